From an optimization exercise on the open Yosys and OpenROAD flow, aimed at small area; shortcuts taken in it are not production practice.
At most, simulation tests tie the RTL to the original design; equivalence was not proved.
Order is by start time. A run may have started before the one above it ended, and the first run may already hold edits.
Some runs may be left out. An edit can pass the tests and still lose a function that they never use.
No functional check of the RTL was part of runs 2 and 3.
Power is estimated from default activity; no workload was simulated.

==> design/flow/design.v <==
module fifo #(parameter WIDTH = 16,parameter DEPTH=16)
(input logic[WIDTH-1:0] fifo_data_in,input logic rst_,fifo_write,fifo_read,clk,
output logic[WIDTH-1:0] fifo_data_out,output logic fifo_full,fifo_empty);
logic [WIDTH-1:0] memory [0:DEPTH-1];
logic [$clog2(WIDTH)-1:0] wr_ptr,rd_ptr;
logic [$clog2(WIDTH):0] cntr;
always_comb begin 
	fifo_empty = cntr ==0;
	fifo_full = cntr == DEPTH;
end
always_ff@(posedge clk,negedge rst_) begin
	if(!rst_)begin
		cntr <= 0;
		wr_ptr <= 0;
		rd_ptr <= 0;
		fifo_data_out <= 0;
		for (int i = 0; i < DEPTH; i++) memory[i] <= '0;
	end
	else begin
		if(fifo_read&&!fifo_empty) begin 
			fifo_data_out <= memory[rd_ptr];
			cntr <= cntr -1;
			rd_ptr <= rd_ptr+1;
		end 
		else if(fifo_write&&!fifo_full) begin
			memory[wr_ptr] <=fifo_data_in;
			cntr <= cntr +1;
			wr_ptr <= wr_ptr+1;
		end
	end
end
endmodule
==> design/flow/run.sh <==
#!/bin/bash
# synth_recipe.tcl (not shown) runs the flow's synth.tcl, then flattens the netlist and writes it again
# the make line also repeats each setting of config.mk as NAME=value (left out here)
make -C /OpenROAD-flow-scripts/flow DESIGN_CONFIG=/design/flow/config.mk WORK_HOME=/design/flow/orfs CLKGATE_MAP_FILE= SYNTH_SCRIPT=/design/flow/synth_recipe.tcl finish
==> design/flow/config.mk <==
export PLATFORM = sky130hd
export DESIGN_NAME = fifo
export DESIGN_NICKNAME = fifo
export VERILOG_FILES = /design/flow/design.v
export SDC_FILE = /design/flow/constraint.sdc
export NUM_CORES = 4
export LEC_CHECK = 0
export CAP_MARGIN = 20
export CORE_MARGIN = 2
export CORE_UTILIZATION = 40
export SLEW_MARGIN = 20
==> design/flow/constraint.sdc <==
create_clock -name core_clock -period 5.0 [get_ports {clk}]
set_input_delay 1.0000 -clock core_clock [delete_from_list [all_inputs] [get_ports {clk}]]
set_output_delay 1.0000 -clock core_clock [all_outputs]
set_load 0.01 [all_outputs]
==> results.rst, run 1 <==
.. list-table::
   :header-rows: 1

   * - Metric
     - Value
   * - Half-perimeter wire length after detailed placement
     - 20.05 mm
   * - Crit path buffers/inverters
     - 1
   * - Insertion delay of the later-clocked pin in the worst-skew pair
     - 0.56 ns
   * - Max-slew headroom at the worst pin
     - 27.64%
   * - Clock-pin slew reported for the worst setup and hold paths after clock tree synthesis
     - 0.06 ns
   * - Clock Tree Buf Depth
     - 3
   * - Largest net degree at the start of global routing
     - ~110
   * - Net Count, Synth
     - 1036
   * - Slowest-stage cell, CP
     - sky130_fd_sc_hd__or3_1
   * - Netlist Area Pre-Place
     - 13600 µm²
   * - Layer with the highest usage after global routing
     - met2
   * - Fmax
     - 291.0 MHz
   * - Worst Setup Start Kind
     - flip-flop
   * - Filler cells
     - 3054
   * - Post-synthesis sequential element count
     - 285
   * - Synth-to-layout area growth
     - 12.49%
   * - Number of clock sinks seen by CTS
     - 285
   * - Critical Path Sink Type
     - flip-flop
   * - Height of the die
     - 188.4 µm
   * - Instance count of the mapped netlist
     - 1004
   * - Post_cts resized
     - 0
   * - Critical path arrival
     - 3.86 ns
   * - Vias in the first global route
     - 8892
   * - Cell family contributing the most delay on the critical path
     - compound AO/OA/AOI/OAI gates
   * - Buffer count from post-CTS setup fixing
     - 0
   * - Maximum ir drop on the vdd rail
     - a little over 300 µV
   * - Area used by multi-input combinational logic
     - 6017 µm²
   * - Critical path's largest stage delay
     - 0.77 ns
   * - Detailed Routing Iterations Pass 1
     - 7
   * - Transition at the pin with the smallest max-transition slack
     - 1.085 ns
   * - Cell at the root of the clock tree
     - sky130_fd_sc_hd__clkbuf_16
   * - Remaining number of nets flagged by the antenna check after routing
     - 0
   * - Distinct cell type count of the synthesized netlist
     - 60
   * - Nets
     - 1036
   * - Flip-flop and latch area
     - 7134 µm²
   * - Placed Cells incl. Taps
     - 1419
   * - CP required
     - 5.42 ns
   * - Final period util
     - roughly 69%
   * - Non-filler instance count after layout
     - approximately 1.5k
   * - Primary flip-flop cell chosen by synthesis mapping
     - sky130_fd_sc_hd__dfrtp_1
   * - Ratio of cells with drive above 1 in the final layout
     - 34.11%
   * - Cell-by-cell listing of the critical path
     - inv_1, ha_2, or3_1, o221ai_1, a311oi_1, a21oi_1
   * - Async SR Flop Fraction
     - 100.0%
   * - Core Rows
     - 67
   * - Number of H-tree levels
     - 1
   * - Total congestion overflow
     - 0
   * - Number of vias in the routed layout
     - ~8.5k
   * - Post-route DRC
     - 0
   * - Max FO, Critical Path
     - 24
   * - Worst min path class
     - reg -> reg
   * - Worst clock skew
     - 0.01082 ns
   * - Number of warnings reported in the yosys synthesis log
     - 2
   * - Antenna violations before repair
     - 0
   * - Power density cells
     - roughly 640 nW/µm²
   * - Fraction of met3 tracks used by global routing
     - 2.775%
   * - Outcome
     - complete, no violations
   * - TritonCTS Buffers
     - 31
   * - Final GP Congestion
     - roughly 0.74
   * - RSZ-0062 raised after global routing
     - false
   * - Final worst path period need
     - between 3 and 4 ns
   * - Final Max Slew Viols
     - 0
   * - Core Area
     - 33530 µm²
   * - Average vias per placed instance
     - 5.762
   * - GR met2 Demand/Resource
     - 33.22%
   * - Syn Area/Cell
     - 13.55 µm²
   * - Post-detailed-routing wire length
     - 34.92 mm
   * - Most used cells in the layout excluding fill and tap cells
     - sky130_fd_sc_hd__dfrtp_1 (283), sky130_fd_sc_hd__mux2_2 (177), sky130_fd_sc_hd__mux2_4 (80), sky130_fd_sc_hd__a22oi_1 (36), sky130_fd_sc_hd__clkdlybuf4s50_1 (36)
   * - Hold Startpoint
     - memory[0][3]
   * - Initial Utilization
     - 40.56%
   * - Number of buffers inserted by hold repair at cts
     - 0
   * - TritonCTS clock tree
     - done
   * - Source of the critical timing path
     - rd_ptr[0]
   * - Setup CP Type
     - reg -> reg
   * - Horizontal die dimension
     - 188.4 µm
   * - Max-Cap Viols
     - 0
   * - Final sum of negative setup slack
     - 0 ns
   * - Number of top-level pins
     - 38
   * - Count of routing violations after the opening detailed-route iteration
     - 612
   * - Final setup violation count
     - 0
   * - Leak Pwr
     - 6.919 nW
   * - Number of enable-type register cells in the synthesized netlist
     - 0
   * - Global-route wire length before repair
     - 55.05 mm
   * - WL/cell
     - 23.64 µm
   * - GRT Overall Usage
     - between 20% and 30%
   * - Total inserted antenna cells
     - 0
   * - Portion of the post-synthesis area used by sequential elements
     - a little over half
   * - Commonest non-fill, non-tap cell in the layout
     - sky130_fd_sc_hd__dfrtp_1
   * - Floorplan die area
     - 35490 µm²
   * - Final Hold Vio Count
     - 0
   * - Input/output buffers
     - 37
   * - FF-to-FF Start
     - rd_ptr[0]
   * - Met1 usage
     - 28.24%
synthesized netlist by cell type (6+ instances only):
cell type                   instances  share of area, %
sky130_fd_sc_hd__a311oi_1           8              0.52
sky130_fd_sc_hd__o21ai_0            7              0.26
sky130_fd_sc_hd__mux2i_1           34               2.5
sky130_fd_sc_hd__a211oi_1          14              0.77
sky130_fd_sc_hd__nand3_4            8               1.0
sky130_fd_sc_hd__a222oi_1          12              0.88
sky130_fd_sc_hd__mux2_2           177                15
sky130_fd_sc_hd__or3_1             16              0.74
sky130_fd_sc_hd__a2111oi_0          7              0.45
sky130_fd_sc_hd__a32o_1             6              0.44
sky130_fd_sc_hd__ha_1              11               1.0
sky130_fd_sc_hd__nand2_1           28              0.77
sky130_fd_sc_hd__a22oi_1           36               2.0
sky130_fd_sc_hd__a21oi_1           31               1.1
sky130_fd_sc_hd__inv_1             13              0.36
sky130_fd_sc_hd__nor2_1            14              0.39
sky130_fd_sc_hd__nor3_1             6              0.22
sky130_fd_sc_hd__dfrtp_1          285                52
sky130_fd_sc_hd__clkbuf_1          48               1.3
sky130_fd_sc_hd__mux2_4            80               8.8
sky130_fd_sc_hd__a31oi_1            8              0.37
sky130_fd_sc_hd__buf_6              9              0.75
sky130_fd_sc_hd__buf_2             11              0.40
sky130_fd_sc_hd__nand3_1           11              0.40
sky130_fd_sc_hd__nand3_2            8              0.59
sky130_fd_sc_hd__o22ai_1           12              0.55
sky130_fd_sc_hd__a221oi_1           8              0.52
sky130_fd_sc_hd__nand3b_1           9              0.50
sky130_fd_sc_hd__xnor2_1            8              0.52
sky130_fd_sc_hd__a22o_1            13              0.84
sky130_fd_sc_hd__buf_1             14              0.39
routing by layer:
layer / wire (µm) / part of all wire (%)
met1: 16160 / 46
met2: 16840 / 48
met3: 1427 / 4.1
met4: 495 / 1.4
met5: 0 / 0
where the power goes:
group | switching (mW) | internal, mW
clock network | 0.922 | 1.39
registers | 0.668 | 3.31
logic | 1.78 | 1.76
total | 3.37 | 6.46
flip-flops by register name, indices dropped and copies added (netlist names):
| name | count |
|---|---|
| memory | 256 |
| fifo_data_out | 16 |
| cntr | 5 |
| rd_ptr | 4 |
| wr_ptr | 4 |
per-stage QoR:
| stage | hold WS, ns | area, µm² | util, % | setup WS [ns] | power (mW) |
|---|---|---|---|---|---|
| 5_1_grt | 0.5137 | 15300 | 45.63 | 1.315 | 10.42 |
| 3_5_place_dp | 0.4880 | 14270 | 42.56 | 1.391 | 7.560 |
| 6_report | 0.4982 | 15300 | 45.63 | 1.564 | 9.834 |
| 3_3_place_gp | 0.4808 | 14270 | 42.56 | 1.416 | 7.484 |
| 2_1_floorplan | 0.4724 | 13600 | - | 2.112 | 6.422 |
| 4_1_cts | 0.5013 | 15300 | 45.63 | 1.549 | 9.901 |
worst paths after layout:
check	slack [ns]	to	cells past startpoint
min in group asynchronous	0.51	memory[7][12]	1
hold / removal	0.50	memory[0][3]	1
setup / recovery	1.56	fifo_data_out[15]	6
max in group asynchronous	3.53	memory[14][9]	2
hold reg to reg	0.50	memory[0][3]	1
setup reg to reg	1.56	fifo_data_out[15]	6
final cells by class:
type | instances | share of cell area [%]
sequential | 285 | 46.63
multi-input combinational | 621 | 39.33
timing repair buffer | 51 | 3.304
clock buffer | 50 | 5.929
inverter | 14 | 0.3435
clock inverter | 8 | 0.8014
tap | 448 | 3.664
cell families after synthesis:
family,Yosys count,share of synthesized area (%)
buffers and inverters,98,3.431
DFF,285,52.44
adders and majority gates,12,1.159
and+or+nand+nor,115,5.492
xor gates and xnor gates,9,0.5796
muxes,293,26.15
AOI/OAI and AO/OA,192,10.75
==> run 2, diff against run 1 <==
==> design/flow/design.v (replaced) <==
module fifo #(parameter WIDTH = 16,parameter DEPTH=16)
(input logic[WIDTH-1:0] fifo_data_in,input logic rst_,fifo_write,fifo_read,clk,
output logic[WIDTH-1:0] fifo_data_out,output logic fifo_full,fifo_empty);
logic [WIDTH-1:0] memory [0:DEPTH-1];
logic [$clog2(DEPTH):0] cntr;
logic pop, push;
logic [DEPTH-1:0] hold, sel;
logic [WIDTH-1:0] rd_data;
always_comb begin
	fifo_empty = cntr == 0;
	fifo_full = cntr == DEPTH;
	pop = fifo_read && !fifo_empty;
	push = fifo_write && !fifo_read && !fifo_full || fifo_write && fifo_empty;
	for (int i = 0; i < DEPTH; i++) begin
		hold[i] = !push && (cntr > i);
		sel[i] = cntr == i + 1;
	end
	rd_data = '0;
	for (int i = 0; i < DEPTH; i++) rd_data = rd_data | (memory[i] & {WIDTH{sel[i]}});
end
always_ff @(posedge clk) begin
	memory[0] <= (memory[0] & {WIDTH{hold[0]}}) | (fifo_data_in & {WIDTH{push}});
	for (int i = 1; i < DEPTH; i++)
		memory[i] <= (memory[i] & {WIDTH{hold[i]}}) | (memory[i-1] & {WIDTH{push}});
end
always_ff @(posedge clk, negedge rst_) begin
	if (!rst_) begin
		cntr <= 0;
		fifo_data_out <= 0;
	end
	else begin
		if (pop) begin
			fifo_data_out <= rd_data;
			cntr <= cntr - 1;
		end
		else if (push)
			cntr <= cntr + 1;
	end
end
endmodule
--- a/design/flow/config.mk
+++ b/design/flow/config.mk
@@ -10,2 +10,4 @@
 export CORE_UTILIZATION = 40
+export CTS_BUF_LIST = sky130_fd_sc_hd__clkbuf_4
+export CTS_CLUSTER_SIZE = 30
 export SLEW_MARGIN = 20
==> results.rst, run 2 <==
.. list-table::
   :header-rows: 1

   * - Metric
     - Value
   * - Outcome
     - complete, no violations
   * - Max FO, Critical Path
     - 19
   * - Worst min path class
     - reg -> reg
   * - Max-Cap Viols
     - 0
   * - RSZ-0062 raised after global routing
     - false
   * - Remaining number of nets flagged by the antenna check after routing
     - 0
   * - Antenna violations before repair
     - 1
   * - Horizontal die dimension
     - approximately 170 µm
   * - Registers with the most flip-flops
     - memory (256), fifo_data_out (16), cntr (5)
   * - Core Area
     - 26800 µm²
   * - Buffer count from post-CTS setup fixing
     - 0
   * - Average vias per placed instance
     - 6.132
   * - Number of enable-type register cells in the synthesized netlist
     - 0
   * - Final Max Slew Viols
     - 0
   * - Crit path buffers/inverters
     - 3
   * - Maximum ir drop on the vdd rail
     - 257.0 µV
   * - Primary flip-flop cell chosen by synthesis mapping
     - sky130_fd_sc_hd__dfxtp_1
   * - Switching power share of the total
     - 39.04%
   * - Clock Tree Buf Depth
     - 3
   * - WL/cell
     - 23.61 µm
   * - Critical Path Sink Type
     - output port
   * - Netlist Area Pre-Place
     - 10840 µm²
   * - Flip-flop count of the largest register after layout
     - 256
   * - Clock network fraction of total power
     - between 20 and 30%
   * - Most used cells in the layout excluding fill and tap cells
     - sky130_fd_sc_hd__dfxtp_1 (256), sky130_fd_sc_hd__a22o_1 (185), sky130_fd_sc_hd__nand2_1 (177), sky130_fd_sc_hd__clkbuf_4 (115), sky130_fd_sc_hd__nand3_1 (97)
   * - Ratio of cells with drive above 1 in the final layout
     - between 10% and 20%
   * - Top register by number of flip-flops
     - memory
   * - Final period util
     - 85.57%
   * - Cell family contributing the most delay on the critical path
     - buffers and inverters
   * - Synth cell count leaders
     - sky130_fd_sc_hd__dfxtp_1 (256), sky130_fd_sc_hd__a22o_1 (185), sky130_fd_sc_hd__nand2_1 (178)
   * - Vias in the first global route
     - ~9k
   * - Worst Setup Start Kind
     - flip-flop
   * - Cell at the root of the clock tree
     - sky130_fd_sc_hd__clkbuf_4
   * - Depth of the worst register-to-register path
     - 7
   * - Core Rows
     - 60
   * - Setup CP Type
     - reg -> out
   * - Final GP Congestion
     - 0.8621
   * - Area leader, netlist
     - sky130_fd_sc_hd__dfxtp_1
   * - Area used by multi-input combinational logic
     - a little under 5000 µm²
   * - Leak Pwr
     - 5.206 nW
   * - Post-detailed-routing wire length
     - 35.86 mm
   * - Total congestion overflow
     - 0
   * - Initial Utilization
     - 40.43%
   * - Final setup violation count
     - 0
   * - Critical path arrival
     - 3.28 ns
   * - Async SR Flop Fraction
     - roughly 7.6%
   * - Share of the synthesized area in the top cell type
     - 47.30%
   * - Net Switching
     - 2.933 mW
   * - Most used cell along the critical path
     - sky130_fd_sc_hd__inv_1
   * - Filler cells
     - 2496
   * - TritonCTS clock tree
     - done
   * - Crit path depth
     - 5
   * - Post-synthesis sequential element count
     - 277
   * - Combinational share of power
     - 30.5%
   * - Global-route wire length before repair
     - 54.25 mm
   * - GRT Overall Usage
     - 25.21%
   * - Final Hold Vio Count
     - 0
   * - Detailed Routing Iterations Pass 1
     - 8
   * - Worst hold path depth
     - 2
   * - Final sum of negative setup slack
     - 0 ns
   * - Distinct cell type count of the synthesized netlist
     - 57
   * - Number of top-level pins
     - 38
   * - Commonest non-fill, non-tap cell in the layout
     - sky130_fd_sc_hd__dfxtp_1
   * - Net Count, Synth
     - 1110
   * - Worst hold slack
     - 0.4525 ns
   * - Fmax
     - 233.7 MHz
   * - Final worst path period need
     - 4.279 ns
   * - Number of buffers inserted by hold repair at cts
     - 0
   * - Cell-by-cell listing of the critical path
     - inv_1, ha_1, or4b_1, inv_1, clkdlybuf4s50_1
   * - Internal power summed over all cells
     - 4.580 mW
   * - Height of the die
     - 168.6 µm
   * - Leading cell type by number of instances after synthesis
     - sky130_fd_sc_hd__dfxtp_1
   * - Clock-pin slew reported for the worst setup and hold paths after clock tree synthesis
     - 0.07 ns
   * - Insertion delay of the later-clocked pin in the worst-skew pair
     - roughly 0.67 ns
   * - Floorplan die area
     - 28420 µm²
   * - Number of vias in the routed layout
     - 9314
   * - Max-slew headroom at the worst pin
     - 16.79%
   * - Half-perimeter wire length after detailed placement
     - 21.74 mm
   * - CP required
     - 4.00 ns
   * - Slowest-stage cell, CP
     - sky130_fd_sc_hd__or4b_1
   * - Top cells by area in the synthesized netlist
     - sky130_fd_sc_hd__dfxtp_1 (47%), sky130_fd_sc_hd__a22o_1 (15%), sky130_fd_sc_hd__nand2_1 (6.2%)
   * - Largest net degree at the start of global routing
     - 144
   * - Synth-to-layout area growth
     - 15.24%
   * - Input/output buffers
     - 37
   * - Instance count of the mapped netlist
     - 1084
   * - Post-route DRC
     - 0
   * - Fraction of power consumed by sequential logic
     - 41.4%
   * - TritonCTS Buffers
     - 73
   * - Post_cts resized
     - 0
   * - Transition at the pin with the smallest max-transition slack
     - between 1 and 1.5 ns
   * - Count of routing violations after the opening detailed-route iteration
     - about 1.3k
   * - Flip-flop and latch area
     - 5652 µm²
   * - Number of H-tree levels
     - 3
   * - Worst clock skew
     - 0.03043 ns
   * - Nets
     - 1151
   * - Critical path's largest stage delay
     - 0.83 ns
   * - Power density cells
     - 601.6 nW/µm²
   * - Portion of the post-synthesis area used by sequential elements
     - 52.15%
   * - Number of warnings reported in the yosys synthesis log
     - 2
   * - Number of clock sinks seen by CTS
     - 277
   * - Syn Area/Cell
     - 9.996 µm²
## run 2: layer usage
metal | global-route usage [%] | share of wire, % | wire (µm)
met5 | 0 | 0 | 0
met4 | 9.108 | 2.6 | 915
met3 | 5.167 | 9.1 | 3252
met2 | 39.61 | 45 | 16290
met1 | 34.48 | 43 | 15390
## run 2: kinds of logic (layout without fill, tap and decap cells)
| family | Yosys count | in the layout | share of synthesized area [%] |
|---|---|---|---|
| xor+xnor | 3 | 3 | 0.2425 |
| mux | 28 | 28 | 3.014 |
| fa+ha+maj | 6 | 6 | 0.6928 |
| simple gates | 341 | 341 | 14.50 |
| flops | 277 | 277 | 52.15 |
| compound gates | 325 | 325 | 25.01 |
| buf+inv | 104 | 197 | 4.388 |
| other cells | 0 | 1 | 0 |
## run 2: final timing paths
kind | start | slack, ns | end
max | cntr[1] | 0.72 | fifo_empty
min | memory[7][12] | 0.45 | memory[8][12]
max reg2reg | cntr[1] | 1.46 | memory[1][7]
min reg2reg | memory[7][12] | 0.45 | memory[8][12]
max in group asynchronous | rst_ | 3.98 | fifo_data_out[9]
min in group asynchronous | rst_ | 0.71 | fifo_data_out[15]
## run 2: power by group through the flow
stage | clock, mW | sequential, mW | combinational [mW]
2_1_floorplan | 0 | 2.93 | 1.39
3_3_place_gp | 0 | 3.14 | 2.20
3_5_place_dp | 0 | 3.14 | 2.26
4_1_cts | 2.16 | 3.09 | 2.26
5_1_grt | 2.29 | 3.17 | 2.40
6_report | 2.11 | 3.11 | 2.29
## run 2: layout make-up
type                            instances  share of cell area, %
Antenna cell                            1                0.02004
Clock buffer                          115                  6.914
Clock inverter                         12                 0.9920
Inverter                                7                 0.2104
Multi-Input combinational cell        703                  38.47
Sequential cell                       277                  45.26
Tap cell                              341                  3.417
Timing Repair Buffer                   63                  4.719
## run 2: metrics by stage
stage                     setup slack [ns]  utilization (%)  area, µm²  total power [mW]  cells
after floorplan                      2.297                -      10840             4.321   1084
after global placement               1.079            42.74      11450             5.341   1390
after detailed placement             1.466            42.88      11490             5.394   1391
after CTS                           0.7365            46.56      12480             7.506   1518
after global routing                0.5613            46.59      12490             7.854   1519
final                               0.7213            46.59      12490             7.513   1519
## run 2: tightest hold or removal path: stages (launching register included)
cell	delay (ns)
sky130_fd_sc_hd__dfxtp_1	0.33
sky130_fd_sc_hd__nand2_1	0.06
sky130_fd_sc_hd__nand2_1	0.04
==> run 3, diff against run 2 <==
--- a/design/flow/config.mk
+++ b/design/flow/config.mk
@@ -10,4 +10,2 @@
 export CORE_UTILIZATION = 40
-export CTS_BUF_LIST = sky130_fd_sc_hd__clkbuf_4
-export CTS_CLUSTER_SIZE = 30
 export SLEW_MARGIN = 20
==> results.rst, run 3 <==
.. list-table::
   :header-rows: 1

   * - Metric
     - Value
   * - Outcome
     - complete, no violations
   * - Horizontal die dimension
     - 168.6 µm
   * - Reg-to-reg endpoint
     - fifo_data_out[12]
   * - Number of enable-type register cells in the synthesized netlist
     - 0
   * - Final standard cell area without fillers
     - 12490 µm²
   * - Final worst path period need
     - 4.141 ns
   * - Post_cts resized
     - 0
   * - Setup CP Type
     - reg -> out
   * - Final GP Congestion
     - 0.8621
   * - Distinct cell type count of the synthesized netlist
     - 57
   * - Detailed Routing Iterations Pass 1
     - 5
   * - Filler cells
     - between 2k and 2.5k
   * - Nets
     - 1107
   * - Portion of the post-synthesis area used by sequential elements
     - 52.15%
   * - Utilization after layout
     - 46.60%
   * - Core Area
     - around 27000 µm²
   * - Cell at the root of the clock tree
     - sky130_fd_sc_hd__clkbuf_16
   * - Half-perimeter wire length after detailed placement
     - 21.74 mm
   * - Top register by number of flip-flops
     - memory
   * - Leading cell type by number of instances after synthesis
     - sky130_fd_sc_hd__dfxtp_1
   * - Final period util
     - 82.82%
   * - Most used cell along the critical path
     - sky130_fd_sc_hd__inv_1
   * - Termination of the worst setup path
     - fifo_empty
   * - Area used by multi-input combinational logic
     - 4803 µm²
   * - Commonest non-fill, non-tap cell in the layout
     - sky130_fd_sc_hd__dfxtp_1
   * - Final Max Slew Viols
     - 0
   * - TritonCTS clock tree
     - done
   * - Final setup violation count
     - 0
   * - CP required
     - 4.00 ns
   * - Slowest-stage cell, CP
     - sky130_fd_sc_hd__or4b_1
   * - Critical path arrival
     - 3.14 ns
   * - Critical path's largest stage delay
     - roughly 0.83 ns
   * - Async SR Flop Fraction
     - 7.581%
   * - Most used cells in the layout excluding fill and tap cells
     - sky130_fd_sc_hd__dfxtp_1 (256), sky130_fd_sc_hd__a22o_1 (185), sky130_fd_sc_hd__nand2_1 (177), sky130_fd_sc_hd__nand3_1 (97), sky130_fd_sc_hd__a22oi_1 (51)
   * - Core Rows
     - 60
   * - Netlist Area Pre-Place
     - about 11000 µm²
   * - Number of buffers inserted by hold repair at cts
     - 0
   * - Crit path buffers/inverters
     - 3
   * - Post-detailed-routing wire length
     - about 35 mm
   * - Number of warnings reported in the yosys synthesis log
     - 2
   * - FF-to-FF Start
     - cntr[1]
   * - Placed Area
     - 11490 µm²
   * - Antenna violations before repair
     - 0
   * - Cell family contributing the most delay on the critical path
     - buffers and inverters
   * - Fmax
     - 241.5 MHz
   * - Power density cells
     - 611.2 nW/µm²
   * - Average vias per placed instance
     - 6.204
   * - Floorplan die area
     - approximately 28000 µm²
   * - Synth-to-layout area growth
     - 15.25%
   * - Primary flip-flop cell chosen by synthesis mapping
     - sky130_fd_sc_hd__dfxtp_1
   * - Non-filler instance count after layout
     - 1444
   * - Count of routing violations after the opening detailed-route iteration
     - approximately 1.1k
   * - Buffer count from post-CTS setup fixing
     - 0
   * - Transition at the pin with the smallest max-transition slack
     - about 1.2 ns
   * - Number of top-level pins
     - 38
   * - Max-slew headroom at the worst pin
     - 18.31%
   * - Placed Cells incl. Taps
     - ~1.4k
   * - Number of clock sinks seen by CTS
     - between 200 and 300
   * - Total inserted antenna cells
     - 0
   * - Global-route wire length before repair
     - between 50 and 60 mm
   * - Worst clock skew
     - 0.01097 ns
   * - RSZ-0062 raised after global routing
     - false
   * - Flip-flop and latch area
     - 5652 µm²
   * - Syn Area/Cell
     - approximately 10 µm²
   * - Worst min path class
     - reg -> reg
   * - Number of H-tree levels
     - 1
   * - Cell-by-cell listing of the critical path
     - inv_1, ha_1, or4b_1, inv_1, clkdlybuf4s50_1
   * - Height of the die
     - 168.6 µm
   * - Share of the synthesized area in the top cell type
     - 47.30%
   * - Remaining number of nets flagged by the antenna check after routing
     - 0
   * - Number of vias in the routed layout
     - 8959
   * - Depth of the worst register-to-register path
     - 7
   * - Ratio of cells with drive above 1 in the final layout
     - 10.70%
   * - Initial Utilization
     - 40.43%
   * - Synth cell count leaders
     - sky130_fd_sc_hd__dfxtp_1 (256), sky130_fd_sc_hd__a22o_1 (185), sky130_fd_sc_hd__nand2_1 (178)
   * - Source of the critical timing path
     - cntr[1]
   * - GRT Overall Usage
     - around a quarter
   * - Clock-pin slew reported for the worst setup and hold paths after clock tree synthesis
     - 0.06 ns
   * - Registers with the most flip-flops
     - memory (256), fifo_data_out (16), cntr (5)
   * - Net Count, Synth
     - 1110
   * - Crit path depth
     - 5
   * - Largest net degree at the start of global routing
     - 144
   * - Area leader, netlist
     - sky130_fd_sc_hd__dfxtp_1
   * - Input/output buffers
     - 37
   * - Clock Tree Buf Depth
     - 3
   * - Maximum ir drop on the vdd rail
     - 374.1 µV
   * - TritonCTS Buffers
     - 29
   * - Final sum of negative setup slack
     - 0 ns
   * - Max FO, Critical Path
     - 19
   * - Critical Path Sink Type
     - output port
   * - Pre-CTS worst setup slack
     - 1.466 ns
   * - Vias in the first global route
     - between 8k and 9k
   * - Worst Setup Start Kind
     - flip-flop
   * - Insertion delay of the later-clocked pin in the worst-skew pair
     - 0.54 ns
   * - Leak Pwr
     - between 5 and 6 nW
   * - Slack of the critical path
     - 0.8589 ns
   * - Total congestion overflow
     - 0
   * - Flip-flop count of the largest register after layout
     - roughly 260
   * - Post-synthesis sequential element count
     - 277
   * - Post-route DRC
     - 0
   * - Max-Cap Viols
     - 0
   * - Final Hold Vio Count
     - 0
   * - Register-to-register path setup slack
     - 1.56 ns
   * - WL/cell
     - 24.46 µm
   * - Top cells by area in the synthesized netlist
     - sky130_fd_sc_hd__dfxtp_1 (47%), sky130_fd_sc_hd__a22o_1 (15%), sky130_fd_sc_hd__nand2_1 (6.2%)
   * - Instance count of the mapped netlist
     - roughly 1.1k
## run 3: cell counts after synthesis
No cell type changed its count.
## run 3: power by group
| group | switching (mW) | internal [mW] |
|---|---|---|
| clock | 0.891 | 1.34 |
| sequential | 0.484 | 2.63 |
| combinational | 1.54 | 0.756 |
| total | 2.91 | 4.72 |
## run 3: worst register-to-register path, stage by stage, from the launching register on
cell	delay, ns
sky130_fd_sc_hd__dfrtp_1	0.62
sky130_fd_sc_hd__inv_1	0.26
sky130_fd_sc_hd__ha_1	0.27
sky130_fd_sc_hd__or4b_1	0.69
sky130_fd_sc_hd__nand2_1	0.40
sky130_fd_sc_hd__a221o_1	0.36
sky130_fd_sc_hd__a2111oi_0	0.55
sky130_fd_sc_hd__a21oi_1	0.14
## run 3: how the worst min path moves through the flow
stage | startpoint | end | slack, ns | depth (start not counted)
finish | memory[9][14] | memory[10][14] | 0.45 | 2
global route | memory[9][8] | memory[10][8] | 0.47 | 2
CTS | memory[3][2] | memory[4][2] | 0.46 | 2
detailed placement | memory[7][11] | memory[8][11] | 0.45 | 2
global placement | memory[2][1] | memory[3][1] | 0.44 | 2
floorplan | memory[2][0] | memory[3][0] | 0.43 | 2
## run 3: cells by family after synthesis
| kind of cell | share of synthesized area (%) |
|---|---|
| muxes | 3.014 |
| and+or+nand+nor | 14.50 |
| buffers and inverters | 4.388 |
| AOI/OAI and AO/OA | 25.01 |
| DFF | 52.15 |
| xor gates and xnor gates | 0.2425 |
| adders and majority gates | 0.6928 |
## run 3: cell type report
cell class                      count  area share [%]
Multi-Input combinational cell    703           38.46
Tap cell                          341           3.416
Timing Repair Buffer               63           4.719
Clock buffer                       42           6.843
Inverter                            7          0.2104
Clock inverter                     11           1.092
Sequential cell                   277           45.26
## run 3: per-layer routing
layer,vias up,routed length [µm],global-route usage [%]
met5,-,0,0
met4,0,852,8.021
met3,76,2799,3.063
met2,431,16130,39.04
met1,4376,15530,34.65
li1,4076,-,-
## run 3: per-stage QoR
stage	hold slack [ns]	power [mW]
finish	0.4522	7.633
global route	0.4743	7.907
CTS	0.4569	7.596
detailed placement	0.4485	5.394
global placement	0.4439	5.341
floorplan	0.4283	4.321
==> run 4, diff against run 3 <==
==> design/flow/design.v (replaced) <==
module fifo_ao22 (input logic a, b, c, d, output logic y);
	assign y = a & b | c & d;
endmodule
module fifo_aoi222 (input logic a1, a2, b1, b2, c1, c2, output logic y);
	assign y = !(a1 & a2 | b1 & b2 | c1 & c2);
endmodule
module fifo_nand2 (input logic a, b, output logic y);
	assign y = !(a & b);
endmodule
module fifo_nand3 (input logic a, b, c, output logic y);
	assign y = !(a & b & c);
endmodule
module fifo_ao211 (input logic a1, a2, b, c, output logic y);
	assign y = a1 & a2 | b | c;
endmodule
module fifo_rdbit (input logic [15:0] q, sel, input logic keep, cur, output logic y);
	logic [5:0] g;
	logic n0, n1;
	fifo_aoi222 u_g0 (q[0],  sel[0],  q[1],  sel[1],  q[2],  sel[2],  g[0]);
	fifo_aoi222 u_g1 (q[3],  sel[3],  q[4],  sel[4],  q[5],  sel[5],  g[1]);
	fifo_aoi222 u_g2 (q[6],  sel[6],  q[7],  sel[7],  q[8],  sel[8],  g[2]);
	fifo_aoi222 u_g3 (q[9],  sel[9],  q[10], sel[10], q[11], sel[11], g[3]);
	fifo_aoi222 u_g4 (q[12], sel[12], q[13], sel[13], q[14], sel[14], g[4]);
	fifo_nand2  u_g5 (q[15], sel[15], g[5]);
	fifo_nand3  u_n0 (g[0], g[1], g[2], n0);
	fifo_nand3  u_n1 (g[3], g[4], g[5], n1);
	fifo_ao211  u_o  (cur, keep, n0, n1, y);
endmodule
module fifo #(parameter WIDTH = 16,parameter DEPTH=16)
(input logic[WIDTH-1:0] fifo_data_in,input logic rst_,fifo_write,fifo_read,clk,
output logic[WIDTH-1:0] fifo_data_out,output logic fifo_full,fifo_empty);
logic [WIDTH-1:0] memory [0:DEPTH-1];
logic [WIDTH-1:0] mem_d [0:DEPTH-1];
logic [$clog2(DEPTH):0] top;
logic pop, push, npush, keep;
logic [DEPTH-1:0] sel;
logic [WIDTH-1:0] rd_data;
always_comb begin
	fifo_empty = top[$clog2(DEPTH)];
	fifo_full = top == DEPTH - 1;
	pop = fifo_read && !fifo_empty;
	push = fifo_write && !pop && !fifo_full;
	npush = !push;
	keep = !pop;
	for (int i = 0; i < DEPTH; i++) sel[i] = pop && top[$clog2(DEPTH)-1:0] == i;
end
for (genvar i = 0; i < DEPTH; i++) begin : row
	for (genvar b = 0; b < WIDTH; b++) begin : bit_
		fifo_ao22 u_nx (.a(memory[i][b]), .b(npush),
			.c(i == 0 ? fifo_data_in[b] : memory[i == 0 ? 0 : i-1][b]), .d(push),
			.y(mem_d[i][b]));
	end
end
for (genvar b = 0; b < WIDTH; b++) begin : col
	logic [DEPTH-1:0] q;
	for (genvar i = 0; i < DEPTH; i++) assign q[i] = memory[i][b];
	fifo_rdbit u_rd (.q(q), .sel(sel), .keep(keep), .cur(fifo_data_out[b]), .y(rd_data[b]));
end
always_ff @(posedge clk) begin
	for (int i = 0; i < DEPTH; i++) memory[i] <= mem_d[i];
end
always_ff @(posedge clk, negedge rst_) begin
	if (!rst_) begin
		top <= '1;
		fifo_data_out <= 0;
	end
	else begin
		fifo_data_out <= rd_data;
		if (pop)
			top <= top - 1;
		else if (push)
			top <= top + 1;
	end
end
endmodule
--- a/design/flow/config.mk
+++ b/design/flow/config.mk
@@ -11 +11,3 @@
 export SLEW_MARGIN = 20
+export SYNTH_HIERARCHICAL = 1
+export SYNTH_MINIMUM_KEEP_SIZE = 0
==> results.rst, run 4 <==
.. list-table::
   :header-rows: 1

   * - Metric
     - Value
   * - Outcome
     - complete, no violations
   * - Horizontal die dimension
     - 157.6 µm
   * - Netlist Area Pre-Place
     - 9438 µm²
   * - Number of vias in the routed layout
     - 7267
   * - TritonCTS clock tree
     - done
   * - Height of the die
     - 157.6 µm
   * - Fraction of met3 tracks used by global routing
     - ~2.5%
   * - Portion of the post-synthesis area used by sequential elements
     - 59.94%
   * - Clock Tree Buf Depth
     - 3
   * - FF-to-FF Start
     - top[4]
   * - Setup CP Type
     - reg -> out
   * - Filler cells
     - about 2.0k
   * - Net Count, Synth
     - roughly 760
   * - Share of the synthesized area in the top cell type
     - 54.30%
   * - Synth-to-layout area growth
     - 20.07%
   * - Total inserted antenna cells
     - 0
   * - Most used cells in the layout excluding fill and tap cells
     - sky130_fd_sc_hd__a22o_1 (256), sky130_fd_sc_hd__dfxtp_1 (256), sky130_fd_sc_hd__a222oi_1 (80), sky130_fd_sc_hd__clkdlybuf4s50_1 (37), sky130_fd_sc_hd__nand3_1 (36)
   * - Final Max Slew Viols
     - 0
   * - Fmax
     - 307.9 MHz
   * - WL/cell
     - 21.04 µm
   * - Final setup violation count
     - 0
   * - Registers with the most flip-flops
     - memory (256), fifo_data_out (16), top (5)
   * - RSZ-0062 raised after global routing
     - false
   * - Syn Area/Cell
     - approximately 13 µm²
   * - CP required
     - 4.00 ns
   * - GR met2 Demand/Resource
     - between 20% and 30%
   * - Total congestion overflow
     - 0
   * - Vias in the first global route
     - 6805
   * - Max FO, Critical Path
     - 15
   * - Largest net degree at the start of global routing
     - 257
   * - Source of the critical timing path
     - top[2]
   * - Input/output buffers
     - 37
   * - Flip-flop count of the largest register after layout
     - 256
   * - Critical Path Sink Type
     - output port
   * - Number of buffers inserted by hold repair at cts
     - 0
   * - Worst Setup Start Kind
     - flip-flop
   * - Number of top-level pins
     - 38
   * - Number of clock sinks seen by CTS
     - about 280
   * - Depth of the worst register-to-register path
     - 7
   * - Power density cells
     - 686.9 nW/µm²
   * - Ratio of cells with drive above 1 in the final layout
     - a little under a tenth
   * - Clock-pin slew reported for the worst setup and hold paths after clock tree synthesis
     - about 0.060 ns
   * - Global-route wire length before repair
     - around 38 mm
   * - Number of warnings reported in the yosys synthesis log
     - 10
   * - Initial Utilization
     - 40.45%
   * - Top register by number of flip-flops
     - memory
   * - Number of H-tree levels
     - 1
   * - Post-synthesis sequential element count
     - 277
   * - Final GP Congestion
     - 0.8265
   * - Area leader, netlist
     - sky130_fd_sc_hd__dfxtp_1
   * - Layer with the highest usage after global routing
     - met2
   * - Number of enable-type register cells in the synthesized netlist
     - 0
   * - TritonCTS Buffers
     - 28
   * - Floorplan die area
     - around 25000 µm²
   * - Instance count of the mapped netlist
     - between 700 and 800
   * - Distinct cell type count of the synthesized netlist
     - 36
   * - Detailed Routing Iterations Pass 1
     - 6
   * - Crit path buffers/inverters
     - 1
   * - Register-to-register path setup slack
     - 2.42 ns
   * - Post-detailed-routing wire length
     - 24.41 mm
   * - Insertion delay of the later-clocked pin in the worst-skew pair
     - 0.54 ns
   * - Cell family contributing the most delay on the critical path
     - flip-flops
   * - Average vias per placed instance
     - ~6.3
   * - Slowest-stage cell, CP
     - sky130_fd_sc_hd__dfstp_2
   * - Worst hold slack
     - 0.4886 ns
   * - Crit path depth
     - 3
   * - Final Total Pwr
     - 7.784 mW
   * - Cell-by-cell listing of the critical path
     - nand4_1, nor2_1, clkdlybuf4s50_1
   * - Leak Pwr
     - 4.580 nW
   * - Termination of the worst setup path
     - fifo_full
   * - Primary flip-flop cell chosen by synthesis mapping
     - sky130_fd_sc_hd__dfxtp_1
   * - Max-Cap Viols
     - 0
   * - Worst clock skew
     - 0.01277 ns
   * - Transition at the pin with the smallest max-transition slack
     - ~1.3 ns
   * - Synth cell count leaders
     - sky130_fd_sc_hd__a22o_1 (256), sky130_fd_sc_hd__dfxtp_1 (256), sky130_fd_sc_hd__a222oi_1 (80)
   * - Half-perimeter wire length after detailed placement
     - 14.27 mm
   * - Met1 usage
     - 27.79%
   * - Worst min path class
     - reg -> reg
   * - Post-route DRC
     - 0
   * - Count of routing violations after the opening detailed-route iteration
     - 819
   * - Critical path arrival
     - 2.25 ns
   * - Maximum ir drop on the vdd rail
     - between 200 and 300 µV
   * - Post_cts resized
     - 0
   * - Top cells by area in the synthesized netlist
     - sky130_fd_sc_hd__dfxtp_1 (54%), sky130_fd_sc_hd__a22o_1 (24%), sky130_fd_sc_hd__a222oi_1 (8.5%)
   * - GRT Overall Usage
     - between 10% and 20%
   * - Reg-to-reg endpoint
     - top[2]
   * - Final Hold Vio Count
     - 0
   * - Async SR Flop Fraction
     - 7.581%
   * - Antenna violations before repair
     - 0
   * - Buffer count from post-CTS setup fixing
     - 0
   * - Remaining number of nets flagged by the antenna check after routing
     - 0
   * - Cell at the root of the clock tree
     - sky130_fd_sc_hd__clkbuf_16
   * - Core Rows
     - 56
   * - Critical path's largest stage delay
     - 0.74 ns
   * - Final period util
     - 64.95%
   * - Final worst path period need
     - 3.247 ns
   * - Max-slew headroom at the worst pin
     - 15.23%
   * - Nets
     - 841
   * - Core Area
     - around 23000 µm²
==> run 4: routing by layer <==
layer | wire (µm) | vias up
li1 | - | 3372
met4 | 503 | 0
met5 | 0 | -
met2 | 11180 | 251
met3 | 1589 | 37
met1 | 11130 | 3607
==> run 4: worst min path at each step <==
stage,from,end,slack (ns),cells past startpoint
floorplan,memory[15][0],memory[15][0],0.46,1
global placement,memory[15][15],memory[15][15],0.47,1
detailed placement,memory[15][3],memory[15][3],0.47,1
CTS,memory[15][7],memory[15][7],0.49,1
global route,memory[15][9],memory[15][9],0.51,1
finish,memory[15][0],memory[15][0],0.49,1
==> run 4: power by group <==
group	switching [mW]	internal (mW)
Sequential	0.888	3.24
Combinational	0.620	0.925
Clock	0.848	1.26
Total	2.36	5.43
==> run 4: Yosys stat by module (local to each module, per instance), a selection <==
module / flip-flops and latches / area, µm² / times used / cells
fifo_aoi222: 0 / 10.01 / 80 / 1
fifo: 277 / 6035 / 1 / 342
fifo_ao22: 0 / 8.758 / 256 / 1
fifo_ao211: 0 / 8.758 / 16 / 1
fifo_nand2: 0 / 3.754 / 16 / 1
fifo_nand3: 0 / 5.005 / 32 / 1
==> run 4: kinds of logic (layout without fill, tap and decap cells) <==
family	count (synthesis)	in the layout	share of synthesized area [%]
AO/OA/AOI/OAI	363	363	34.64
flip-flops	277	277	59.94
AND/OR/NAND/NOR	86	86	4.401
buffers and inverters	12	111	0.5833
XOR/XNOR	2	2	0.1856
adder cells (fa/ha/maj)	1	1	0.1326
multiplexers	1	1	0.1193
==> run 4: area by class of cell <==
class / count / area, µm² / share of cell area (%)
clock inverters: 10 / 136.4 / 1.203
flip-flops and latches: 277 / 5657 / 49.92
well taps: 319 / 399.1 / 3.522
clock buffers: 41 / 799.5 / 7.055
inverters: 5 / 23.77 / 0.2098
repair buffers: 55 / 530.5 / 4.681
multi-input cells: 453 / 3786 / 33.41
==> run 4: through the flow <==
step / utilization (%) / setup WS [ns] / cell area, µm² / TNS (ns) / cells
floorplan: - / -4.675 / 9478 / -1196.75 / 742
global placement: 44.56 / 1.489 / 10400 / 0 / 1109
detailed placement: 44.56 / 1.308 / 10400 / 0 / 1109
CTS: 48.57 / 1.757 / 11330 / 0 / 1160
global route: 48.57 / 1.651 / 11330 / 0 / 1160
finish: 48.57 / 1.753 / 11330 / 0 / 1160
==> run 4: worst reg2reg max path: cells and delay by family (launching register included) <==
kind                       cells  cell delay, ns
DFF                            1            0.67
buffers and inverters          1            0.60
AOI/OAI and AO/OA              1            0.33
xor gates and xnor gates       2            0.33
and+or+nand+nor                2            0.31
adders and majority gates      1            0.26
==> run 5, diff against run 4 <==
==> design/flow/flow/run.sh (new file) <==
#!/bin/bash
# The standard layout with two changes: the port buffers are the smallest
# buffer, and the clock tree is built from larger clusters of clkbuf_8
# leaves without dummy loads.
set -euo pipefail
P=sky130_fd_sc_hd__
bash standard.sh \
  "BUFFER_PORTS_ARGS=-buffer_cell ${P}buf_1" \
  "CTS_ARGS=-sink_clustering_enable -sink_clustering_size 16 -sink_clustering_max_diameter 100 -buf_list ${P}clkbuf_8 -root_buf ${P}clkbuf_16 -dont_use_dummy_load -repair_clock_nets" \
  finish > standard_finish.log 2>&1
==> design/flow/standard.sh (new file) <==
#!/bin/bash
# synth_recipe.tcl (not shown) runs the flow's synth.tcl, then flattens the netlist and writes it again
# the make line also repeats each setting of config.mk as NAME=value (left out here)
make -C /OpenROAD-flow-scripts/flow DESIGN_CONFIG=/design/flow/config.mk WORK_HOME=/design/flow/orfs CLKGATE_MAP_FILE= SYNTH_SCRIPT=/design/flow/synth_recipe.tcl "${@:-finish}"
removed: design/flow/run.sh
==> results.rst, run 5 <==
.. list-table::
   :header-rows: 1

   * - Metric
     - Value
   * - Outcome
     - complete, no violations
   * - Net Switching
     - 2.136 mW
   * - Final Hold Vio Count
     - 0
   * - Syn Area/Cell
     - about 13 µm²
   * - Registers with the most flip-flops
     - memory (256), fifo_data_out (16), top (5)
   * - Vias in the first global route
     - between 6k and 7k
   * - Final standard cell area without fillers
     - around 10000 µm²
   * - Primary flip-flop cell chosen by synthesis mapping
     - sky130_fd_sc_hd__dfxtp_1
   * - Core Area
     - 23330 µm²
   * - Horizontal die dimension
     - 157.6 µm
   * - Transition at the pin with the smallest max-transition slack
     - about 1.2 ns
   * - Netlist Area Pre-Place
     - 9438 µm²
   * - Worst clock skew
     - 0.04618 ns
   * - Utilization after layout
     - approximately 45%
   * - Fraction of power consumed by sequential logic
     - around three fifths
   * - Max FO, Critical Path
     - 16
   * - Critical path arrival
     - 3.42 ns
   * - Fmax
     - 332.7 MHz
   * - Fraction of met3 tracks used by global routing
     - 2.080%
   * - Max-Cap Viols
     - 0
   * - Top cells by area in the synthesized netlist
     - sky130_fd_sc_hd__dfxtp_1 (54%), sky130_fd_sc_hd__a22o_1 (24%), sky130_fd_sc_hd__a222oi_1 (8.5%)
   * - Combinational share of power
     - 21.7%
   * - Most used cells in the layout excluding fill and tap cells
     - sky130_fd_sc_hd__a22o_1 (256), sky130_fd_sc_hd__dfxtp_1 (256), sky130_fd_sc_hd__a222oi_1 (80), sky130_fd_sc_hd__buf_1 (37), sky130_fd_sc_hd__nand3_1 (36)
   * - Maximum ir drop on the vdd rail
     - 239.3 µV
   * - Input/output buffers
     - 37
   * - Number of top-level pins
     - 38
   * - Remaining number of nets flagged by the antenna check after routing
     - 0
   * - Core Rows
     - 56
   * - GRT Overall Usage
     - 18.42%
   * - Final setup violation count
     - 0
   * - Final worst path period need
     - 3.006 ns
   * - Max-slew headroom at the worst pin
     - about 19%
   * - Synth cell count leaders
     - sky130_fd_sc_hd__a22o_1 (256), sky130_fd_sc_hd__dfxtp_1 (256), sky130_fd_sc_hd__a222oi_1 (80)
   * - Register-to-register path setup slack
     - 2.35 ns
   * - Count of routing violations after the opening detailed-route iteration
     - 839
   * - Average vias per placed instance
     - 6.305
   * - Leak Pwr
     - approximately 4.2 nW
   * - Total inserted antenna cells
     - 0
   * - Worst Setup Start Kind
     - input port
   * - Floorplan die area
     - ~25000 µm²
   * - Distinct cell type count of the synthesized netlist
     - 36
   * - Placed Area
     - 10130 µm²
   * - Antenna violations before repair
     - 0
   * - Pre-CTS worst setup slack
     - around 1.6 ns
   * - Insertion delay of the later-clocked pin in the worst-skew pair
     - 0.50 ns
   * - Number of enable-type register cells in the synthesized netlist
     - 0
   * - Worst hold path depth
     - 1
   * - Final period util
     - 60.12%
   * - Critical Path Sink Type
     - flip-flop
   * - Switching power share of the total
     - 32.14%
   * - Post_cts resized
     - 0
   * - GR met2 Demand/Resource
     - about 29%
   * - Cell at the root of the clock tree
     - sky130_fd_sc_hd__clkbuf_16
   * - TritonCTS clock tree
     - done
   * - TritonCTS Buffers
     - 21
   * - Synth-to-layout area growth
     - 10.71%
   * - Clock network fraction of total power
     - approximately 17%
   * - Initial Utilization
     - 40.45%
   * - Clock Tree Buf Depth
     - 3
   * - Half-perimeter wire length after detailed placement
     - 13.05 mm
   * - Global-route wire length before repair
     - 36.69 mm
   * - Area leader, netlist
     - sky130_fd_sc_hd__dfxtp_1
   * - Net Count, Synth
     - 763
   * - Number of warnings reported in the yosys synthesis log
     - 10
   * - Final Max Slew Viols
     - 0
   * - Largest net degree at the start of global routing
     - roughly 260
   * - Top register by number of flip-flops
     - memory
   * - Portion of the post-synthesis area used by sequential elements
     - 59.94%
   * - Power density cells
     - 635.9 nW/µm²
   * - Depth of the worst register-to-register path
     - 5
   * - Post-detailed-routing wire length
     - 23.30 mm
   * - Height of the die
     - 157.6 µm
   * - Number of clock sinks seen by CTS
     - 277
   * - Instance count of the mapped netlist
     - 742
   * - Number of buffers inserted by hold repair at cts
     - 0
   * - Share of the synthesized area in the top cell type
     - 54.30%
   * - Clock-pin slew reported for the worst setup and hold paths after clock tree synthesis
     - around 0.10 ns
   * - WL/cell
     - a little over 20 µm
   * - Setup CP Type
     - in -> reg
   * - RSZ-0062 raised after global routing
     - false
   * - Layer with the highest usage after global routing
     - met2
   * - Detailed Routing Iterations Pass 1
     - 9
   * - Async SR Flop Fraction
     - 7.581%
   * - Nets
     - 828
   * - CP required
     - 5.41 ns
   * - Post-route DRC
     - 0
   * - Number of H-tree levels
     - 1
   * - Buffer count from post-CTS setup fixing
     - 0
   * - Internal power summed over all cells
     - 4.509 mW
   * - Post-synthesis sequential element count
     - 277
   * - Final GP Congestion
     - roughly 0.83
   * - Flip-flop count of the largest register after layout
     - about 260
   * - Ratio of cells with drive above 1 in the final layout
     - a little under 7%
   * - Worst min path class
     - reg -> reg
   * - Number of vias in the routed layout
     - 7087
   * - Met1 usage
     - 26.53%
   * - Total congestion overflow
     - 0
   * - Slack of the critical path
     - 1.994 ns
## run 5: cell counts after synthesis
No cell type changed its count.
## run 5: power by group through the flow
stage                     registers [mW]  logic, mW  clock network, mW
after floorplan                     3.86       1.22                  0
after global placement              4.06       1.37                  0
after detailed placement            4.12       1.45                  0
after CTS                           4.08       1.45               1.14
after global routing                4.24       1.58               1.22
final                               4.10       1.44               1.10
## run 5: metrics by stage
stage	cells	power (mW)	hold slack, ns	setup TNS, ns
after floorplan	742	5.074	0.4560	-1196.75
after global placement	1103	5.428	0.4684	0
after detailed placement	1103	5.572	0.4709	0
after CTS	1124	6.673	0.4438	0
after global routing	1124	7.045	0.4620	0
final	1124	6.644	0.4486	0
## run 5: cells by family after synthesis
group                      synth area share [%]
AOI/OAI and AO/OA                         34.64
DFF                                       59.94
muxes                                    0.1193
adders and majority gates                0.1326
buffers and inverters                    0.5833
xor gates and xnor gates                 0.1856
and+or+nand+nor                           4.401
## run 5: final timing paths
path	from	end
worst max-delay path	fifo_read	fifo_data_out[2]
worst min-delay path	memory[3][15]	memory[4][15]
worst min register to register	memory[3][15]	memory[4][15]
worst max register to register	top[1]	fifo_data_out[2]
min in group asynchronous	rst_	fifo_data_out[6]
max in group asynchronous	rst_	top[3]
## run 5: routing by layer
| layer | up-vias | part of all wire (%) |
|---|---|---|
| li1 | 3311 | - |
| met1 | 3525 | 47 |
| met2 | 215 | 46 |
| met3 | 36 | 4.6 |
| met4 | 0 | 2.0 |
| met5 | - | 0 |
## run 5: cell type report
type                       instances  area, µm²
fill                            2124      12880
sequential                       277       5657
multi-input combinational        453       3805
tap                              319      399.1
clock buffer                      21      322.8
timing repair buffer              49      241.5
inverter                           5      23.77
## run 5: modules after synthesis (local to each module, per instance), a selection
module / cells / area, µm² / flops+latches
fifo: 342 / 6035 / 277
fifo_ao22: 1 / 8.758 / 0
fifo_nand2: 1 / 3.754 / 0
fifo_ao211: 1 / 8.758 / 0
fifo_aoi222: 1 / 10.01 / 0
fifo_nand3: 1 / 5.005 / 0
## run 5: critical path: stages
cell and delay [ns]:
sky130_fd_sc_hd__buf_1 0.33, sky130_fd_sc_hd__or4b_1 0.65, sky130_fd_sc_hd__nor2_2 0.84, sky130_fd_sc_hd__a222oi_1 0.21, sky130_fd_sc_hd__nand3_1 0.25, sky130_fd_sc_hd__a211o_1 0.12
==> run 6, diff against run 5 <==
==> design/flow/design.v (replaced) <==
module fifo_ao22 (input logic a1, a2, b1, b2, output logic y);    
	assign y = a1 & a2 | b1 & b2;
endmodule
module fifo_aoi222 (input logic a1, a2, b1, b2, c1, c2, output logic y);   
	assign y = !(a1 & a2 | b1 & b2 | c1 & c2);
endmodule
module fifo_ao211 (input logic a1, a2, b, c, output logic y);    
	assign y = a1 & a2 | b | c;
endmodule
module fifo_ao32 (input logic a1, a2, a3, b1, b2, output logic y);   
	assign y = a1 & a2 & a3 | b1 & b2;
endmodule
module fifo_inv (input logic a, output logic y);
	assign y = !a;
endmodule
module fifo_nand2 (input logic a, b, output logic y);
	assign y = !(a & b);
endmodule
module fifo_nand3 (input logic a, b, c, output logic y);
	assign y = !(a & b & c);
endmodule
module fifo_nand4 (input logic a, b, c, d, output logic y);
	assign y = !(a & b & c & d);
endmodule
module fifo_nor2 (input logic a, b, output logic y);
	assign y = !(a | b);
endmodule
module fifo_nor3 (input logic a, b, c, output logic y);
	assign y = !(a | b | c);
endmodule
module fifo_nor4 (input logic a, b, c, d, output logic y);
	assign y = !(a | b | c | d);
endmodule
module fifo_and3 (input logic a, b, c, output logic y);
	assign y = a & b & c;
endmodule
module fifo_or2 (input logic a, b, output logic y);
	assign y = a | b;
endmodule
module fifo_andn (input logic a, b, output logic y);
	assign y = !a & b;
endmodule
module fifo_orn (input logic a, b, output logic y);
	assign y = a | !b;
endmodule
module fifo_nor2and (input logic a, b, c, output logic y);
	assign y = !a & !b & c;
endmodule
module fifo_nand3n (input logic a, b, c, output logic y);
	assign y = !(!a & b & c);
endmodule
module fifo_or3n (input logic a, b, c, output logic y);
	assign y = a | b | !c;
endmodule
module fifo_xor2 (input logic a, b, output logic y);
	assign y = a ^ b;
endmodule
module fifo_mux2 (input logic a, b, s, output logic y);
	assign y = s ? b : a;
endmodule
module fifo_rdbit (input logic [15:0] q, sel, input logic keep, cur, output logic y);
	logic [5:0] g;
	logic n0, n1;
	fifo_aoi222 u_g0 (q[0],  sel[0],  q[1],  sel[1],  q[2],  sel[2],  g[0]);
	fifo_aoi222 u_g1 (q[3],  sel[3],  q[4],  sel[4],  q[5],  sel[5],  g[1]);
	fifo_aoi222 u_g2 (q[6],  sel[6],  q[7],  sel[7],  q[8],  sel[8],  g[2]);
	fifo_aoi222 u_g3 (q[9],  sel[9],  q[10], sel[10], q[11], sel[11], g[3]);
	fifo_aoi222 u_g4 (q[12], sel[12], q[13], sel[13], q[14], sel[14], g[4]);
	fifo_nand2  u_g5 (q[15], sel[15], g[5]);
	fifo_nand3  u_n0 (g[0], g[1], g[2], n0);
	fifo_nand3  u_n1 (g[3], g[4], g[5], n1);
	fifo_ao211  u_o  (cur, keep, n0, n1, y);
endmodule
module fifo_ctrl (input logic [4:0] top, input logic fifo_read, fifo_write,
	output logic fifo_full, pop, keep, push, npush, output logic [15:0] sel,
	output logic [4:0] top_d);
	logic na4, a4, any, d2, t2, u3, d3, t3, d4, t4;
	logic [3:0] nlo, nhi;
	logic [4:0] tg;
	fifo_nand4   u_na4 (top[0], top[1], top[2], top[3], na4);
	fifo_nor2    u_full (top[4], na4, fifo_full);
	fifo_andn    u_pop (top[4], fifo_read, pop);
	fifo_inv     u_keep (pop, keep);
	fifo_nor2and u_push (pop, fifo_full, fifo_write, push);
	fifo_inv     u_npush (push, npush);
	fifo_or2     u_lo0 (top[1], top[0], nlo[0]);
	fifo_orn     u_lo1 (top[1], top[0], nlo[1]);
	fifo_orn     u_lo2 (top[0], top[1], nlo[2]);
	fifo_nand2   u_lo3 (top[1], top[0], nlo[3]);
	fifo_or3n    u_hi0 (top[3], top[2], pop, nhi[0]);
	fifo_nand3n  u_hi1 (top[3], top[2], pop, nhi[1]);
	fifo_nand3n  u_hi2 (top[2], top[3], pop, nhi[2]);
	fifo_nand3   u_hi3 (top[3], top[2], pop, nhi[3]);
	for (genvar i = 0; i < 16; i++) begin : dec
		fifo_nor2 u_sel (nhi[i/4], nlo[i%4], sel[i]);
	end
	fifo_nand2   u_any (npush, keep, tg[0]);
	fifo_mux2    u_t1 (pop, push, top[0], tg[1]);
	fifo_nor2    u_d2 (top[0], top[1], d2);
	fifo_ao32    u_t2 (push, top[0], top[1], pop, d2, tg[2]);
	fifo_and3    u_u3 (top[0], top[1], top[2], u3);
	fifo_nor3    u_d3 (top[0], top[1], top[2], d3);
	fifo_ao22    u_t3 (push, u3, pop, d3, tg[3]);
	fifo_inv     u_a4 (na4, a4);
	fifo_nor4    u_d4 (top[0], top[1], top[2], top[3], d4);
	fifo_ao22    u_t4 (push, a4, pop, d4, tg[4]);
	for (genvar i = 0; i < 5; i++) begin : cnt
		fifo_xor2 u_x (top[i], tg[i], top_d[i]);
	end
endmodule
module fifo #(parameter WIDTH = 16,parameter DEPTH=16)
(input logic[WIDTH-1:0] fifo_data_in,input logic rst_,fifo_write,fifo_read,clk,
output logic[WIDTH-1:0] fifo_data_out,output logic fifo_full,fifo_empty);
logic [DEPTH-1:0][WIDTH-1:0] memory, mem_d;
logic [4:0] top, top_d;
logic pop, push, npush, keep;
logic [DEPTH-1:0] sel;
logic [WIDTH-1:0] rd_data;
assign fifo_empty = top[4];
fifo_ctrl u_ctrl (.top(top), .fifo_read(fifo_read), .fifo_write(fifo_write),
	.fifo_full(fifo_full), .pop(pop), .keep(keep), .push(push), .npush(npush),
	.sel(sel), .top_d(top_d));
for (genvar i = 0; i < DEPTH; i++) begin : row
	for (genvar b = 0; b < WIDTH; b++) begin : bit_
		if (i == 0) begin : first
			fifo_ao22 u_nx (memory[i][b], npush, fifo_data_in[b], push, mem_d[i][b]);
		end else begin : next
			fifo_ao22 u_nx (memory[i][b], npush, memory[i-1][b], push, mem_d[i][b]);
		end
	end
end
for (genvar b = 0; b < WIDTH; b++) begin : col
	logic [DEPTH-1:0] q;
	for (genvar i = 0; i < DEPTH; i++) begin : r
		assign q[i] = memory[i][b];
	end
	fifo_rdbit u_rd (.q(q), .sel(sel), .keep(keep), .cur(fifo_data_out[b]), .y(rd_data[b]));
end
always_ff @(posedge clk) memory <= mem_d;
always_ff @(posedge clk, negedge rst_) begin
	if (!rst_) begin
		top <= '1;
		fifo_data_out <= 0;
	end
	else begin
		top <= top_d;
		fifo_data_out <= rd_data;
	end
end
endmodule
==> results.rst, run 6 <==
.. list-table::
   :header-rows: 1

   * - Metric
     - Value
   * - Outcome
     - complete, no violations
   * - Leading cell type by number of instances after synthesis
     - sky130_fd_sc_hd__a22o_1
   * - Worst min path class
     - reg -> reg
   * - RSZ-0062 raised after global routing
     - false
   * - Cell at the root of the clock tree
     - sky130_fd_sc_hd__clkbuf_16
   * - Number of vias in the routed layout
     - 6960
   * - Post_cts resized
     - 0
   * - Hold Startpoint
     - memory[28]
   * - Pre-CTS worst setup slack
     - 2.035 ns
   * - Transition at the pin with the smallest max-transition slack
     - 1.154 ns
   * - Buffer count from post-CTS setup fixing
     - 0
   * - Instance count of the mapped netlist
     - approximately 720
   * - Vias in the first global route
     - 6834
   * - Number of H-tree levels
     - 1
   * - Horizontal die dimension
     - ~160 µm
   * - Placed Area
     - about 10000 µm²
   * - Worst hold slack
     - 0.4520 ns
   * - Portion of the post-synthesis area used by sequential elements
     - 60.55%
   * - Remaining number of nets flagged by the antenna check after routing
     - 0
   * - Registers with the most flip-flops
     - memory (256), fifo_data_out (16), top (5)
   * - Area leader, netlist
     - sky130_fd_sc_hd__dfxtp_1
   * - Area used by multi-input combinational logic
     - 3687 µm²
   * - Register-to-register path setup slack
     - 2.35 ns
   * - Height of the die
     - 156.8 µm
   * - Core Area
     - 22780 µm²
   * - Largest net degree at the start of global routing
     - 261
   * - Final Hold Vio Count
     - 0
   * - CP required
     - roughly 4 ns
   * - Distinct cell type count of the synthesized netlist
     - 23
   * - Final sum of negative setup slack
     - 0 ns
   * - TritonCTS clock tree
     - done
   * - Number of top-level pins
     - 38
   * - Fmax
     - 361.2 MHz
   * - Insertion delay of the later-clocked pin in the worst-skew pair
     - 0.50 ns
   * - Core Rows
     - 55
   * - Post-detailed-routing wire length
     - 23.10 mm
   * - Antenna violations before repair
     - 0
   * - Clock-pin slew reported for the worst setup and hold paths after clock tree synthesis
     - 0.11 ns
   * - Power density cells
     - 637.4 nW/µm²
   * - Async SR Flop Fraction
     - 7.581%
   * - Slack of the critical path
     - between 2 and 2.5 ns
   * - Final worst path period need
     - 2.769 ns
   * - Utilization after layout
     - 45.51%
   * - Non-filler instance count after layout
     - 1110
   * - Setup CP Type
     - reg -> out
   * - Most used cells in the layout excluding fill and tap cells
     - sky130_fd_sc_hd__a22o_1 (258), sky130_fd_sc_hd__dfxtp_1 (256), sky130_fd_sc_hd__a222oi_1 (80), sky130_fd_sc_hd__buf_1 (37), sky130_fd_sc_hd__nand3_1 (33)
   * - Source of the critical timing path
     - top[0]
   * - Total inserted antenna cells
     - 0
   * - Number of enable-type register cells in the synthesized netlist
     - 0
   * - Final Max Slew Viols
     - 0
   * - Post-synthesis sequential element count
     - 277
   * - Critical path arrival
     - between 1.5 and 2 ns
   * - TritonCTS Buffers
     - 21
   * - Top cells by area in the synthesized netlist
     - sky130_fd_sc_hd__dfxtp_1 (55%), sky130_fd_sc_hd__a22o_1 (24%), sky130_fd_sc_hd__a222oi_1 (8.6%)
   * - Netlist Area Pre-Place
     - 9341 µm²
   * - Share of the synthesized area in the top cell type
     - 54.86%
   * - Max-slew headroom at the worst pin
     - 23.06%
   * - Number of clock sinks seen by CTS
     - 277
   * - GRT Overall Usage
     - 18.41%
   * - Filler cells
     - 2105
   * - Leak Pwr
     - 4.137 nW
   * - Placed Cells incl. Taps
     - 1089
   * - Final standard cell area without fillers
     - 10370 µm²
   * - Post-route DRC
     - 0
   * - Worst Setup Start Kind
     - flip-flop
   * - Max-Cap Viols
     - 0
   * - Half-perimeter wire length after detailed placement
     - 13.22 mm
   * - Syn Area/Cell
     - 12.94 µm²
   * - Ratio of cells with drive above 1 in the final layout
     - 6.524%
   * - Commonest non-fill, non-tap cell in the layout
     - sky130_fd_sc_hd__a22o_1
   * - Clock Tree Buf Depth
     - 3
   * - Nets
     - 819
   * - Max FO, Critical Path
     - 12
   * - Synth-to-layout area growth
     - 10.97%
   * - Final setup violation count
     - 0
   * - Final Total Pwr
     - 6.607 mW
   * - Number of warnings reported in the yosys synthesis log
     - 7
   * - Input/output buffers
     - 37
   * - Final GP Congestion
     - 0.7450
   * - Floorplan die area
     - 24590 µm²
   * - Worst clock skew
     - 0.05151 ns
   * - Initial Utilization
     - 41.01%
   * - Number of buffers inserted by hold repair at cts
     - 0
   * - Critical Path Sink Type
     - output port
   * - Flip-flop count of the largest register after layout
     - 256
   * - WL/cell
     - between 20 and 25 µm
   * - Global-route wire length before repair
     - between 30 and 40 mm
   * - Maximum ir drop on the vdd rail
     - about 320 µV
   * - Top register by number of flip-flops
     - memory
   * - Synth cell count leaders
     - sky130_fd_sc_hd__a22o_1 (258), sky130_fd_sc_hd__dfxtp_1 (256), sky130_fd_sc_hd__a222oi_1 (80)
   * - Primary flip-flop cell chosen by synthesis mapping
     - sky130_fd_sc_hd__dfxtp_1
   * - Average vias per placed instance
     - roughly 6.3
   * - Flip-flop and latch area
     - around 5700 µm²
   * - Net Count, Synth
     - 742
   * - Count of routing violations after the opening detailed-route iteration
     - 1050
   * - Final period util
     - between 50% and 60%
   * - FF-to-FF Start
     - top[0]
   * - Total congestion overflow
     - 0
   * - Detailed Routing Iterations Pass 1
     - 7
[run 6: report_power, final]
group	internal (mW)	leakage, nW	switching (mW)
Combinational	0.864	1.59	0.721
Sequential	3.15	2.38	0.766
Clock	0.434	0.166	0.676
[run 6: final cells by class]
type                    instances  area share, %
flip-flops and latches        277          54.57
inverters                       3         0.1569
repair buffers                 54          2.812
multi-input cells             442          35.57
well taps                     313          3.778
clock buffers                  21          3.114
[run 6: cells by family after synthesis]
| kind of cell | after synthesis | share of synthesized area [%] |
|---|---|---|
| DFF | 277 | 60.55 |
| buffers and inverters | 3 | 0.1205 |
| AOI/OAI and AO/OA | 355 | 34.37 |
| muxes | 1 | 0.1607 |
| and+or+nand+nor | 81 | 4.326 |
| xor gates and xnor gates | 5 | 0.4688 |
[run 6: routing by layer]
layer,wire (µm),up-vias,track usage (%)
met4,375,0,5.417
met1,10970,3438,26.20
li1,-,3254,-
met2,10450,235,29.14
met3,1312,33,2.548
met5,0,-,0
[run 6: final timing paths]
path / cells past startpoint / to
worst max-delay path: 3 / fifo_full
worst min-delay path: 1 / memory[44]
worst max register to register: 6 / memory[100]
worst min register to register: 1 / memory[44]
max in group asynchronous: 2 / top[0]
min in group asynchronous: 2 / fifo_data_out[11]
[run 6: modules after synthesis, one instance, submodules excluded, a selection]
module,area (µm²),times used,cells
fifo_nand4,6.256,1,1
fifo_nand3,5.005,33,1
fifo_nor3,10.01,1,1
fifo_nor2,3.754,18,1
fifo_inv,3.754,3,1
fifo_ao22,8.758,258,1
fifo,5657,1,277
fifo_ao32,10.01,1,1
fifo_or2,6.256,1,1
fifo_xor2,8.758,5,1
[run 6: worst max-delay path, cell delays in order (launching register included)]
cell                      delay (ns)
sky130_fd_sc_hd__dfstp_2        0.68
sky130_fd_sc_hd__nand4_1        0.16
sky130_fd_sc_hd__nor2_1         0.24
sky130_fd_sc_hd__buf_1          0.19
==> run 7, diff against run 6 <==
--- a/design/flow/design.v
+++ b/design/flow/design.v
@@ -8,2 +8,5 @@
 	assign y = a1 & a2 | b | c;
+endmodule
+module fifo_ao21 (input logic a1, a2, b, output logic y);    
+	assign y = a1 & a2 | b;
 endmodule
@@ -26,8 +29,2 @@
 	assign y = !(a | b);
-endmodule
-module fifo_nor3 (input logic a, b, c, output logic y);
-	assign y = !(a | b | c);
-endmodule
-module fifo_nor4 (input logic a, b, c, d, output logic y);
-	assign y = !(a | b | c | d);
 endmodule
@@ -57,5 +54,2 @@
 endmodule
-module fifo_mux2 (input logic a, b, s, output logic y);
-	assign y = s ? b : a;
-endmodule
 module fifo_rdbit (input logic [15:0] q, sel, input logic keep, cur, output logic y);
@@ -76,3 +70,3 @@
 	output logic [4:0] top_d);
-	logic na4, a4, any, d2, t2, u3, d3, t3, d4, t4;
+	logic na4, a4, n0, d2, u3, d3;
 	logic [3:0] nlo, nhi;
@@ -97,3 +91,4 @@
 	fifo_nand2   u_any (npush, keep, tg[0]);
-	fifo_mux2    u_t1 (pop, push, top[0], tg[1]);
+	fifo_inv     u_n0 (top[0], n0);
+	fifo_ao22    u_t1 (push, top[0], pop, n0, tg[1]);
 	fifo_nor2    u_d2 (top[0], top[1], d2);
@@ -101,7 +96,6 @@
 	fifo_and3    u_u3 (top[0], top[1], top[2], u3);
-	fifo_nor3    u_d3 (top[0], top[1], top[2], d3);
+	fifo_nor2    u_d3 (nlo[0], top[2], d3);
 	fifo_ao22    u_t3 (push, u3, pop, d3, tg[3]);
 	fifo_inv     u_a4 (na4, a4);
-	fifo_nor4    u_d4 (top[0], top[1], top[2], top[3], d4);
-	fifo_ao22    u_t4 (push, a4, pop, d4, tg[4]);
+	fifo_ao21    u_t4 (push, a4, sel[0], tg[4]);
 	for (genvar i = 0; i < 5; i++) begin : cnt
==> design/flow/flow/run.sh (replaced) <==
#!/bin/bash
# The standard layout with two changes: the port buffers are the smallest
# buffer, and the clock tree is built from small clusters of clkbuf_4
# leaves under a clkbuf_8 root, without dummy loads.
set -euo pipefail
P=sky130_fd_sc_hd__
bash standard.sh \
  "BUFFER_PORTS_ARGS=-buffer_cell ${P}buf_1" \
  "CTS_ARGS=-sink_clustering_enable -sink_clustering_size 10 -sink_clustering_max_diameter 100 -buf_list ${P}clkbuf_4 -root_buf ${P}clkbuf_8 -dont_use_dummy_load -repair_clock_nets" \
  finish > standard_finish.log 2>&1
==> results.rst, run 7 <==
.. list-table::
   :header-rows: 1

   * - Metric
     - Value
   * - Ratio of cells with drive above 1 in the final layout
     - 7.512%
   * - Nets
     - 834
   * - Area leader, netlist
     - sky130_fd_sc_hd__dfxtp_1
   * - Synth cell count leaders
     - sky130_fd_sc_hd__a22o_1 (258), sky130_fd_sc_hd__dfxtp_1 (256), sky130_fd_sc_hd__a222oi_1 (80)
   * - Remaining number of nets flagged by the antenna check after routing
     - 0
   * - Instance count of the mapped netlist
     - 722
   * - Async SR Flop Fraction
     - 7.581%
   * - Slowest-stage cell, CP
     - sky130_fd_sc_hd__inv_6
   * - Crit path buffers/inverters
     - 2
   * - Clock-pin slew reported for the worst setup and hold paths after clock tree synthesis
     - 0.11 ns
   * - Number of enable-type register cells in the synthesized netlist
     - 0
   * - Height of the die
     - 156.6 µm
   * - Commonest non-fill, non-tap cell in the layout
     - sky130_fd_sc_hd__a22o_1
   * - Horizontal die dimension
     - 156.6 µm
   * - Average vias per placed instance
     - 6.188
   * - TritonCTS Buffers
     - 31
   * - Flip-flop count of the largest register after layout
     - 256
   * - Placed Cells incl. Taps
     - ~1.1k
   * - Max-Cap Viols
     - 0
   * - Post-detailed-routing wire length
     - 22.56 mm
   * - Synth-to-layout area growth
     - 10.63%
   * - Final period util
     - 55.97%
   * - Insertion delay of the later-clocked pin in the worst-skew pair
     - between 0.5 and 0.6 ns
   * - TritonCTS clock tree
     - done
   * - Power density cells
     - 645.4 nW/µm²
   * - Leak Pwr
     - 4.166 nW
   * - Worst Setup Start Kind
     - flip-flop
   * - Top cells by area in the synthesized netlist
     - sky130_fd_sc_hd__dfxtp_1 (55%), sky130_fd_sc_hd__a22o_1 (24%), sky130_fd_sc_hd__a222oi_1 (8.6%)
   * - Core Area
     - 22780 µm²
   * - Final GP Congestion
     - 0.7932
   * - Net Count, Synth
     - between 700 and 800
   * - Final setup violation count
     - 0
   * - Syn Area/Cell
     - approximately 13 µm²
   * - Critical path arrival
     - approximately 3.3 ns
   * - Outcome
     - complete, no violations
   * - Cell-by-cell listing of the critical path
     - nand4_1, nor2_1, nor3b_4, inv_6, buf_4, a22o_1
   * - Clock Tree Buf Depth
     - 3
   * - Portion of the post-synthesis area used by sequential elements
     - 60.70%
   * - Post-route DRC
     - 0
   * - Global-route wire length before repair
     - around 36 mm
   * - Primary flip-flop cell chosen by synthesis mapping
     - sky130_fd_sc_hd__dfxtp_1
   * - Vias in the first global route
     - 6575
   * - Share of the synthesized area in the top cell type
     - 54.99%
   * - Post-synthesis sequential element count
     - 277
   * - Final Total Pwr
     - 6.654 mW
   * - Number of clock sinks seen by CTS
     - between 200 and 300
   * - Number of buffers inserted by hold repair at cts
     - 0
   * - Filler cells
     - 2127
   * - Worst min path class
     - in -> async
   * - Maximum ir drop on the vdd rail
     - 191.8 µV
   * - Max FO, Critical Path
     - 154
   * - Half-perimeter wire length after detailed placement
     - 12.66 mm
   * - Post_cts resized
     - 0
   * - Non-filler instance count after layout
     - 1125
   * - Cell at the root of the clock tree
     - sky130_fd_sc_hd__clkbuf_8
   * - RSZ-0062 raised after global routing
     - false
   * - Max-slew headroom at the worst pin
     - roughly 25%
   * - Critical path's largest stage delay
     - 0.73 ns
   * - Final Hold Vio Count
     - 0
   * - Antenna violations before repair
     - 0
   * - Buffer count from post-CTS setup fixing
     - 0
   * - Floorplan die area
     - 24530 µm²
   * - Total congestion overflow
     - 0
   * - Most used cells in the layout excluding fill and tap cells
     - sky130_fd_sc_hd__a22o_1 (258), sky130_fd_sc_hd__dfxtp_1 (256), sky130_fd_sc_hd__a222oi_1 (80), sky130_fd_sc_hd__buf_1 (37), sky130_fd_sc_hd__nand3_1 (33)
   * - Top register by number of flip-flops
     - memory
   * - Detailed Routing Iterations Pass 1
     - 6
   * - Critical Path Sink Type
     - flip-flop
   * - Worst clock skew
     - 0.04234 ns
   * - WL/cell
     - ~20 µm
   * - Input/output buffers
     - 37
   * - Register-to-register path setup slack
     - 2.20 ns
   * - Cell family contributing the most delay on the critical path
     - buffers and inverters
   * - Total inserted antenna cells
     - 0
   * - Final worst path period need
     - 2.798 ns
   * - Netlist Area Pre-Place
     - 9319 µm²
   * - Utilization after layout
     - 45.26%
   * - Number of warnings reported in the yosys synthesis log
     - 7
   * - Number of H-tree levels
     - 1
   * - Core Rows
     - 55
   * - FF-to-FF Start
     - top[0]
   * - GRT Overall Usage
     - 18.09%
   * - Initial Utilization
     - between 40% and 50%
   * - Distinct cell type count of the synthesized netlist
     - 21
   * - Final Max Slew Viols
     - 0
   * - Transition at the pin with the smallest max-transition slack
     - 1.131 ns
   * - CP required
     - 5.49 ns
   * - Reg-to-reg endpoint
     - memory[17]
   * - Setup CP Type
     - reg -> reg
   * - Count of routing violations after the opening detailed-route iteration
     - 923
   * - Fmax
     - 357.4 MHz
   * - Largest net degree at the start of global routing
     - 261
   * - Registers with the most flip-flops
     - memory (256), fifo_data_out (16), top (5)
   * - Number of top-level pins
     - 38
   * - Leading cell type by number of instances after synthesis
     - sky130_fd_sc_hd__a22o_1
   * - Number of vias in the routed layout
     - between 6k and 7k
   * - Depth of the worst register-to-register path
     - 6
run 7: stage by stage:
step / setup slack (ns) / instance area (µm²) / hold WS, ns / TNS, ns
after floorplan: -8.406 / 9325 / 0.4560 / -2167.00
after global routing: 2.109 / 10310 / 0.3800 / 0
after CTS: 2.191 / 10280 / 0.3756 / 0
after global placement: 2.098 / 10030 / 0.4708 / 0
final: 2.202 / 10310 / 0.4072 / 0
after detailed placement: 2.005 / 10030 / 0.4705 / 0
run 7: cells by family (layout without fill, tap and decap cells):
family / Yosys count / count (layout) / share of synthesized area (%)
AO/OA/AOI/OAI: 356 / 356 / 34.53
XOR/XNOR: 5 / 5 / 0.4699
buffers and inverters: 4 / 94 / 0.1611
flip-flops: 277 / 277 / 60.70
AND/OR/NAND/NOR: 80 / 80 / 4.135
run 7: worst max-delay path by stage:
stage,start,endpoint,slack [ns],depth (start not counted)
after floorplan,fifo_read,memory[0],-8.41,4
after detailed placement,fifo_read,memory[81],2.00,6
final,top[0],memory[17],2.20,6
after global placement,fifo_read,memory[20],2.10,6
after global routing,top[0],memory[41],2.11,6
after CTS,top[0],fifo_full,2.19,3
run 7: layout make-up:
type                            count  area [µm²]  area share [%]
Clock buffer                       31       251.5           2.439
Inverter                            4       20.02          0.1942
Multi-Input combinational cell    441        3654           35.44
Sequential cell                   277        5657           54.87
Tap cell                          313       391.6           3.799
Timing Repair Buffer               59       336.6           3.265
run 7: modules after synthesis (local to each module, per instance), excerpt:
module / flops+latches / area [µm²] / cells inside / times used
fifo_ao32: 0 / 10.01 / 1 / 1
fifo_ao21: 0 / 7.507 / 1 / 1
fifo_nor2: 0 / 3.754 / 1 / 19
fifo_aoi222: 0 / 10.01 / 1 / 80
fifo_nand4: 0 / 6.256 / 1 / 1
fifo_or3n: 0 / 8.758 / 1 / 1
fifo_nand3n: 0 / 7.507 / 1 / 2
fifo_nand2: 0 / 3.754 / 1 / 18
fifo_xor2: 0 / 8.758 / 1 / 5
fifo_andn: 0 / 13.76 / 1 / 1
run 7: metal layers:
layer	share of wire (%)	global-route usage [%]	vias to the layer above
met5	0	0	-
met4	2.1	5.854	0
met3	5.7	3.102	36
met2	45	28.07	203
met1	47	25.69	3428
li1	-	-	3295
run 7: power by group:
group	switching [mW]	internal [mW]
clock network	0.668	0.314
logic	0.716	0.915
registers	0.808	3.23
total	2.19	4.46
==> run 8, diff against run 7 <==
--- a/design/flow/config.mk
+++ b/design/flow/config.mk
@@ -9,3 +9,3 @@
 export CORE_MARGIN = 2
-export CORE_UTILIZATION = 40
+export CORE_UTILIZATION = 60
 export SLEW_MARGIN = 20
==> results.rst, run 8 <==
.. list-table::
   :header-rows: 1

   * - Metric
     - Value
   * - Outcome
     - complete, no violations
   * - Syn Area/Cell
     - 12.91 µm²
   * - Final Max Slew Viols
     - 0
   * - CP required
     - ~5.5 ns
   * - Cell family contributing the most delay on the critical path
     - buffers and inverters
   * - Multiplexer share of the synthesized area
     - 0%
   * - Area leader, netlist
     - sky130_fd_sc_hd__dfxtp_1
   * - Placed Cells incl. Taps
     - 969
   * - Transition at the pin with the smallest max-transition slack
     - 1.037 ns
   * - Critical Path Sink Type
     - flip-flop
   * - Crit path depth
     - 6
   * - Number of H-tree levels
     - 1
   * - Worst clock skew
     - 0.02530 ns
   * - Cell-by-cell listing of the critical path
     - nand4_1, nor2_1, nor3b_4, inv_6, buf_4, a22o_1
   * - Crit path buffers/inverters
     - 2
   * - Adder-cell share of the synthesized area
     - 0%
   * - Insertion delay of the later-clocked pin in the worst-skew pair
     - 0.54 ns
   * - Total congestion overflow
     - 0
   * - Number of enable-type register cells in the synthesized netlist
     - 0
   * - Remaining number of nets flagged by the antenna check after routing
     - 0
   * - Max-Cap Viols
     - 0
   * - TritonCTS Buffers
     - 31
   * - Post_cts resized
     - 0
   * - Depth of the worst register-to-register path
     - 6
   * - Register-to-register path setup slack
     - 2.09 ns
   * - Post-detailed-routing wire length
     - 21.67 mm
   * - Met2 Routed Length
     - slightly below 10 mm
   * - Worst Setup Start Kind
     - flip-flop
   * - Cell at the root of the clock tree
     - sky130_fd_sc_hd__clkbuf_8
   * - Registers with the most flip-flops
     - memory (256), fifo_data_out (16), top (5)
   * - Most used cells in the layout excluding fill and tap cells
     - sky130_fd_sc_hd__a22o_1 (258), sky130_fd_sc_hd__dfxtp_1 (256), sky130_fd_sc_hd__a222oi_1 (80), sky130_fd_sc_hd__buf_1 (37), sky130_fd_sc_hd__nand3_1 (33)
   * - Antenna violations before repair
     - 0
   * - Dominant combinational cell family by area after synthesis
     - compound AO/OA/AOI/OAI gates
   * - Total inserted antenna cells
     - 0
   * - Core Rows
     - 45
   * - Share of the synthesized area in the top cell type
     - 54.99%
   * - Area share of xor/xnor cells in the synthesized design
     - less than 1%
   * - Core Area
     - around 15000 µm²
   * - Flip-flop count of the largest register after layout
     - 256
   * - Vias in the first global route
     - 6573
   * - Source of the critical timing path
     - top[0]
   * - Input/output buffers
     - 37
   * - Area fraction in compound gates after synthesis
     - about 35%
   * - Nets
     - 834
   * - Final Hold Vio Count
     - 0
   * - Half-perimeter wire length after detailed placement
     - 12.46 mm
   * - Worst min path class
     - in -> async
   * - Ratio of cells with drive above 1 in the final layout
     - 7.512%
   * - GRT Overall Usage
     - approximately a quarter
   * - Max-slew headroom at the worst pin
     - 30.84%
   * - Async SR Flop Fraction
     - 7.581%
   * - Count of routing violations after the opening detailed-route iteration
     - 895
   * - Synth-to-layout area growth
     - 8.607%
   * - Top register by number of flip-flops
     - memory
   * - Floorplan die area
     - 16540 µm²
   * - Height of the die
     - 128.6 µm
   * - RSZ-0062 raised after global routing
     - false
   * - Net Count, Synth
     - 742
   * - Slowest-stage cell, CP
     - sky130_fd_sc_hd__buf_4
   * - Buffer count from post-CTS setup fixing
     - 0
   * - Termination of the worst setup path
     - memory[110]
   * - Met3 routed wirelength
     - 1.502 mm
   * - Portion of the post-synthesis area used by sequential elements
     - 60.70%
   * - Initial Utilization
     - between 60% and 70%
   * - Average vias per placed instance
     - roughly 7.0
   * - Netlist Area Pre-Place
     - 9319 µm²
   * - Primary flip-flop cell chosen by synthesis mapping
     - sky130_fd_sc_hd__dfxtp_1
   * - Highest metal layer used by the detailed router
     - met4
   * - Final GP Congestion
     - 0.7725
   * - Number of clock sinks seen by CTS
     - 277
   * - Met1 wire length
     - 10.00 mm
   * - Number of warnings reported in the yosys synthesis log
     - 7
   * - Slack of the critical path
     - 2.090 ns
   * - Critical path arrival
     - 3.39 ns
   * - Largest net degree at the start of global routing
     - 126
   * - Instance count of the mapped netlist
     - 722
   * - Distinct cell type count of the synthesized netlist
     - 21
   * - Pre-CTS worst setup slack
     - roughly 1.7 ns
   * - Final setup violation count
     - 0
   * - Placed Area
     - 9869 µm²
   * - FF-to-FF Start
     - top[0]
   * - Leak Pwr
     - between 4 and 5 nW
   * - Number of top-level pins
     - 38
   * - WL/cell
     - between 20 and 25 µm
   * - Leading cell type by number of instances after synthesis
     - sky130_fd_sc_hd__a22o_1
   * - Global-route wire length before repair
     - 34.62 mm
   * - Power density cells
     - 655.5 nW/µm²
   * - Post-synthesis sequential element count
     - roughly 280
   * - TritonCTS clock tree
     - done
   * - Top cells by area in the synthesized netlist
     - sky130_fd_sc_hd__dfxtp_1 (55%), sky130_fd_sc_hd__a22o_1 (24%), sky130_fd_sc_hd__a222oi_1 (8.6%)
   * - Detailed Routing Iterations Pass 1
     - 7
   * - Number of vias in the routed layout
     - ~7.0k
   * - Max FO, Critical Path
     - 125
   * - Clock Tree Buf Depth
     - 3
   * - Fmax
     - 343.6 MHz
   * - Horizontal die dimension
     - 128.6 µm
   * - Final standard cell area without fillers
     - 10120 µm²
   * - Clock-pin slew reported for the worst setup and hold paths after clock tree synthesis
     - 0.11 ns
   * - Final worst path period need
     - 2.910 ns
   * - Post-route DRC
     - 0
   * - Non-filler instance count after layout
     - roughly 1.0k
   * - Number of buffers inserted by hold repair at cts
     - 0
   * - Critical path's largest stage delay
     - 0.70 ns
   * - Filler cells
     - 1192
   * - Synth cell count leaders
     - sky130_fd_sc_hd__a22o_1 (258), sky130_fd_sc_hd__dfxtp_1 (256), sky130_fd_sc_hd__a222oi_1 (80)
   * - Final period util
     - 58.20%
   * - Setup CP Type
     - reg -> reg
   * - Reg-to-reg endpoint
     - memory[110]
   * - Maximum ir drop on the vdd rail
     - 331.7 µV
   * - Fraction of the mapped netlist area in simple logic gates
     - 4.135%
   * - Commonest non-fill, non-tap cell in the layout
     - sky130_fd_sc_hd__a22o_1
run 8: cells by family after synthesis:
| group | count (synthesis) |
|---|---|
| AO/OA/AOI/OAI | 356 |
| XOR/XNOR | 5 |
| buffers and inverters | 4 |
| flip-flops | 277 |
| AND/OR/NAND/NOR | 80 |
run 8: modules after synthesis, one instance, submodules excluded, excerpt:
module       cells  cell area [µm²]
fifo_nand3n      1            7.507
fifo_xor2        1            8.758
fifo_orn         1            6.256
fifo_aoi222      1            10.01
fifo_nand4       1            6.256
fifo_or2         1            6.256
fifo_nor2        1            3.754
fifo_ao21        1            7.507
run 8: power by group:
group	leakage, nW	internal, mW	switching, mW
Clock	0.150	0.315	0.653
Sequential	2.38	3.23	0.815
Combinational	1.63	0.904	0.715
run 8: routing by layer:
metal,GRT usage (%),vias up
met1,37.46,3456
met2,39.02,272
met4,8.376,0
met3,5.780,37
met5,0,-
li1,-,3283
run 8: final cells by class:
class | count | area [µm²] | share of cell area (%)
inverter | 4 | 20.02 | 0.1978
sequential | 277 | 5657 | 55.89
clock buffer | 31 | 251.5 | 2.485
tap | 188 | 235.2 | 2.324
multi-input combinational | 441 | 3654 | 36.10
timing repair buffer | 59 | 304.0 | 3.004
run 8: worst min path at each step:
stage,to,slack (ns),depth (start not counted)
after CTS,fifo_data_out[5],0.39,2
final,fifo_data_out[5],0.41,2
after floorplan,memory[240],0.46,1
after detailed placement,memory[241],0.47,1
after global placement,memory[241],0.47,1
after global routing,fifo_data_out[7],0.43,2
run 8: per-stage QoR:
stage | setup TNS [ns] | total power, mW | utilization [%] | hold WS, ns
after floorplan | -2167.00 | 5.167 | - | 0.4560
after global placement | 0 | 5.532 | 64.92 | 0.4685
after detailed placement | 0 | 5.678 | 64.92 | 0.4704
after CTS | 0 | 6.634 | 66.58 | 0.3941
after global routing | 0 | 7.027 | 66.58 | 0.4332
final | 0 | 6.634 | 66.58 | 0.4126
==> run 9, diff against run 8 <==
--- a/design/flow/design.v
+++ b/design/flow/design.v
@@ -33,5 +33,2 @@
 endmodule
-module fifo_or2 (input logic a, b, output logic y);
-	assign y = a | b;
-endmodule
 module fifo_andn (input logic a, b, output logic y);
@@ -39,13 +36,4 @@
 endmodule
-module fifo_orn (input logic a, b, output logic y);
-	assign y = a | !b;
-endmodule
 module fifo_nor2and (input logic a, b, c, output logic y);
 	assign y = !a & !b & c;
-endmodule
-module fifo_nand3n (input logic a, b, c, output logic y);
-	assign y = !(!a & b & c);
-endmodule
-module fifo_or3n (input logic a, b, c, output logic y);
-	assign y = a | b | !c;
 endmodule
@@ -70,4 +58,4 @@
 	output logic [4:0] top_d);
-	logic na4, a4, n0, d2, u3, d3;
-	logic [3:0] nlo, nhi;
+	logic na4, a4, u3;
+	logic [3:0] nt, lo, hi;
 	logic [4:0] tg;
@@ -79,21 +67,21 @@
 	fifo_inv     u_npush (push, npush);
-	fifo_or2     u_lo0 (top[1], top[0], nlo[0]);
-	fifo_orn     u_lo1 (top[1], top[0], nlo[1]);
-	fifo_orn     u_lo2 (top[0], top[1], nlo[2]);
-	fifo_nand2   u_lo3 (top[1], top[0], nlo[3]);
-	fifo_or3n    u_hi0 (top[3], top[2], pop, nhi[0]);
-	fifo_nand3n  u_hi1 (top[3], top[2], pop, nhi[1]);
-	fifo_nand3n  u_hi2 (top[2], top[3], pop, nhi[2]);
-	fifo_nand3   u_hi3 (top[3], top[2], pop, nhi[3]);
+	for (genvar i = 0; i < 4; i++) begin : inv
+		fifo_inv u_nt (top[i], nt[i]);
+	end
+	fifo_nor2    u_lo0 (top[1], top[0], lo[0]);
+	fifo_nor2    u_lo1 (top[1], nt[0], lo[1]);
+	fifo_nor2    u_lo2 (nt[1], top[0], lo[2]);
+	fifo_nor2    u_lo3 (nt[1], nt[0], lo[3]);
+	fifo_nor2    u_hi0 (top[3], top[2], hi[0]);
+	fifo_nor2    u_hi1 (top[3], nt[2], hi[1]);
+	fifo_nor2    u_hi2 (nt[3], top[2], hi[2]);
+	fifo_nor2    u_hi3 (nt[3], nt[2], hi[3]);
 	for (genvar i = 0; i < 16; i++) begin : dec
-		fifo_nor2 u_sel (nhi[i/4], nlo[i%4], sel[i]);
+		fifo_and3 u_sel (pop, hi[i/4], lo[i%4], sel[i]);
 	end
 	fifo_nand2   u_any (npush, keep, tg[0]);
-	fifo_inv     u_n0 (top[0], n0);
-	fifo_ao22    u_t1 (push, top[0], pop, n0, tg[1]);
-	fifo_nor2    u_d2 (top[0], top[1], d2);
-	fifo_ao32    u_t2 (push, top[0], top[1], pop, d2, tg[2]);
+	fifo_ao22    u_t1 (push, top[0], pop, nt[0], tg[1]);
+	fifo_ao32    u_t2 (push, top[0], top[1], pop, lo[0], tg[2]);
 	fifo_and3    u_u3 (top[0], top[1], top[2], u3);
-	fifo_nor2    u_d3 (nlo[0], top[2], d3);
-	fifo_ao22    u_t3 (push, u3, pop, d3, tg[3]);
+	fifo_ao32    u_t3 (pop, lo[0], nt[2], push, u3, tg[3]);
 	fifo_inv     u_a4 (na4, a4);
==> results.rst, run 9 <==
.. list-table::
   :header-rows: 1

   * - Metric
     - Value
   * - Outcome
     - complete, no violations
   * - Net Count, Synth
     - 743
   * - Input/output buffers
     - 37
   * - Leading cell type by number of instances after synthesis
     - sky130_fd_sc_hd__a22o_1
   * - Height of the die
     - 128.8 µm
   * - Vias in the first global route
     - 6399
   * - Internal power summed over all cells
     - 4.413 mW
   * - Post_cts resized
     - 0
   * - Nets
     - 818
   * - Max-Cap Viols
     - 0
   * - GRT Overall Usage
     - 26.33%
   * - Final period util
     - 57.19%
   * - Share of the synthesized area in the top cell type
     - a little over half
   * - Critical path's largest stage delay
     - 0.64 ns
   * - Worst min path class
     - in -> async
   * - Syn Area/Cell
     - 12.92 µm²
   * - Net Switching
     - 2.241 mW
   * - Total inserted antenna cells
     - 0
   * - Utilization after layout
     - 66.06%
   * - Final setup violation count
     - 0
   * - Worst hold slack
     - 0.4011 ns
   * - Worst Setup Start Kind
     - flip-flop
   * - Number of top-level pins
     - 38
   * - CP required
     - roughly 4 ns
   * - WL/cell
     - 22.80 µm
   * - Max-slew headroom at the worst pin
     - 22.85%
   * - Global-route wire length before repair
     - 34.98 mm
   * - Synth cell count leaders
     - sky130_fd_sc_hd__a22o_1 (257), sky130_fd_sc_hd__dfxtp_1 (256), sky130_fd_sc_hd__a222oi_1 (80)
   * - Core Area
     - 15200 µm²
   * - Top cells by area in the synthesized netlist
     - sky130_fd_sc_hd__dfxtp_1 (55%), sky130_fd_sc_hd__a22o_1 (24%), sky130_fd_sc_hd__a222oi_1 (8.6%)
   * - Power density cells
     - 662.6 nW/µm²
   * - RSZ-0062 raised after global routing
     - false
   * - Instance count of the mapped netlist
     - 723
   * - Antenna violations before repair
     - 0
   * - Setup CP Type
     - reg -> out
   * - Max FO, Critical Path
     - 8
   * - TritonCTS clock tree
     - done
   * - Floorplan die area
     - 16590 µm²
   * - Area leader, netlist
     - sky130_fd_sc_hd__dfxtp_1
   * - Critical path arrival
     - around 1.9 ns
   * - Final standard cell area without fillers
     - 10040 µm²
   * - Remaining number of nets flagged by the antenna check after routing
     - 0
   * - Combinational share of power
     - about 25%
   * - Core Rows
     - between 40 and 50
   * - Post-synthesis sequential element count
     - 277
   * - Worst clock skew
     - 0.03572 ns
   * - Detailed Routing Iterations Pass 1
     - 9
   * - TritonCTS Buffers
     - 31
   * - Leak Pwr
     - 4.151 nW
   * - Initial Utilization
     - 61.46%
   * - Portion of the post-synthesis area used by sequential elements
     - 60.55%
   * - Number of buffers inserted by hold repair at cts
     - 0
   * - Number of warnings reported in the yosys synthesis log
     - 7
   * - Area used by multi-input combinational logic
     - 3666 µm²
   * - Primary flip-flop cell chosen by synthesis mapping
     - sky130_fd_sc_hd__dfxtp_1
   * - Clock-pin slew reported for the worst setup and hold paths after clock tree synthesis
     - 0.12 ns
   * - Final Max Slew Viols
     - 0
   * - Clock network fraction of total power
     - 14.6%
   * - Cell at the root of the clock tree
     - sky130_fd_sc_hd__clkbuf_8
   * - Final Hold Vio Count
     - 0
   * - Async SR Flop Fraction
     - 7.581%
   * - Maximum ir drop on the vdd rail
     - about 320 µV
   * - Fraction of power consumed by sequential logic
     - 60.5%
   * - Average vias per placed instance
     - 7.247
   * - Filler cells
     - 1183
   * - Netlist Area Pre-Place
     - 9343 µm²
   * - Horizontal die dimension
     - between 100 and 150 µm
   * - Distinct cell type count of the synthesized netlist
     - 17
   * - Top register by number of flip-flops
     - memory
   * - Final worst path period need
     - approximately 2.9 ns
   * - Slowest-stage cell, CP
     - sky130_fd_sc_hd__dfstp_2
   * - Flip-flop and latch area
     - 5657 µm²
   * - Final GP Congestion
     - just under 0.8
   * - Post-detailed-routing wire length
     - 22.44 mm
   * - Half-perimeter wire length after detailed placement
     - 12.71 mm
   * - Ratio of cells with drive above 1 in the final layout
     - 5.528%
   * - Cell-by-cell listing of the critical path
     - nand4_1, nor2_1, buf_1
   * - Placed Area
     - 9791 µm²
   * - Number of H-tree levels
     - 1
   * - Flip-flop count of the largest register after layout
     - 256
   * - Commonest non-fill, non-tap cell in the layout
     - sky130_fd_sc_hd__a22o_1
   * - Buffer count from post-CTS setup fixing
     - 0
   * - Registers with the most flip-flops
     - memory (256), fifo_data_out (16), top (5)
   * - Final sum of negative setup slack
     - 0 ns
   * - Insertion delay of the later-clocked pin in the worst-skew pair
     - 0.56 ns
   * - Clock Tree Buf Depth
     - 3
   * - Pre-CTS worst setup slack
     - approximately 2.0 ns
   * - Transition at the pin with the smallest max-transition slack
     - 1.157 ns
   * - Synth-to-layout area growth
     - 7.486%
   * - Number of clock sinks seen by CTS
     - between 200 and 300
   * - Switching power share of the total
     - 33.68%
   * - Number of enable-type register cells in the synthesized netlist
     - 0
   * - Non-filler instance count after layout
     - 984
   * - Post-route DRC
     - 0
   * - Final Total Pwr
     - 6.653 mW
   * - Most used cells in the layout excluding fill and tap cells
     - sky130_fd_sc_hd__a22o_1 (257), sky130_fd_sc_hd__dfxtp_1 (256), sky130_fd_sc_hd__a222oi_1 (80), sky130_fd_sc_hd__buf_1 (37), sky130_fd_sc_hd__nand3_1 (32)
   * - Largest net degree at the start of global routing
     - 261
   * - Count of routing violations after the opening detailed-route iteration
     - 1066
   * - Total congestion overflow
     - 0
   * - Critical Path Sink Type
     - output port
   * - Number of vias in the routed layout
     - just over 7k
   * - Slack of the critical path
     - 2.141 ns
   * - Placed Cells incl. Taps
     - 953
   * - Fmax
     - 349.7 MHz
## run 9: changes by cell type after synthesis
cell and change:
sky130_fd_sc_hd__or3b_1 -1, sky130_fd_sc_hd__nand3_1 -1, sky130_fd_sc_hd__nand2b_1 -2, sky130_fd_sc_hd__nand2_1 -1, sky130_fd_sc_hd__nand3b_1 -2, sky130_fd_sc_hd__a32o_1 +1, sky130_fd_sc_hd__nor2_1 -10, sky130_fd_sc_hd__or2_1 -1
sky130_fd_sc_hd__inv_1 +3, sky130_fd_sc_hd__and3_1 +16, sky130_fd_sc_hd__a22o_1 -1
## run 9: power groups by stage
stage	sequential (mW)	clock [mW]	combinational [mW]
6_report	4.03	0.973	1.66
5_1_grt	4.14	1.10	1.80
4_1_cts	3.99	1.00	1.64
3_5_place_dp	4.03	0	1.64
3_3_place_gp	3.98	0	1.56
2_1_floorplan	3.83	0	1.30
## run 9: cells by family after synthesis
family                 after synthesis  synth area share, %
XOR/XNOR                             5               0.4687
AO/OA/AOI/OAI                      356                34.46
AND/OR/NAND/NOR                     78                4.245
buffers and inverters                7               0.2813
flip-flops                         277                60.55
## run 9: Yosys stat by module (local to each module, per instance), a selection
module | copies in the design | flip-flops and latches | cells
fifo | 1 | 277 | 277
fifo_nand4 | 1 | 0 | 1
fifo_nand3 | 32 | 0 | 1
fifo_inv | 7 | 0 | 1
fifo_ao21 | 1 | 0 | 1
fifo_ao32 | 2 | 0 | 1
fifo_nor2and | 1 | 0 | 1
fifo_and3 | 17 | 0 | 1
fifo_ao22 | 257 | 0 | 1
## run 9: path summary, 6_finish.rpt
| kind | from | end | slack [ns] | cells past startpoint |
|---|---|---|---|---|
| max | top[0] | fifo_full | 2.14 | 3 |
| min | rst_ | fifo_data_out[15] | 0.40 | 2 |
| max reg2reg | top[0] | memory[69] | 2.25 | 6 |
| min reg2reg | memory[88] | memory[104] | 0.48 | 1 |
| max in group asynchronous | rst_ | top[0] | 4.28 | 2 |
| min in group core_clock | memory[88] | memory[104] | 0.48 | 1 |
## run 9: critical path: cells and delay by family (launching register included)
kind	cells	cell delay (ns)
buffers and inverters	1	0.19
DFF	1	0.64
and+or+nand+nor	2	0.48
## run 9: final cells by class
class | instances | area share (%)
Timing Repair Buffer | 42 | 2.006
Tap cell | 188 | 2.342
Inverter | 7 | 0.3115
Multi-Input combinational cell | 439 | 36.51
Sequential cell | 277 | 56.33
Clock buffer | 31 | 2.504
## run 9: metal layers
metal	vias up	global-route usage, %	routed length, µm
li1	3268	-	-
met1	3556	40.07	10650
met2	279	39.18	10010
met5	-	0	0
met3	28	4.407	1480
met4	0	6.586	298

## what the ideal ports hide
How much do the figures lean on ideal ports? The routed layouts below were timed once more, with nothing changed but the port constraints.
Step 1: set_driving_cell puts a clkbuf_16 on clk and a buf_2 on each other input, an assumption about the parent block.
Step 2 moves the port delays by t, midway between the first and last clock arrival at a register: inputs arrive t later, outputs are due t later. That takes back most of the time a late clock gives input paths.
a / b / c = ideal / step 1 / step 2; a / b = the first two.
run | shift t [ns] | slack for setup (ns) | worst setup path after step 2 | clock arrival spread, ns | worst slew at a driven data input, ns
run 1 | 0.601 | 1.564 / 1.564 / 1.360 | input to register | 0.011 / 0.011 | 0.05
run 2 | 0.697 | 0.721 / 0.678 / 1.375 | register to output | 0.033 / 0.032 | 0.03
run 3 | 0.589 | 0.859 / 0.808 / 1.397 | register to output | 0.011 / 0.011 | 0.03
run 4 | 0.579 | 1.753 / 1.710 / 1.295 | input to register | 0.014 / 0.014 | 0.04
run 5 | 0.515 | 1.994 / 2.012 / 1.497 | input to register | 0.047 / 0.046 | 0.04
run 6 | 0.514 | 2.232 / 2.187 / 1.939 | input to register | 0.051 / 0.052 | 0.03
run 7 | 0.581 | 2.202 / 2.187 / 1.898 | input to register | 0.045 / 0.045 | 0.05
run 8 | 0.571 | 2.090 / 2.090 / 1.581 | input to register | 0.025 / 0.026 | 0.03
run 9 | 0.581 | 2.141 / 2.105 / 1.839 | input to register | 0.036 / 0.036 | 0.03
After both steps every run listed still meets setup and hold. For run 8, which loses most, drivers alone change the setup slack by 0.000 ns; drivers and shift together by -0.509 ns.
